Context: an optimization exercise on an open-source flow, tuned for small area. The choices shown serve that exercise and are no tape-out recipe.
At most, simulation tests tie the RTL to the original design; equivalence was not proved.
Runs are listed by start time; runs that overlapped did not see each other's results, and the first one shown may already differ from the original design.
Not every run is shown, and edits may drop behaviour that the tests do not exercise.
No functional check of the RTL was part of run 6.
The clock port is modelled as an ideal driver; clocking choices that lean on that would not hold on a real chip.
Power figures rest on the tool's default switching activity, not on a simulated workload.

==> constraint.sdc <==
create_clock -name core_clock -period 10.0 [get_ports {clk}]
set_input_delay 2.0000 -clock core_clock [delete_from_list [all_inputs] [get_ports {clk}]]
set_output_delay 2.0000 -clock core_clock [all_outputs]
set_load 0.01 [all_outputs]
==> design.v <==
module pong(clk, row, column, left, right, pause, reset, barra, bola);
	input clk;
	input [9:0] row, column;
	input right, left, pause, reset;
	output reg barra;
	output reg bola;
	reg innerClk;
	reg [19:0] innerCounter;
	reg [9:0] x;
	reg [9:0] y;
	reg [9:0] x1;
	reg [9:0] y1;
	reg [9:0] cont_aux;
	reg [9:0] cont_aux2;
	reg [9:0] colisao;
	reg [9:0] cont;
	always@(posedge clk)
		begin
			barra <= (row < x + 10  && row > x && column < y + 70 && column > y)? 1 : 0;
			bola <= (row < x1 + 12 && row > x1 && column < y1 + 12 && column > y1)? 1 : 0;		
		end
	always@(posedge clk)
	begin
		if(!reset)
		begin
			innerCounter <= 0;
			innerClk <= 0;
		end
		else
		begin
			innerCounter <= (innerCounter >= 255)? 0 : innerCounter + 1;
			innerClk <= (innerCounter == 254)? 1 : 0;
		end
	end
	always@(posedge clk)
	if(!reset || innerClk)
	begin
		if(reset)
		begin
			if(right == 0)
				y <= (y >= 565)? 565 : y + 1;
			if (left == 0)
				y <= (y <= 0)? 0 : y - 1;	
		end
		if(!reset)
		begin
			x <= 439;
			y <= 320;
		end
	end
		always@(posedge clk)
		if(!reset || innerClk)
		begin
			if(!reset)
			begin
				cont = 0;
				x1 <= 20;
				y1 <= 320;
				cont_aux = 0;
				colisao = 0;
			end
			if(reset)
			begin
				if(cont == 0)
				begin
					x1 <= x1 + 1;
				end
				if(x == x1 + 12 && y < y1 + 12 && y + 30 > y1)
				begin
					colisao = 1;
					cont_aux = 0;
					cont_aux2 = 0;
					cont = 1;
				end
				if(x == x1 + 12 && y + 35 > y1 && y1 + 12 > y + 30)
				begin
					colisao = 2;
					cont_aux = 0;
					cont_aux2 = 0;
					cont = 1;
				end
				if(x == x1 + 12 && y + 70 > y1 && y1 + 12 > y + 40)
				begin
					colisao = 3;
					cont_aux2 = 0;
					cont_aux = 0;
					cont = 1;
				end
				if(x == x1 + 12 && y + 40 > y1 && y1 + 12 > y + 35)
				begin
					colisao = 4;
					cont_aux = 0;
					cont_aux2 = 0;
					cont = 1;
				end
				if(colisao == 1)
				begin
					x1 <= x1 - 1;
					y1 <= y1 - 1;
					cont_aux = 0;
				end
				if(colisao == 2)
				begin				
					x1 <= x1 - 1;
					y1 <= y1 - 1;
					y1 <= y1 - 1;
					cont_aux = 0;
				end
				if(colisao == 3)
				begin	
					x1 <= x1 - 1;
					y1 <= y1 + 1;
					cont_aux = 0;
				end
				if(colisao == 4)
				begin
					x1 <= x1 - 1;
					y1 <= y1 + 1;
					y1 <= y1 + 1;		
					cont_aux = 0;
				end
				if(y1 == 630 && cont_aux == 0)
				begin
					cont_aux = 1;
					colisao = 0;
				end
				if(cont_aux == 1)
				begin
					x1 <= x1 - 1;
					y1 <= y1 - 1;
				end
				if(x1 == 0 && cont_aux == 1)
				begin
					cont_aux = 2;
				end
				if(cont_aux == 2)
				begin
					x1 <= x1 + 1;
					y1 <= y1 - 1;
					colisao = 0;
				end
				if(y1 == 0 && cont_aux == 2)
				begin
					cont_aux = 3;
				end
				if(cont_aux == 3)
				begin
					x1 <= x1 + 1;
					y1 <= y1 + 1;
				end
				if(y1 == 0 && cont_aux == 0 && colisao != 2)
				begin
					colisao = 0;
					cont_aux = 4;
				end 
				if(cont_aux == 4)
				begin
					x1 <= x1 - 1;
					y1 <= y1 + 1;
				end
				if(x1 == 0 && cont_aux == 4)
				begin
					cont_aux = 5;
				end
				if(cont_aux == 5)
				begin
					x1 <= x1 + 1;
					y1 <= y1 + 1;
				end 
				if(y1 == 630 && cont_aux == 5)
				begin
					cont_aux = 6;
				end
				if(cont_aux == 6)
				begin
					x1 <= x1 + 1;
					y1 <= y1 - 1;
				end
				if(cont_aux == 0 && x1 == 0 && colisao == 3)
				begin
					colisao = 0;
					cont_aux = 8;
				end
				if(cont_aux == 8)
				begin
					x1 <= x1 + 1;
					y1 <= y1 + 1;
				end
				if(cont_aux == 8 && y1 == 630)
				begin
					cont_aux = 9;
				end
				if(cont_aux == 9)
				begin
					x1 <= x1 + 1;
					y1 <= y1 - 1;
				end
				if(cont_aux == 0 && x1 == 0 && colisao == 1)
				begin
					colisao = 0;
					cont_aux = 10;
				end
				if(cont_aux == 10)
				begin
					x1 <= x1 + 1;
					y1 <= y1 - 1;
				end
				if(y1 == 0 && cont_aux == 10)
				begin
					cont_aux = 11;
				end	
				if(cont_aux == 11)
				begin
					x1 <= x1 + 1;
					y1 <= y1 + 1;
				end
				if(colisao == 4 && x1 <= 0 && cont_aux == 0)
				begin
					colisao = 0;
					cont_aux = 16;
				end
				if(cont_aux == 16)
				begin
					x1 <= x1 + 1;
					y1 <= y1 + 1;
				end
				if(cont_aux == 16 && y1 == 630)
				begin
					cont_aux = 17;
				end
				if(cont_aux == 17)
				begin
					x1 <= x1 + 1;
					y1 <= y1 - 1;
				end
				if(colisao == 4 && y1 >= 630 && cont_aux == 0)
				begin
					colisao = 0;
					cont_aux = 18;
				end
				if(cont_aux == 18)
				begin
					x1 <= x1 - 1;
					y1 <= y1 - 1;
				end
				if(cont_aux == 18 && x1 == 0)
				begin
					cont_aux = 19;
				end
				if(cont_aux == 19)
				begin
					x1 <= x1 + 1;
					y1 <= y1 - 1;
				end
				if(cont_aux == 19 && y1 <= 0)
				begin
					cont_aux = 25;
				end
				if(cont_aux == 25)
				begin
					x1 <= x1 + 1;
					y1 <= y1 + 1;
				end
				if(colisao == 2 && x1 <= 0 && cont_aux == 0)
				begin
					colisao = 0;
					cont_aux = 20;
				end
				if(cont_aux == 20)
				begin
					x1 <= x1 + 1;
					y1 <= y1 - 1;
				end
				if(cont_aux == 20 && y1 <= 0)
				begin
					cont_aux = 21;
				end
				if(cont_aux == 21)
				begin
					x1 <= x1 + 1;
					y1 <= y1 + 1;
				end
				if(colisao == 2 && y1 <= 0 && cont_aux == 0)
				begin
					colisao = 0;
					cont_aux = 22;
				end
				if(cont_aux == 22)
				begin
					x1 <=  x1 - 1;
					y1 <=  y1 + 1;
				end
				if(cont_aux == 22 && x1 <= 0)
				begin
					cont_aux = 23;
				end
				if(cont_aux == 23)
				begin
					x1 <= x1 + 1;
					y1 <= y1 + 1;
				end
				if(cont_aux == 23 && y1 >= 630)
				begin
					cont_aux = 24;
				end
				if(cont_aux == 24)
				begin
					x1 <= x1 + 1;
					y1 <= y1 - 1;
				end
				if(x1 >= 460 || x1 < 0)
				begin
					cont = 0;
					y1 <= 320;
					x1 <= 20;
					cont_aux = 0;
					colisao = 0;
				end
			end	
		end
endmodule 
==> config.mk <==
export PLATFORM = sky130hd
export DESIGN_NAME = pong
export DESIGN_NICKNAME = pong
export VERILOG_FILES = /design/flow/design.v
export SDC_FILE = /design/flow/constraint.sdc
export NUM_CORES = 4
export LEC_CHECK = 0
export CAP_MARGIN = 20
export CORE_MARGIN = 2
export CORE_UTILIZATION = 40
export PLACE_DENSITY = 0.6
export SLEW_MARGIN = 20
==> run.sh <==
#!/bin/bash
# synth_recipe.tcl (not shown) runs the flow's synth.tcl, then flattens the netlist and writes it again
# the make line also repeats each setting of config.mk as NAME=value (left out here)
make -C /OpenROAD-flow-scripts/flow DESIGN_CONFIG=/design/flow/config.mk WORK_HOME=/design/flow/orfs CLKGATE_MAP_FILE= SYNTH_SCRIPT=/design/flow/synth_recipe.tcl finish
==> results_dict.tcl, run 1 <==
set metrics [dict create \
    status "finished clean" \
    drc_errors 0 \
    nNetsFinal 1714 \
    via_per_inst 6.34 \
    synth_area_um2 12100 \
    period_share_pct 91.4 \
    fin_hold_ws_ns 0.504 \
    drive_gt1_share_pct 6.18 \
    routed-via-count 12200 \
    power.leakage_nw 5.18 \
    initial_core_util_pct 40.7 \
    avgSynthCellArea_um2 7.87 \
    min_period_ns 9.14 \
    cts_tree "done" \
    netlist_top_cells_count "ha_1 (157), nor2_1 (123), a21oi_1 (117), nand2_1 (117), inv_1 (84)" \
    cts_htree_levels 3 \
    clk-insertion-delay-late_ns 0.39 \
    hold_class "register to register" \
    end_kind "register" \
    cts-buffers-inserted 9 \
    grt_max_degree 51 \
    synth_top_area_share_pct 16.3 \
    powerDensity_nw_per_um2 112 \
    area_growth_pct 7.27 \
    cts_sinks 83 \
    layout.cells.non_filler 1927 \
    crit_chain "inv_1 > ha_1 > or3_1 > xnor2_1 > inv_1 > ha_1 > a21o_1 > nand2_1 > and4_1 > o22ai_1 > o22ai_1 > o21ai_1 > nand2b_1 > o211ai_2 > o21ai_0 > or3b_1 > o21a_1 > mux2i_1 > o21ai_0 > and4_1 > a32o_1 > a32oi_2 > o211a_1 > o21ai_0" \
    synth_flop_cell "edfxtp_1" \
    yosysMostFrequentCell "ha_1" \
    path_clk_slew_ns 0.08 \
    grt-ovfl-total 0 \
    antenna_cells 0 \
    chipHeight_um 178 \
    first_iter_violations 1336 \
    rsz0062_at_grt "false" \
    critPathKind "register to register" \
    crit_family "compound AO/OA/AOI/OAI gates" \
    crit_path_max_incr_delay_ns 0.82 \
    drt_first_pass_iters 6 \
    place_hpwl_um 31700 \
    grt_pass1_vias 11400 \
    ys_seq_area_share_pct 18.7 \
    ys_ff_latch 83 \
    synthCells 1535 \
    clk_path_buf_depth 2 \
    tns_ns 0 \
    io_pins 27 \
    synth_top_area_cell "ha_1" \
    path_buf_inv 2 \
    tightest_slew_ns 1.04 \
    worst_slew_margin_rel_pct 30.9 \
    antenna_found_initial 1 \
    crit_path_start_kind "register" \
    synth_warnings 1 \
    port_buffers 25 \
    antenna_left 0 \
    skew_ns 0.0276 \
    peakVddDrop_mv 0.105 \
    setup_viol 0 \
    place_inst 1911 \
    drv_slew 0 \
    cp.arrival_ns 9.21 \
    fmax_mhz 109 \
    ys_async_sr_fraction_pct 0 \
    die_area_um2 31600 \
    worstPathMaxFanout 18 \
    wl_per_cell_um 21.5 \
    finalHoldViolCount 0 \
    cp.required_ns 10.08 \
    nFillCells 2991 \
    clock-root-buffer "clkbuf_16" \
    cap_viol_max_count 0 \
    yosysUniqueCellTypes 116 \
    drt-total-wl_um 41400 \
    synth_edf_count 60 \
    synth.area.top_cells "ha_1 (16%), edfxtp_1 (15%), xnor2_1 (5.0%)" \
    place.gp.congestion 0.985 \
    crit_top_cell "o21ai_0" \
    cp_slowest_cell "a32oi_2" \
    rows 63 \
    cts_hold_buf 0 \
    cts_resized 0 \
    post_cts_buffers 0 \
    die_x_um 178 \
    track_usage_pct 26.4 \
    core_um2 29700 \
    grt_pass1_wl_um 65000 \
]
==> cell families (layout without fill, tap and decap cells) <==
family / Yosys count / after routing / synth area share (%)
AND/OR/NAND/NOR: 590 / 590 / 25.9
AO/OA/AOI/OAI: 460 / 460 / 26.9
adder cells (fa/ha/maj): 157 / 157 / 16.3
buffers and inverters: 155 / 146 / 5.49
flip-flops: 83 / 83 / 18.7
XOR/XNOR: 80 / 80 / 5.92
multiplexers: 9 / 9 / 0.797
other: 1 / 12 / 0.0310
==> layout by cell type, fill, tap and decap left out, drive strengths merged, types with 17 or more instances in the layout <==
| cell | netlist | layout |
|---|---|---|
| ha | 157 | 157 |
| nor2 | 125 | 125 |
| a21oi | 120 | 120 |
| nand2 | 117 | 117 |
| inv | 86 | 92 |
| o21ai | 85 | 85 |
| xnor2 | 70 | 70 |
| nand3 | 62 | 62 |
| edfxtp | 60 | 60 |
| nor3 | 47 | 47 |
| and3 | 38 | 38 |
| nand4 | 34 | 34 |
| nor4 | 29 | 29 |
| clkdlybuf4s50 | 0 | 25 |
| a211oi | 25 | 25 |
| or3 | 24 | 24 |
| nor2b | 24 | 24 |
| o211ai | 24 | 24 |
| dfxtp | 23 | 23 |
| a31oi | 21 | 21 |
| nand2b | 21 | 21 |
| a21o | 20 | 20 |
| and2 | 17 | 17 |
| o22ai | 17 | 17 |
==> where the power goes <==
| group | switching, W | leakage, nW | internal (W) | total [W] |
|---|---|---|---|---|
| combinational | 0.000387 | 4.23 | 0.000245 | 0.000632 |
| clock | 0.000184 | 0.155 | 0.000202 | 0.000386 |
| sequential | 0.0000375 | 0.793 | 0.000392 | 0.000429 |
| total | 0.000608 | 5.18 | 0.000838 | 0.00145 |
==> state kept, by name (all words and copies together) (netlist names) <==
signal        cells
barra             1
y                10
x1               10
colisao          10
innerCounter     20
cont_aux         10
y1               10
cont             10
bola              1
innerClk          1
==> layout make-up <==
class	instances	area, um^2	area share (%)
Clock buffer	9	225	1.74
Sequential cell	83	2260	17.5
Multi-Input combinational cell	1308	9200	71.0
Inverter	92	345	2.66
Tap cell	390	488	3.77
Timing Repair Buffer	38	348	2.68
Clock inverter	7	87.6	0.676
==> final timing paths <==
check | slack, ns | cells after the start | endpoint | from
worst min-delay path | 0.50 | 1 | innerCounter[0] | innerCounter[0]
worst max register to register | 0.86 | 24 | y1[8] | y1[3]
worst min register to register | 0.50 | 1 | innerCounter[0] | innerCounter[0]
worst max-delay path | 0.86 | 24 | y1[8] | y1[3]
==> metrics by stage <==
step                total power, W  cell area [um^2]  util [%]  worst slack, ns
floorplan                 0.000882             12100         -             2.81
detailed placement         0.00105             12600      42.6             1.24
finish                     0.00145             13000      43.6            0.863
global placement           0.00104             12600      42.6             1.26
CTS                        0.00144             13000      43.6             1.22
global route               0.00153             13000      43.6            0.457
==> per-layer routing <==
metal / vias up / GRT usage [%] / part of all wire, %
li1: 5784 / - / -
met1: 5798 / 38.6 / 46
met2: 553 / 39.4 / 42
met3: 72 / 4.63 / 8.9
met4: 2 / 7.55 / 2.1
met5: - / 0 / 0.031
==> inputs of run 2 (changes only) <==
==> design.v (replaced) <==
module pong(clk, row, column, left, right, pause, reset, barra, bola);
	input clk;
	input [9:0] row, column;
	input right, left, pause, reset;
	output reg barra;
	output reg bola;
	reg [7:0] lf;
	wire lz = ~|lf[6:0];
	wire tick = lz & ~lf[7];
	wire fb = lf[7] ^ lf[5] ^ lf[4] ^ lf[3] ^ lz;
	reg [9:0] y;
	reg [8:0] x1;
	reg [9:0] y1;
	reg srv, dxn, dyn;
	function [10:0] sub10(input [9:0] a, input [9:0] b);
		integer i;
		reg c;
		begin
			c = 1'b1;
			for (i = 0; i < 10; i = i + 1) begin
				sub10[i] = a[i] ^ ~b[i] ^ c;
				c = (a[i] & ~b[i]) | (a[i] & c) | (~b[i] & c);
			end
			sub10[10] = ~c;
		end
	endfunction
	function [9:0] step10(input [9:0] v, input d);
		integer i;
		reg c;
		begin
			c = 1'b1;
			for (i = 0; i < 10; i = i + 1) begin
				step10[i] = v[i] ^ c;
				c = c & (v[i] ^ d);
			end
		end
	endfunction
	wire [10:0] dpc = sub10(column, y);
	wire [10:0] dbr = sub10(row, {1'b0, x1});
	wire [10:0] dbc = sub10(column, y1);
	wire prow = (row[9:3] == 7'd55) | (row == 10'd448);
	wire pcol = (dpc[10:7] == 4'd0) & (dpc[6:0] != 7'd0) &
		(~dpc[6] | (dpc[5:3] == 3'd0 & ~(dpc[2] & dpc[1])));
	wire brow = (dbr[10:4] == 7'd0) & (dbr[3:0] != 4'd0) & ~(dbr[3] & dbr[2]);
	wire bcol = (dbc[10:4] == 7'd0) & (dbc[3:0] != 4'd0) & ~(dbc[3] & dbc[2]);
	always @(posedge clk) begin
		barra <= prow & pcol;
		bola <= brow & bcol;
	end
	wire [10:0] f = sub10(y1, y);
	wire fneg = (f[10:4] == 7'h7f) & (f[3:0] >= 4'd5);
	wire fpos = (f[10:7] == 4'd0) & (~f[6] | (f[5:3] == 3'd0 & ~(f[2] & f[1])));
	wire hit = (x1 == 9'd427) & (fneg | fpos);
	wire hup = fpos & (f[6] | f[5] | (f[4] & f[3]));
	wire x0 = (x1 == 9'd0);
	wire y0 = (y1 == 10'd0);
	wire y630 = (y1 == 10'd630);
	wire out = (x1 == 9'd460);
	reg ndx, ndy;
	always @(*) begin
		ndx = dxn;
		ndy = dyn;
		if (dxn && x0) ndx = 1'b0;
		if (dyn && y0) ndy = 1'b0;
		if (!dyn && y630) ndy = 1'b1;
		if (hit) begin
			ndx = 1'b1;
			ndy = !hup;
		end
	end
	wire ydn = !left;
	wire ymove = ydn ? (y != 10'd0) : (!right && y != 10'd565);
	wire [9:0] yn = step10(y, ydn);
	wire xd = (srv && !hit) ? 1'b0 : ndx;
	wire [9:0] x1n = step10({1'b0, x1}, xd);
	wire [9:0] y1n = step10(y1, ndy);
	always @(posedge clk) begin
		if (!reset) begin
			lf <= 8'd1;
			y <= 10'd320;
			x1 <= 9'd20;
			y1 <= 10'd320;
			srv <= 1'b1;
			dxn <= 1'b0;
			dyn <= 1'b0;
		end else begin
			lf <= {lf[6:0], fb};
			if (tick) begin
				if (ymove)
					y <= yn;
				if (out) begin
					x1 <= 9'd20;
					y1 <= 10'd320;
					srv <= 1'b1;
				end else begin
					x1 <= x1n[8:0];
					if (!srv || hit) begin
						srv <= 1'b0;
						dxn <= ndx;
						dyn <= ndy;
						y1 <= y1n;
					end
				end
			end
		end
	end
endmodule
==> run 2 against run 1 <==
Still clean on timing, DRC and antenna. Sequential cell count is 41 lower. Via count shrank 76%. Critical path depth down 5. Synthesized cell count shrank 74%. Count of clock-buffer cells in the layout decreased by 4. Non-clock buffer count fell by 10. Largest power group is now sequential cells.
==> results_dict.tcl, run 2 <==
set metrics [dict create \
    status "finished clean" \
    top_regs "y1: 10 flops, y: 10 flops, x1: 9 flops" \
    yosysUniqueCellTypes 63 \
    reg2reg_slack_ns 3.08 \
    tightest_slew_ns 0.981 \
    final_common_cell "inv_1" \
    synth_edf_count 0 \
    crit_path_max_incr_delay_ns 0.85 \
    clock-root-buffer "clkbuf_8" \
    initial_core_util_pct 41.7 \
    grt-ovfl-total 0 \
    place_ws_ns 3.15 \
    synth.area.top_cells "dfxtp_1 (24%), fa_1 (20%), inv_1 (5.2%)" \
    drv_slew 0 \
    path_buf_inv 3 \
    antenna_found_initial 0 \
    antenna_cells 0 \
    powerDensity_nw_per_um2 103 \
    drt_first_pass_iters 4 \
    grt_pass1_wl_um 13900 \
    setup_viol 0 \
    hold_class "register to register" \
    post_cts_buffers 0 \
    finalHoldViolCount 0 \
    synth_top_area_cell "dfxtp_1" \
    p_total_w 0.000399 \
    worst_slew_margin_rel_pct 34.1 \
    clockPowerShare_pct 29.8 \
    cts_resized 0 \
    final_cell_mix "inv_1 (48), dfxtp_1 (42), fa_1 (35)" \
    cp.arrival_ns 7.15 \
    chipHeight_um 97.0 \
    crit_chain "inv_1 > ha_1 > inv_1 > fa_1 > fa_1 > fa_1 > fa_1 > fa_1 > fa_1 > fa_1 > fa_1 > inv_1 > fa_1 > nand4b_1 > o31ai_1 > a21oi_4 > or4_1 > a211o_1 > o22ai_1" \
    min_period_ns 6.92 \
    wl_per_cell_um 15.6 \
    place_hpwl_um 6320 \
    tns_ns 0 \
    p_sw_share_pct 32.7 \
    end_kind "register" \
    fmax_mhz 145 \
    pwr-share-seq_pct 44.7 \
    synth_top_area_share_pct 24.3 \
    worstPathMaxFanout 16 \
    synth_flop_cell "dfxtp_1" \
    synth_area_um2 3460 \
    r2r-end "y1[4]" \
    timing.rr.start "y1[0]" \
    antenna_left 0 \
    clk-insertion-delay-late_ns 0.31 \
    via_per_inst 5.55 \
    cap_viol_max_count 0 \
    drt-total-wl_um 8160 \
    netlist_top_cells_count "inv_1 (48), dfxtp_1 (42), fa_1 (35), nand2_1 (29), nor2_1 (28)" \
    core_um2 8300 \
    track_usage_pct 18.0 \
    path_clk_slew_ns 0.09 \
    grt_pass1_vias 2926 \
    p_sw_w 0.000131 \
    cp.required_ns 10.24 \
    cts_hold_buf 0 \
    area_growth_pct 12.3 \
    fin_util_pct 46.8 \
    whs_endpoint "lf[7]" \
    nNetsFinal 482 \
    cts_tree "done" \
    grt_max_degree 19 \
    dpl_cell_area_um2 3780 \
    cp_slowest_cell "o31ai_1" \
    period_share_pct 69.2 \
    io_pins 27 \
    crit_top_cell "fa_1" \
    synth_warnings 1 \
    rsz0062_at_grt "false" \
    skew_ns 0.0119 \
    routed-via-count 2903 \
    avgSynthCellArea_um2 8.69 \
    rows 33 \
    p_comb_share_pct 25.5 \
    ys_ff_latch 42 \
    ys_seq_area_share_pct 24.3 \
    drive_gt1_share_pct 5.02 \
    critPathKind "register to register" \
    clk_path_buf_depth 2 \
    power.leakage_nw 1.56 \
    p_int_w 0.000268 \
    ys_async_sr_fraction_pct 0 \
    yosysMostFrequentCell "inv_1" \
    port_buffers 25 \
    die_area_um2 9410 \
    drc_errors 0 \
    cts_sinks 42 \
    place.gp.congestion 0.845 \
    fin_ws_ns 3.08 \
    first_iter_violations 216 \
    hold_depth 1 \
    hp-start "lf[6]" \
    synthCells 398 \
    cts-buffers-inserted 5 \
    die_x_um 97.0 \
    cts_htree_levels 2 \
    crit_path_start_kind "register" \
    worstRegToRegCells 19 \
    final_area_um2 3880 \
    crit_family "adder cells" \
    peakVddDrop_mv 0.0463 \
]
run 2: cell count changes in the layout (fill, tap and decap cells not counted), sizes merged, moves of 32 or more:
cell,before,now
o21ai,85,13
edfxtp,60,0
ha,157,5
nand2,117,29
a21oi,120,17
inv,92,49
fa,0,35
nor3,47,15
nor2,125,28
nand3,62,15
xnor2,70,14
run 2: kinds of logic after synthesis:
logic type,Yosys count,share of synthesized area [%]
AO/OA/AOI/OAI,70,14.5
adder cells (fa/ha/maj),40,22.1
XOR/XNOR,19,4.81
flip-flops,42,24.3
AND/OR/NAND/NOR,153,23.9
buffers and inverters,64,7.49
multiplexers,10,2.93
run 2: stage by stage:
stage,hold slack [ns],std cells
finish,0.467,523
CTS,0.474,523
detailed placement,0.446,515
global placement,0.442,515
floorplan,0.430,398
global route,0.485,523
run 2: power by group through the flow:
stage,clock network [W],logic [W],registers [W]
after floorplan,0,0.0000732,0.000179
after global placement,0,0.0000972,0.000182
after detailed placement,0,0.000100,0.000182
after CTS,0.000122,0.000101,0.000179
after global routing,0.000129,0.000116,0.000180
final,0.000119,0.000102,0.000178
run 2: area by class of cell:
cell class | count | area, um^2
timing repair buffer | 28 | 273
multi-input combinational | 292 | 2360
fill | 807 | 4420
clock inverter | 3 | 25.0
inverter | 48 | 180
clock buffer | 5 | 68.8
sequential | 42 | 841
tap | 105 | 131
run 2: how the worst max path moves through the flow:
stage              start    end  cells past startpoint  slack, ns
2_1_floorplan      y1[0]  y1[4]                     20       3.88
3_3_place_gp   column[0]   bola                     17       3.24
3_5_place_dp   column[0]   bola                     17       3.15
4_1_cts            y1[0]  y1[4]                     19       3.13
5_1_grt            y1[0]  y1[4]                     19       2.77
6_report           y1[0]  y1[4]                     19       3.08
run 2: per-layer routing:
layer / GRT usage [%] / part of all wire (%) / wire length [um]
met1: 24.6 / 48 / 3960
met4: 5.85 / 1.9 / 154
met5: 0 / 0 / 0
met2: 28.5 / 45 / 3650
met3: 3.61 / 4.8 / 393
==> inputs of run 3 (changes only) <==
==> design.v (replaced) <==
module pong(clk, row, column, left, right, pause, reset, barra, bola);
	input clk;
	input [9:0] row, column;
	input right, left, pause, reset;
	output reg barra;
	output reg bola;
	reg [7:0] lf;
	wire lz = ~|lf[6:0];
	wire tick = lz & ~lf[7];
	wire fb = lf[7] ^ lf[5] ^ lf[4] ^ lf[3] ^ lz;
	reg [9:0] yc;
	reg [8:0] x1c;
	reg [9:0] y1c;
	reg srv, dxn, dyn;
	function [10:0] add10(input [9:0] a, input [9:0] b);
		integer i;
		reg c;
		begin
			c = 1'b0;
			for (i = 0; i < 10; i = i + 1) begin
				add10[i] = a[i] ^ b[i] ^ c;
				c = (a[i] & b[i]) | (a[i] & c) | (b[i] & c);
			end
			add10[10] = c;
		end
	endfunction
	function [9:0] step10(input [9:0] v, input d, input e);
		integer i;
		reg c;
		begin
			c = e;
			for (i = 0; i < 10; i = i + 1) begin
				step10[i] = v[i] ^ c;
				c = c & (v[i] ^ d);
			end
		end
	endfunction
	wire [10:0] spc = add10(column, yc);
	wire [10:0] sbr = add10(row, {1'b1, x1c});
	wire [10:0] sbc = add10(column, y1c);
	wire prow = (row[9:3] == 7'd55) | (row == 10'd448);
	wire pcol = spc[10] & (spc[9:7] == 3'd0) &
		(~spc[6] | (spc[5:3] == 3'd0 & ~(spc[2] & (spc[1] | spc[0]))));
	wire brow = sbr[10] & (sbr[9:4] == 6'd0) & ~(sbr[3] & (sbr[2] | (sbr[1] & sbr[0])));
	wire bcol = sbc[10] & (sbc[9:4] == 6'd0) & ~(sbc[3] & (sbc[2] | (sbc[1] & sbc[0])));
	always @(posedge clk) begin
		barra <= prow & pcol;
		bola <= brow & bcol;
	end
	wire [10:0] h = add10(~y1c, yc);
	wire fneg = ~h[10] & (h[9:4] == 6'h3f) & (h[3] | h[2]);
	wire fpos = h[10] & (h[9:7] == 3'd0) & (~h[6] | (h[5:3] == 3'd0 & ~(h[2] & (h[1] | h[0]))));
	wire hit = (x1c == ~9'd427) & (fneg | fpos);
	wire hup = fpos & (h[6] | h[5] | (h[4] & (h[3] | (h[2] & h[1] & h[0]))));
	wire x0 = (x1c == 9'h1ff);
	wire y0 = (y1c == 10'h3ff);
	wire y630 = (y1c == ~10'd630);
	wire out = (x1c == ~9'd460);
	reg ndx, ndy;
	always @(*) begin
		ndx = dxn;
		ndy = dyn;
		if (dxn && x0) ndx = 1'b0;
		if (dyn && y0) ndy = 1'b0;
		if (!dyn && y630) ndy = 1'b1;
		if (hit) begin
			ndx = 1'b1;
			ndy = !hup;
		end
	end
	wire ydn = !left;
	wire ymove = tick & (ydn ? (yc != 10'h3ff) : (!right && yc != ~10'd565));
	wire [9:0] ycn = step10(yc, !ydn, ymove);
	wire diag = !srv || hit;
	wire [9:0] x1cn = step10({1'b1, x1c}, !(diag ? ndx : 1'b0), tick);
	wire [9:0] y1cn = step10(y1c, !ndy, tick & diag);
	wire ld = !reset | (tick & out);
	always @(posedge clk) begin
		lf <= reset ? {lf[6:0], fb} : 8'd1;
		yc <= reset ? ycn : ~10'd320;
		x1c <= ld ? ~9'd20 : x1cn[8:0];
		y1c <= ld ? ~10'd320 : y1cn;
		if (ld) begin
			srv <= 1'b1;
		end else if (tick && diag) begin
			srv <= 1'b0;
			dxn <= ndx;
			dyn <= ndy;
		end
	end
endmodule
==> run 3 against run 2 <==
Still clean. Global-route usage grew 0.21 points. First-iteration DRC count shrank 44%. Critical path depth grew 1. Hold slack is essentially flat. Via count shrank 11%. Critical path type unchanged. Critical endpoint is now y1c[5].
==> results_dict.tcl, run 3 <==
set metrics [dict create \
    path_clk_slew_ns 0.08 \
    crit_path_start_kind "register" \
    rows 32 \
    layout.cells.non_filler 478 \
    cts_resized 0 \
    use_met1_pct 24.0 \
    antenna_found_initial 0 \
    synth_xor_xnor_area_share_pct 5.89 \
    drv_slew 0 \
    hold_class "register to register" \
    via_per_inst 5.41 \
    ys_ff_latch 42 \
    netlist_top_cells_count "dfxtp_1 (40), nand2_1 (36), fa_1 (35), inv_1 (26), nor2_1 (19)" \
    use_met2_pct 32.0 \
    crit_chain "inv_1 > ha_1 > fa_1 > fa_1 > fa_1 > fa_1 > fa_1 > fa_1 > fa_1 > inv_1 > fa_1 > inv_1 > fa_1 > nor4bb_1 > nand4_1 > o22a_1 > a211o_1 > o2bb2ai_1 > and3_1 > o21ai_1" \
    place_hpwl_um 5780 \
    synthAdderAreaFrac_pct 23.3 \
    drt_first_pass_iters 4 \
    port_buffers 25 \
    end_kind "register" \
    synth_area_um2 3270 \
    peakVddDrop_mv 0.0796 \
    final_common_cell "dfxtp_1" \
    nNetsFinal 440 \
    status "finished clean" \
    wl_per_cell_um 15.6 \
    powerDensity_nw_per_um2 96.8 \
    first_iter_violations 120 \
    tightest_slew_ns 0.837 \
    post_cts_buffers 0 \
    grt_pass1_wl_um 12600 \
    clk_path_buf_depth 2 \
    period_share_pct 68.2 \
    routed-via-count 2584 \
    ys_seq_area_share_pct 26.3 \
    synth_warnings 1 \
    crit_family "adder cells" \
    grt_max_degree 22 \
    yosysMostFrequentCell "dfxtp_1" \
    grt-ovfl-total 0 \
    worstPathMaxFanout 11 \
    min_period_ns 6.82 \
    cts-buffers-inserted 5 \
    avgSynthCellArea_um2 9.21 \
    place_ws_ns 3.01 \
    power.leakage_nw 1.39 \
    finalHoldViolCount 0 \
    fmax_mhz 147 \
    place.gp.congestion 0.818 \
    place_inst 470 \
    antenna_left 0 \
    synthCells 355 \
    clock-root-buffer "clkbuf_8" \
    core_um2 7810 \
    die_x_um 94.4 \
    setup_viol 0 \
    initial_core_util_pct 41.9 \
    cp_slowest_cell "o2bb2ai_1" \
    crit_top_cell "fa_1" \
    skew_ns 0.00907 \
    met3_usage_pct 2.71 \
    path_buf_inv 3 \
    cts_tree "done" \
    cts_sinks 42 \
    grt_pass1_vias 2601 \
    grt_busiest_layer "met2" \
    cts_hold_buf 0 \
    yosysUniqueCellTypes 62 \
    synth.area.top_cells "dfxtp_1 (24%), fa_1 (21%), xnor2_1 (4.8%)" \
    cp.required_ns 10.15 \
    area_growth_pct 12.9 \
    muxShareOfSynthArea_pct 1.87 \
    ys_async_sr_fraction_pct 0 \
    worst_slew_margin_rel_pct 44.2 \
    rsz0062_at_grt "false" \
    critPathKind "register to register" \
    top_regs "y1c: 10 flops, yc: 10 flops, x1c: 9 flops" \
    final_cell_mix "dfxtp_1 (40), nand2_1 (36), fa_1 (35)" \
    cp.arrival_ns 6.97 \
    die_area_um2 8920 \
    drt-total-wl_um 7460 \
    track_usage_pct 18.2 \
    synth_compound_area_share_pct 15.1 \
    crit_path_max_incr_delay_ns 0.65 \
    tns_ns 0 \
    io_pins 27 \
    clk-insertion-delay-late_ns 0.29 \
    fin_hold_ws_ns 0.467 \
    drc_errors 0 \
    drive_gt1_share_pct 5.85 \
    synth_edf_count 2 \
    antenna_cells 0 \
    synth_flop_cell "dfxtp_1" \
    yosys.area_share.simple_pct 22.6 \
    cts_htree_levels 2 \
    chipHeight_um 94.4 \
    cap_viol_max_count 0 \
    synth_top_family_by_area "adder cells" \
    synth_top_area_share_pct 24.5 \
    fin_ws_ns 3.18 \
    synth_top_area_cell "dfxtp_1" \
]
## run 3: cell types whose count changed after synthesis, sizes merged, moves of 7 or more
cell / previous run / this run
nor2: 28 / 19
or3: 14 / 7
nand2: 29 / 36
inv: 48 / 27
## run 3: report_power, final
part	total [W]	internal, W	switching [W]
Clock	0.000117	0.0000556	0.0000617
Sequential	0.000179	0.000172	0.00000714
Combinational	0.0000608	0.0000303	0.0000305
## run 3: logic make-up after synthesis
group | count (synthesis)
and+or+nand+nor | 137
AOI/OAI and AO/OA | 68
DFF | 42
buffers and inverters | 40
adders and majority gates | 40
xor gates and xnor gates | 22
muxes | 6
## run 3: final cells by class
class | count | area, um^2
clock buffers | 6 | 82.6
clock inverters | 2 | 12.5
fillers | 769 | 4120
inverters | 27 | 101
multi-input cells | 273 | 2250
flip-flops and latches | 42 | 861
well taps | 102 | 128
repair buffers | 26 | 258
## run 3: worst paths after layout
check	startpoint	to	slack, ns	cells after the start
setup / recovery	y1c[0]	y1c[5]	3.18	20
hold reg to reg	lf[2]	lf[3]	0.47	1
setup reg to reg	y1c[0]	y1c[5]	3.18	20
hold / removal	lf[2]	lf[3]	0.47	1
## run 3: per-stage QoR
stage | area (um^2) | util [%] | total power (W)
finish | 3690 | 47.3 | 0.000357
global route | 3690 | 47.3 | 0.000380
CTS | 3690 | 47.3 | 0.000363
detailed placement | 3600 | 46.1 | 0.000245
global placement | 3600 | 46.1 | 0.000243
floorplan | 3270 | - | 0.000220
## run 3: per-layer routing
metal	wire, um	share of wire [%]
met1	3580	48
met2	3650	49
met3	188	2.5
met4	39	0.52
met5	0	0
==> inputs of run 4 (changes only) <==
==> flow/run.sh (new file) <==
#!/bin/bash
# Layout flow: the standard flow (standard.sh) with three changes:
#  - synthesis maps the logic with ABC for area (dch + amap) instead of
#    ORFS's delay script; everything else in synthesis is unchanged, so the
#    registers are those of the standard synthesis;
#  - the port buffers are the smallest buffer, buf_1;
#  - clock tree synthesis settings from flow/cts_args.
# The make output goes to flow.log here; ORFS's own logs are under orfs/logs.
set -euo pipefail
W=$(pwd)
F=$W/flow
sed 's|  log_cmd abc {\*}\$abc_args|  log_cmd abc -script '"$F"'/area.abc {*}[lrange $abc_args 2 end]|' \
	"$FLOW_HOME/scripts/synth.tcl" > "$W/synth_area.tcl"
grep -q 'area.abc' "$W/synth_area.tcl"
sed "s|source \$::env(SCRIPTS_DIR)/synth.tcl|source $W/synth_area.tcl|" \
	"$W/synth_recipe.tcl" > "$W/synth_recipe_area.tcl"
grep -q 'synth_area.tcl' "$W/synth_recipe_area.tcl"
CTS="$(cat "$F/cts_args")"
bash "$W/standard.sh" "SYNTH_SCRIPT=$W/synth_recipe_area.tcl" \
	"BUFFER_PORTS_ARGS=-buffer_cell sky130_fd_sc_hd__buf_1" \
	"CTS_ARGS=$CTS" finish > "$W/flow.log" 2>&1
==> flow/area.abc (new file) <==
strash
dch -f
amap
topo
==> flow/cts_args (new file) <==
-sink_clustering_enable -repair_clock_nets -dont_use_dummy_load -buf_list sky130_fd_sc_hd__clkbuf_4 -root_buf sky130_fd_sc_hd__clkbuf_4 -sink_clustering_size 8
==> standard.sh (new file) <==
#!/bin/bash
# synth_recipe.tcl (not shown) runs the flow's synth.tcl, then flattens the netlist and writes it again
# the make line also repeats each setting of config.mk as NAME=value (left out here)
make -C /OpenROAD-flow-scripts/flow DESIGN_CONFIG=/design/flow/config.mk WORK_HOME=/design/flow/orfs CLKGATE_MAP_FILE= SYNTH_SCRIPT=/design/flow/synth_recipe.tcl "${@:-finish}"
--- a/config.mk
+++ b/config.mk
@@ -8,5 +8,5 @@
 export CAP_MARGIN = 20
 export CORE_MARGIN = 2
-export CORE_UTILIZATION = 40
-export PLACE_DENSITY = 0.6
+export CORE_UTILIZATION = 65
+export PLACE_DENSITY = 0.75
 export SLEW_MARGIN = 20
removed: run.sh
==> run 4 against run 3 <==
Register-to-register slack worse by 2.0 ns. Still clean on timing, DRC and antenna. Global-route usage increased by 9.9 points. Sequential cell count did not move. Power is 17% lower. Largest power group unchanged. Critical path type unchanged. Synthesized area is 12% lower.
==> results_dict.tcl, run 4 <==
set metrics [dict create \
    status "finished clean" \
    io_pins 27 \
    p_sw_w 0.0000818 \
    antenna_cells 0 \
    cp.required_ns 10.28 \
    chipHeight_um 70.6 \
    avgSynthCellArea_um2 9.33 \
    top_regs "y1c: 10 flops, yc: 10 flops, x1c: 9 flops" \
    synth_top_area_share_pct 27.8 \
    drive_gt1_share_pct 2.63 \
    clk_path_buf_depth 2 \
    drv_slew 0 \
    synth.area.top_cells "dfxtp_1 (28%), fa_1 (24%), o221ai_1 (11%)" \
    min_period_ns 8.83 \
    setup_viol 0 \
    clockPowerShare_pct 25.0 \
    die_x_um 70.6 \
    antenna_left 0 \
    cts-buffers-inserted 5 \
    cts_hold_buf 0 \
    final_cell_mix "clkinv_1 (76), dfxtp_1 (40), o221ai_1 (37)" \
    grt_pass1_wl_um 11000 \
    initial_core_util_pct 66.7 \
    peakVddDrop_mv 0.0845 \
    drc_errors 0 \
    fmax_mhz 113 \
    clk-insertion-delay-late_ns 0.34 \
    rows 24 \
    cts_htree_levels 2 \
    synth_top_area_cell "dfxtp_1" \
    crit_top_cell "clkinv_1" \
    area_growth_pct 7.90 \
    fin_hold_ws_ns 0.452 \
    ys_async_sr_fraction_pct 0 \
    grt_max_degree 15 \
    hold_depth 2 \
    routed-via-count 2445 \
    hold_class "register to register" \
    dpl_cell_area_um2 3070 \
    rsz0062_at_grt "false" \
    synthCells 309 \
    final_common_cell "clkinv_1" \
    cp.arrival_ns 9.11 \
    crit_path_start_kind "register" \
    drt-total-wl_um 6310 \
    grt_pass1_vias 2344 \
    p_comb_share_pct 15.4 \
    synth_area_um2 2880 \
    first_iter_violations 195 \
    critPathKind "register to register" \
    place_ws_ns 1.10 \
    drt_first_pass_iters 4 \
    multi_input_area_um2 1750 \
    whs_endpoint "lf[4]" \
    cap_viol_max_count 0 \
    timing.rr.start "y1c[0]" \
    finalHoldViolCount 0 \
    tightest_slew_ns 0.778 \
    cts_resized 0 \
    netlist_top_cells_count "clkinv_1 (76), dfxtp_1 (40), o221ai_1 (37), fa_1 (35), nor2_1 (24)" \
    core_um2 4320 \
    worstPathMaxFanout 9 \
    place_hpwl_um 5200 \
    clock-root-buffer "clkbuf_4" \
    end_kind "register" \
    crit_path_max_incr_delay_ns 0.78 \
    pwr-share-seq_pct 59.6 \
    synth_edf_count 2 \
    regArea_um2 861 \
    path_clk_slew_ns 0.12 \
    hp-start "lf[3]" \
    tns_ns 0 \
    wl_per_cell_um 16.0 \
    yosysUniqueCellTypes 33 \
    startpoint "y1c[0]" \
    power.leakage_nw 1.01 \
    antenna_found_initial 0 \
    reg2reg_slack_ns 1.17 \
    track_usage_pct 28.1 \
    ys_ff_latch 42 \
    skew_ns 0.0193 \
    final_area_um2 3110 \
    cts_sinks 42 \
    fin_util_pct 72.0 \
    powerDensity_nw_per_um2 95.2 \
    r2r-end "x1c[8]" \
    port_buffers 25 \
    cts_tree "done" \
    period_share_pct 88.3 \
    synth_warnings 1 \
    yosysMostFrequentCell "clkinv_1" \
    grt-ovfl-total 0 \
    nNetsFinal 409 \
    p_int_w 0.000214 \
    via_per_inst 6.21 \
    place.gp.congestion 0.905 \
    synth_flop_cell "dfxtp_1" \
    post_cts_buffers 0 \
    die_area_um2 4990 \
    cp_slowest_cell "a2111oi_1" \
    worst_slew_margin_rel_pct 48.0 \
    nFillCells 349 \
    fin_ws_ns 1.17 \
    ys_seq_area_share_pct 29.8 \
    worstRegToRegCells 36 \
    p_sw_share_pct 27.6 \
]
-- run 4: cells by family after synthesis --
group,share of synthesized area (%)
compound gates,22.9
buf+inv,9.89
fa+ha+maj,26.5
flops,29.8
simple gates,10.9
-- run 4: metal layers --
metal  share of wire, %  vias up  GRT usage, %
met3                 10        6          5.56
li1                   -     1197             -
met2                 46       99          43.5
met5                  0        -             0
met4               0.87        0          6.71
met1                 44     1143          41.6
-- run 4: power by group through the flow --
| stage | Combinational [W] | Clock (W) | Sequential (W) |
|---|---|---|---|
| global route | 0.0000538 | 0.0000812 | 0.000177 |
| detailed placement | 0.0000462 | 0 | 0.000180 |
| global placement | 0.0000445 | 0 | 0.000180 |
| floorplan | 0.0000295 | 0 | 0.000179 |
| CTS | 0.0000466 | 0.0000771 | 0.000176 |
| finish | 0.0000457 | 0.0000740 | 0.000176 |
-- run 4: critical path, delay by kind of cell (launching register included) --
family	cells	cell delay [ns]
AOI/OAI and AO/OA	12	2.19
and+or+nand+nor	3	0.94
adders and majority gates	10	3.57
buffers and inverters	11	1.60
DFF	1	0.46
-- run 4: worst max path at each step --
stage	endpoint	slack, ns
after floorplan	y1c[9]	1.83
after global placement	x1c[8]	1.24
after detailed placement	x1c[8]	1.10
after CTS	x1c[8]	1.04
after global routing	x1c[8]	0.40
final	x1c[8]	1.17
-- run 4: area by class of cell --
type	count	area share (%)
multi-input cells	191	56.1
flip-flops and latches	42	27.7
inverters	76	9.17
repair buffers	28	3.74
well taps	52	2.09
clock buffers	5	1.21
-- run 4: metrics by stage --
stage	power, W	std cells
floorplan	0.000208	309
global placement	0.000225	389
detailed placement	0.000226	389
CTS	0.000300	394
global route	0.000312	394
finish	0.000296	394
==> inputs of run 5 (changes only) <==
==> flow/cts_args (replaced) <==
-sink_clustering_enable -repair_clock_nets -dont_use_dummy_load -buf_list sky130_fd_sc_hd__clkbuf_8 -root_buf sky130_fd_sc_hd__clkbuf_8
--- a/config.mk
+++ b/config.mk
@@ -8,5 +8,5 @@
 export CAP_MARGIN = 20
 export CORE_MARGIN = 2
-export CORE_UTILIZATION = 65
-export PLACE_DENSITY = 0.75
+export CORE_UTILIZATION = 40
+export PLACE_DENSITY = 0.6
 export SLEW_MARGIN = 20
==> run 5 against run 4 <==
Global-route usage shrank 9.6 points. Wire length is 5.2% higher. Sequential power about the same. Sequential share of layout area shrank 0.62 points. Synthesized cell count unchanged. Die area grew 59%. Synthesized area is the same. Final cell count increased by 11%.
==> results_dict.tcl, run 5 <==
set metrics [dict create \
    via_per_inst 5.48 \
    rows 30 \
    yosysUniqueCellTypes 33 \
    setup_viol 0 \
    cts_htree_levels 2 \
    antenna_left 0 \
    place_hpwl_um 5380 \
    reg2reg_slack_ns 1.04 \
    dpl_cell_area_um2 3110 \
    first_iter_violations 163 \
    yosysMostFrequentCell "clkinv_1" \
    crit_top_cell "clkinv_1" \
    io_pins 27 \
    whs_endpoint "lf[4]" \
    cts_hold_buf 0 \
    cp_slowest_cell "a2111oi_1" \
    cap_viol_max_count 0 \
    ys_ff_latch 42 \
    clk_path_buf_depth 2 \
    clock-root-buffer "clkbuf_8" \
    drt_first_pass_iters 4 \
    peakVddDrop_mv 0.0649 \
    hp-start "lf[3]" \
    worst_slew_margin_rel_pct 37.6 \
    antenna_found_initial 0 \
    period_share_pct 89.6 \
    die_area_um2 7900 \
    fmax_mhz 112 \
    muxShareOfSynthArea_pct 0 \
    initial_core_util_pct 42.0 \
    crit_path_start_kind "register" \
    final_cell_mix "clkinv_1 (76), dfxtp_1 (40), o221ai_1 (37)" \
    wl_per_cell_um 15.2 \
    routed-via-count 2388 \
    synth_top_area_cell "dfxtp_1" \
    tns_ns 0 \
    drv_slew 0 \
    fin_util_pct 46.3 \
    area_growth_pct 10.4 \
    synth_warnings 1 \
    netlist_top_cells_count "clkinv_1 (76), dfxtp_1 (40), o221ai_1 (37), fa_1 (35), nor2_1 (24)" \
    port_buffers 25 \
    hold_depth 2 \
    nNetsFinal 407 \
    end_kind "register" \
    regArea_um2 861 \
    rsz0062_at_grt "false" \
    synth_xor_xnor_area_share_pct 0 \
    worstPathMaxFanout 9 \
    synthAdderAreaFrac_pct 26.5 \
    power.leakage_nw 1.02 \
    ys_seq_area_share_pct 29.8 \
    place.gp.congestion 0.880 \
    ys_async_sr_fraction_pct 0 \
    core_um2 6870 \
    synth_top_family_by_area "adder cells" \
    drt-total-wl_um 6640 \
    antenna_cells 0 \
    grt_max_degree 15 \
    clk-insertion-delay-late_ns 0.30 \
    top_regs "y1c: 10 flops, yc: 10 flops, x1c: 9 flops" \
    track_usage_pct 18.6 \
    critPathKind "register to register" \
    synth_area_um2 2880 \
    cts_tree "done" \
    path_buf_inv 11 \
    synth.area.top_cells "dfxtp_1 (28%), fa_1 (24%), o221ai_1 (11%)" \
    final_area_um2 3180 \
    cts_resized 0 \
    tightest_slew_ns 0.926 \
    chipHeight_um 88.9 \
    r2r-end "x1c[8]" \
    multi_input_area_um2 1750 \
    worstRegToRegCells 36 \
    status "finished clean" \
    grt_pass1_vias 2270 \
    avgSynthCellArea_um2 9.33 \
    grt_pass1_wl_um 11100 \
    yosys.area_share.simple_pct 10.9 \
    nFillCells 674 \
    synth_top_area_share_pct 27.8 \
    powerDensity_nw_per_um2 101 \
    crit_family "adder cells" \
    skew_ns 0.0350 \
    crit_path_max_incr_delay_ns 0.77 \
    die_x_um 88.9 \
    hold_class "register to register" \
    synth_edf_count 2 \
    cp.arrival_ns 9.20 \
    cp.required_ns 10.24 \
    final_common_cell "clkinv_1" \
    min_period_ns 8.96 \
    synthCells 309 \
    path_clk_slew_ns 0.10 \
    finalHoldViolCount 0 \
    synth_compound_area_share_pct 22.9 \
    cts_sinks 42 \
    post_cts_buffers 0 \
    cts-buffers-inserted 5 \
    drive_gt1_share_pct 2.06 \
    synth_flop_cell "dfxtp_1" \
    grt-ovfl-total 0 \
    drc_errors 0 \
    timing.rr.start "y1c[0]" \
]
==> run 5: cell counts after synthesis <==
No cell type changed its count.
==> run 5: kinds of logic after synthesis <==
group,Yosys count
DFF,42
AOI/OAI and AO/OA,87
and+or+nand+nor,64
buffers and inverters,76
adders and majority gates,40
==> run 5: per-stage QoR <==
| step | setup slack [ns] | instances | total power, W | hold slack (ns) |
|---|---|---|---|---|
| final | 1.04 | 436 | 0.000322 | 0.452 |
| after global routing | 0.271 | 436 | 0.000341 | 0.466 |
| after CTS | 0.879 | 436 | 0.000327 | 0.452 |
| after detailed placement | 0.933 | 431 | 0.000227 | 0.441 |
| after global placement | 1.25 | 431 | 0.000226 | 0.438 |
| after floorplan | 1.83 | 309 | 0.000208 | 0.412 |
==> run 5: where the power goes <==
part,total [W],internal [W],switching (W)
Sequential,0.000177,0.000172,0.00000476
Combinational,0.0000462,0.0000187,0.0000275
Clock,0.0000994,0.0000451,0.0000543
==> run 5: final cells by class <==
cell class	instances	area share [%]
multi-input cells	191	54.9
inverters	76	8.96
flip-flops and latches	42	27.0
well taps	96	3.77
clock buffers	5	2.16
repair buffers	26	3.18
==> run 5: how the worst max path moves through the flow <==
stage	from	cells after the start	slack, ns	endpoint
global placement	y1c[0]	36	1.25	x1c[8]
floorplan	y1c[0]	38	1.83	y1c[9]
finish	y1c[0]	36	1.04	x1c[8]
detailed placement	y1c[0]	36	0.93	x1c[8]
global route	y1c[0]	36	0.27	x1c[8]
CTS	y1c[0]	36	0.88	x1c[8]
==> run 5: tightest hold or removal path, stage by stage, from the launching register on <==
cell	delay, ns
dfxtp_1	0.30
clkinv_1	0.07
nor2_1	0.04
==> run 5: layer usage <==
layer	part of all wire (%)	vias up	global-route usage [%]
met1	49	1119	26.9
met3	4.9	8	3.32
li1	-	1186	-
met4	1.1	0	3.99
met2	45	75	29.2
met5	0	-	0
==> inputs of run 6 (changes only) <==
--- a/design.v
+++ b/design.v
@@ -51,10 +51,10 @@
 	wire fneg = ~h[10] & (h[9:4] == 6'h3f) & (h[3] | h[2]);
 	wire fpos = h[10] & (h[9:7] == 3'd0) & (~h[6] | (h[5:3] == 3'd0 & ~(h[2] & (h[1] | h[0]))));
-	wire hit = (x1c == ~9'd427) & (fneg | fpos);
+	wire hit = ~x1c[8] & ~x1c[7] & ~x1c[5] & x1c[4] & ~x1c[3] & x1c[2] & ~x1c[1] & ~x1c[0] & (fneg | fpos);
 	wire hup = fpos & (h[6] | h[5] | (h[4] & (h[3] | (h[2] & h[1] & h[0]))));
 	wire x0 = (x1c == 9'h1ff);
 	wire y0 = (y1c == 10'h3ff);
 	wire y630 = (y1c == ~10'd630);
-	wire out = (x1c == ~9'd460);
+	wire out = ~x1c[8] & ~x1c[7] & ~x1c[6] & ~x1c[3] & ~x1c[2];
 	reg ndx, ndy;
 	always @(*) begin
@@ -70,5 +70,6 @@
 	end
 	wire ydn = !left;
-	wire ymove = tick & (ydn ? (yc != 10'h3ff) : (!right && yc != ~10'd565));
+	wire ymax = ~yc[9] & ~yc[5] & ~yc[4] & ~yc[2] & ~yc[0];
+	wire ymove = tick & (ydn ? (yc != 10'h3ff) : (!right && !ymax));
 	wire [9:0] ycn = step10(yc, !ydn, ymove);
 	wire diag = !srv || hit;
--- a/flow/run.sh
+++ b/flow/run.sh
@@ -1,9 +1,10 @@
 #!/bin/bash
-# Layout flow: the standard flow (standard.sh) with three changes:
+# Layout flow: the standard flow (standard.sh) with these changes:
 #  - synthesis maps the logic with ABC for area (dch + amap) instead of
 #    ORFS's delay script; everything else in synthesis is unchanged, so the
 #    registers are those of the standard synthesis;
 #  - the port buffers are the smallest buffer, buf_1;
-#  - clock tree synthesis settings from flow/cts_args.
+#  - the clock tree is built of clkbuf_4, and flow/post_cts.tcl upsizes
+#    to clkbuf_8 the buffers whose clock pins would see too high a slew.
 # The make output goes to flow.log here; ORFS's own logs are under orfs/logs.
 set -euo pipefail
@@ -16,6 +17,6 @@
 	"$W/synth_recipe.tcl" > "$W/synth_recipe_area.tcl"
 grep -q 'synth_area.tcl' "$W/synth_recipe_area.tcl"
-CTS="$(cat "$F/cts_args")"
 bash "$W/standard.sh" "SYNTH_SCRIPT=$W/synth_recipe_area.tcl" \
 	"BUFFER_PORTS_ARGS=-buffer_cell sky130_fd_sc_hd__buf_1" \
-	"CTS_ARGS=$CTS" finish > "$W/flow.log" 2>&1
+	"CTS_ARGS=-sink_clustering_enable -repair_clock_nets -dont_use_dummy_load -buf_list sky130_fd_sc_hd__clkbuf_4 -root_buf sky130_fd_sc_hd__clkbuf_4" \
+	"POST_CTS_TCL=$F/post_cts.tcl" finish > "$W/flow.log" 2>&1
==> flow/post_cts.tcl (new file) <==
estimate_parasitics -placement
set resized 0
foreach inst [get_cells *] {
  if { ![string match "*clkbuf_4" [get_property $inst ref_name]] } { continue }
  set out [get_pins -of_objects $inst -filter "direction==output"]
  set worst 0.0
  foreach p [get_pins -of_objects [get_nets -of_objects $out] -filter "direction==input"] {
    set s [get_property $p slew_max]
    if { $s > $worst } { set worst $s }
  }
  if { $worst > 0.100 } {
    replace_cell $inst sky130_fd_sc_hd__clkbuf_8
    incr resized
    puts "post_cts: [get_full_name $inst] worst sink slew $worst ns, now clkbuf_8"
  }
}
puts "post_cts: resized $resized clock buffers"
if { $resized > 0 } {
  detailed_placement
  check_placement -verbose
  estimate_parasitics -placement
}
removed: flow/cts_args
==> run 6 against run 5 <==
Still clean on timing, DRC and antenna. Synthesized cell count down 0.65%. Hold slack got worse by 0.0024 ns. Non-clock buffer count grew 3. Synthesized area fell by 0.48%. Critical endpoint unchanged. Highest routed layer unchanged.
==> results_dict.tcl, run 6 <==
set metrics [dict create \
    synth.area.top_cells "dfxtp_1 (28%), fa_1 (24%), o221ai_1 (11%)" \
    cts_sinks 42 \
    yosysUniqueCellTypes 31 \
    end_kind "register" \
    cp_slowest_cell "nor2_1" \
    path_clk_slew_ns 0.08 \
    first_iter_violations 185 \
    crit_path_start_kind "register" \
    cap_viol_max_count 0 \
    place_hpwl_um 5210 \
    synth_top_area_cell "dfxtp_1" \
    regArea_um2 861 \
    via_per_inst 5.49 \
    dpl_cell_area_um2 3110 \
    antenna_cells 0 \
    fin_util_pct 46.2 \
    tightest_slew_ns 0.796 \
    fmax_mhz 118 \
    synth_area_um2 2870 \
    final_area_um2 3180 \
    peakVddDrop_mv 0.0436 \
    yosysMostFrequentCell "clkinv_1" \
    period_share_pct 84.8 \
    p_int_w 0.000232 \
    synth_flop_cell "dfxtp_1" \
    avgSynthCellArea_um2 9.35 \
    fin_ws_ns 1.52 \
    drc_errors 0 \
    clk-insertion-delay-late_ns 0.34 \
    crit_top_cell "clkinv_1" \
    routed-via-count 2398 \
    place.gp.congestion 0.880 \
    clockPowerShare_pct 30.0 \
    drive_gt1_share_pct 2.64 \
    track_usage_pct 18.0 \
    pwr-share-seq_pct 55.3 \
    place_ws_ns 1.59 \
    worst_slew_margin_rel_pct 46.3 \
    synthCells 307 \
    initial_core_util_pct 41.8 \
    p_sw_w 0.0000885 \
    cp.arrival_ns 8.75 \
    nNetsFinal 408 \
    netlist_top_cells_count "clkinv_1 (77), dfxtp_1 (40), o221ai_1 (36), fa_1 (35), nor2_1 (19)" \
    ys_async_sr_fraction_pct 0 \
    grt_pass1_wl_um 10800 \
    synth_top_area_share_pct 27.9 \
    wl_per_cell_um 14.8 \
    setup_viol 0 \
    cts_tree "done" \
    chipHeight_um 88.7 \
    antenna_left 0 \
    antenna_found_initial 0 \
    area_growth_pct 10.7 \
    power.leakage_nw 1.02 \
    cp.required_ns 10.27 \
    rows 30 \
    finalHoldViolCount 0 \
    status "finished clean" \
    rsz0062_at_grt "false" \
    synth_warnings 1 \
    ys_ff_latch 42 \
    die_x_um 88.7 \
    drt_first_pass_iters 4 \
    final_cell_mix "clkinv_1 (77), dfxtp_1 (40), o221ai_1 (36)" \
    drt-total-wl_um 6460 \
    worstPathMaxFanout 9 \
    p_sw_share_pct 27.6 \
    hold_class "register to register" \
    min_period_ns 8.48 \
    skew_ns 0.0120 \
    powerDensity_nw_per_um2 101 \
    grt-ovfl-total 0 \
    core_um2 6870 \
    p_comb_share_pct 14.7 \
    multi_input_area_um2 1720 \
    grt_pass1_vias 2255 \
    io_pins 27 \
    p_total_w 0.000320 \
    die_area_um2 7870 \
    grt_max_degree 16 \
    ys_seq_area_share_pct 30.0 \
    port_buffers 25 \
    top_regs "y1c: 10 flops, yc: 10 flops, x1c: 9 flops" \
    synth_edf_count 2 \
    final_common_cell "clkinv_1" \
    drv_slew 0 \
    critPathKind "register to register" \
    tns_ns 0 \
    nFillCells 693 \
    crit_path_max_incr_delay_ns 0.49 \
]
## run 6: cell types whose count changed in the layout (fill, tap and decap cells not counted), sizes merged, moves of 3 or more
cell	change
nor2	-5
buf	+3
nor3	+5
nand2	-4
a31oi	+4
## run 6: layer usage
metal | up-vias | share of wire [%] | GRT usage [%]
met5 | - | 0 | 0
met2 | 57 | 46 | 29.0
li1 | 1180 | - | -
met1 | 1156 | 48 | 25.4
met3 | 5 | 5.1 | 3.45
met4 | 0 | 0.96 | 3.99
## run 6: stage by stage
step,hold WS (ns),instances
final,0.450,437
after global routing,0.478,437
after detailed placement,0.451,432
after global placement,0.443,432
after floorplan,0.412,307
## run 6: kinds of logic (layout without fill, tap and decap cells)
kind of cell	count (synthesis)	in the layout	synth area share, %
flip-flops	42	42	30.0
AO/OA/AOI/OAI	86	86	22.2
buffers and inverters	77	111	10.1
AND/OR/NAND/NOR	62	62	11.1
adder cells (fa/ha/maj)	40	40	26.6
## run 6: final timing paths
kind / startpoint / end / slack [ns] / depth (start not counted)
hold / removal: lf[3] / lf[4] / 0.45 / 2
setup / recovery: y1c[0] / x1c[8] / 1.52 / 39
hold reg to reg: lf[3] / lf[4] / 0.45 / 2
setup reg to reg: y1c[0] / x1c[8] / 1.52 / 39
## run 6: area by class of cell
class                      instances  area share (%)
clock buffer                       5            1.97
inverter                          77            9.10
multi-input combinational        188            54.2
sequential                        42            27.1
tap                               96            3.78
timing repair buffer              29            3.90
## run 6: power by group through the flow
stage | clock (W) | sequential [W] | combinational (W)
2_1_floorplan | 0 | 0.000179 | 0.0000306
3_3_place_gp | 0 | 0.000181 | 0.0000470
3_5_place_dp | 0 | 0.000181 | 0.0000479
5_1_grt | 0.000106 | 0.000178 | 0.0000561
6_report | 0.0000960 | 0.000177 | 0.0000472
## run 6: critical path: cells and delay by family (launching register included)
kind            cells  cell delay, ns
compound gates     13            1.58
flops               1            0.46
fa+ha+maj          10            3.47
buf+inv            12            1.82
simple gates        4            1.10
==> inputs of run 7 (changes only) <==
--- a/design.v
+++ b/design.v
@@ -25,4 +25,16 @@
 		end
 	endfunction
+	function [9:0] add9(input [8:0] a, input [8:0] b);
+		integer i;
+		reg c;
+		begin
+			c = 1'b0;
+			for (i = 0; i < 9; i = i + 1) begin
+				add9[i] = a[i] ^ b[i] ^ c;
+				c = (a[i] & b[i]) | (a[i] & c) | (b[i] & c);
+			end
+			add9[9] = c;
+		end
+	endfunction
 	function [9:0] step10(input [9:0] v, input d, input e);
 		integer i;
@@ -37,10 +49,10 @@
 	endfunction
 	wire [10:0] spc = add10(column, yc);
-	wire [10:0] sbr = add10(row, {1'b1, x1c});
+	wire [9:0] sbr = add9(row[8:0], x1c);
 	wire [10:0] sbc = add10(column, y1c);
 	wire prow = (row[9:3] == 7'd55) | (row == 10'd448);
 	wire pcol = spc[10] & (spc[9:7] == 3'd0) &
 		(~spc[6] | (spc[5:3] == 3'd0 & ~(spc[2] & (spc[1] | spc[0]))));
-	wire brow = sbr[10] & (sbr[9:4] == 6'd0) & ~(sbr[3] & (sbr[2] | (sbr[1] & sbr[0])));
+	wire brow = ~row[9] & sbr[9] & (sbr[8:4] == 5'd0) & ~(sbr[3] & (sbr[2] | (sbr[1] & sbr[0])));
 	wire bcol = sbc[10] & (sbc[9:4] == 6'd0) & ~(sbc[3] & (sbc[2] | (sbc[1] & sbc[0])));
 	always @(posedge clk) begin
--- a/config.mk
+++ b/config.mk
@@ -9,4 +9,5 @@
 export CORE_MARGIN = 2
 export CORE_UTILIZATION = 40
+export GPL_TIMING_DRIVEN = 0
 export PLACE_DENSITY = 0.6
 export SLEW_MARGIN = 20
==> run 7 against run 6 <==
Highest routed layer unchanged. Combinational power rose by 6.6%. Largest cell class unchanged. Still clean. Clock power fell by 5.6%. Die area fell by 0.29%. Wire length rose by 0.87%.
==> results_dict.tcl, run 7 <==
set metrics [dict create \
    use_met2_pct 29.5 \
    core_um2 6870 \
    cap_viol_max_count 0 \
    hold_class "register to register" \
    synth.area.top_cells "dfxtp_1 (28%), fa_1 (24%), clkinv_1 (10%)" \
    peakVddDrop_mv 0.0480 \
    synth_top_area_share_pct 28.0 \
    crit_path_start_kind "register" \
    avgSynthCellArea_um2 9.23 \
    rows 30 \
    power.leakage_nw 1.00 \
    drive_gt1_share_pct 2.06 \
    worstRegToRegCells 38 \
    min_period_ns 8.93 \
    cp.arrival_ns 9.16 \
    layout.cells.non_filler 436 \
    rsz0062_at_grt "false" \
    synthCells 310 \
    initial_core_util_pct 41.7 \
    end_kind "register" \
    final_cell_mix "clkinv_1 (77), dfxtp_1 (40), fa_1 (35)" \
    final_area_um2 3140 \
    synth_edf_count 2 \
    ys_async_sr_fraction_pct 0 \
    cp_slowest_cell "clkinv_1" \
    place.gp.congestion 0.915 \
    netlist_top_cells_count "clkinv_1 (77), dfxtp_1 (40), fa_1 (35), o221ai_1 (33), nor2_1 (21)" \
    ys_ff_latch 42 \
    met3_usage_pct 3.17 \
    drc_errors 0 \
    worstPathMaxFanout 10 \
    final_common_cell "clkinv_1" \
    cp-endpoint "y1c[8]" \
    synth_warnings 1 \
    routed-via-count 2381 \
    regArea_um2 861 \
    top_regs "y1c: 10 flops, yc: 10 flops, x1c: 9 flops" \
    drv_slew 0 \
    use_met1_pct 25.7 \
    grt_busiest_layer "met2" \
    powerDensity_nw_per_um2 101 \
    crit_top_cell "clkinv_1" \
    clk-insertion-delay-late_ns 0.33 \
    die_x_um 88.6 \
    port_buffers 25 \
    nFillCells 673 \
    path_clk_slew_ns 0.08 \
    period_share_pct 89.3 \
    antenna_cells 0 \
    nNetsFinal 406 \
    crit_path_max_incr_delay_ns 0.46 \
    startpoint "y1c[0]" \
    chipHeight_um 88.6 \
    place_inst 431 \
    status "finished clean" \
    drt_first_pass_iters 4 \
    grt_max_degree 17 \
    synth_area_um2 2860 \
    synth_flop_cell "dfxtp_1" \
    fmax_mhz 112 \
    cts_tree "done" \
    area_growth_pct 9.79 \
    tns_ns 0 \
    synth_top_area_cell "dfxtp_1" \
    setup_viol 0 \
    tightest_slew_ns 0.747 \
    grt_pass1_vias 2282 \
    grt_pass1_wl_um 11000 \
    grt-ovfl-total 0 \
    wl_per_cell_um 14.9 \
    multi_input_area_um2 1720 \
    antenna_left 0 \
    yosysMostFrequentCell "clkinv_1" \
    place_hpwl_um 5290 \
    worst_slew_margin_rel_pct 50.2 \
    yosysUniqueCellTypes 30 \
    dpl_cell_area_um2 3080 \
    die_area_um2 7850 \
    critPathKind "register to register" \
    first_iter_violations 140 \
    r2r-end "y1c[8]" \
    cts_sinks 42 \
    drt-total-wl_um 6510 \
    track_usage_pct 18.6 \
    reg2reg_slack_ns 1.07 \
    cp.required_ns 10.23 \
    finalHoldViolCount 0 \
    io_pins 27 \
    ys_seq_area_share_pct 30.1 \
    via_per_inst 5.46 \
    skew_ns 0.00976 \
    antenna_found_initial 0 \
    timing.rr.start "y1c[0]" \
]
run 7: changes by cell type in the layout (fill, tap and decap cells not counted), moves of 2 or more:
cell,delta
nand3_1,+5
buf_4,-4
nand4_1,-4
a21oi_1,+3
o21ai_0,+3
o221ai_1,-3
a31oi_1,-2
nand2_1,-2
nor2_1,+2
nor4_1,+2
run 7: worst min path at each step:
stage / from / end / slack [ns] / depth (start not counted)
after floorplan: lf[3] / lf[4] / 0.41 / 2
after global placement: lf[3] / lf[4] / 0.43 / 2
after detailed placement: lf[3] / lf[4] / 0.43 / 2
after global routing: lf[3] / lf[4] / 0.46 / 2
final: lf[3] / lf[4] / 0.44 / 2
run 7: logic make-up after synthesis:
kind of cell	count (synthesis)	share of synthesized area, %
AOI/OAI and AO/OA	89	22.3
adders and majority gates	39	26.2
buffers and inverters	77	10.1
DFF	42	30.1
and+or+nand+nor	63	11.2
run 7: per-layer routing:
metal	vias to the layer above	wire [um]
met5	-	0
li1	1191	-
met4	0	96
met2	46	3030
met3	6	224
met1	1138	3160
run 7: through the flow:
step                utilization, %  hold slack [ns]  total power [W]  setup WS [ns]
finish                        45.7            0.440         0.000317           1.07
global route                  45.7            0.463         0.000338         0.0819
global placement              44.8            0.431         0.000229          0.799
detailed placement            44.8            0.431         0.000231          0.715
floorplan                        -            0.412         0.000211           2.04
run 7: critical path, delay by kind of cell (launching register included):
family | cells | cell delay (ns)
AOI/OAI and AO/OA | 13 | 2.34
adders and majority gates | 10 | 3.48
buffers and inverters | 12 | 1.81
DFF | 1 | 0.41
and+or+nand+nor | 3 | 0.78
run 7: final cells by class:
| cell class | instances | area share, % |
|---|---|---|
| Sequential cell | 42 | 27.4 |
| Multi-Input combinational cell | 191 | 54.8 |
| Clock buffer | 5 | 1.79 |
| Tap cell | 96 | 3.82 |
| Inverter | 77 | 9.20 |
| Timing Repair Buffer | 25 | 2.99 |
run 7: report_power, final:
group          switching [W]  internal [W]  leakage, nW
Sequential        0.00000457      0.000172        0.343
Clock              0.0000542     0.0000364       0.0308
Combinational      0.0000298     0.0000205        0.626
Total              0.0000886      0.000229         1.00
==> inputs of run 8 (changes only) <==
--- a/flow/post_cts.tcl
+++ b/flow/post_cts.tcl
@@ -9,5 +9,5 @@
     if { $s > $worst } { set worst $s }
   }
-  if { $worst > 0.100 } {
+  if { $worst > 0.110 } {
     replace_cell $inst sky130_fd_sc_hd__clkbuf_8
     incr resized
==> run 8 against run 7 <==
Count of clock-buffer cells in the layout stayed put. Core utilization unchanged. Still clean on timing, DRC and antenna. Critical endpoint unchanged. Largest cell class unchanged. Maximum frequency unchanged. Largest power group unchanged. Critical path type unchanged. Combinational power hardly changed. Synthesized area is the same. Clock skew stayed put.
==> results_dict.tcl, run 8 <==
set metrics [dict create \
    grt_pass1_vias 2282 \
    clk-insertion-delay-late_ns 0.33 \
    hold_class "register to register" \
    wl_per_cell_um 14.9 \
    cts_sinks 42 \
    chipHeight_um 88.6 \
    yosysUniqueCellTypes 30 \
    die_x_um 88.6 \
    via_per_inst 5.46 \
    powerDensity_nw_per_um2 101 \
    dpl_cell_area_um2 3080 \
    routed-via-count 2381 \
    cp_slowest_cell "clkinv_1" \
    antenna_found_initial 0 \
    synthCells 310 \
    min_period_ns 8.93 \
    pwr-share-seq_pct 55.6 \
    status "finished clean" \
    end_kind "register" \
    top_regs "y1c: 10 flops, yc: 10 flops, x1c: 9 flops" \
    worstPathMaxFanout 10 \
    timing.rr.start "y1c[0]" \
    r2r-end "y1c[8]" \
    synth_top_area_cell "dfxtp_1" \
    rows 30 \
    peakVddDrop_mv 0.0480 \
    cp.arrival_ns 9.16 \
    cts_tree "done" \
    port_buffers 25 \
    core_um2 6870 \
    grt_pass1_wl_um 11000 \
    synth_warnings 1 \
    finalHoldViolCount 0 \
    final_area_um2 3140 \
    tightest_slew_ns 0.747 \
    ys_ff_latch 42 \
    setup_viol 0 \
    antenna_left 0 \
    place.gp.congestion 0.915 \
    skew_ns 0.00976 \
    ys_async_sr_fraction_pct 0 \
    grt_max_degree 17 \
    crit_path_start_kind "register" \
    initial_core_util_pct 41.7 \
    synth_edf_count 2 \
    synth_top_area_share_pct 28.0 \
    synth.area.top_cells "dfxtp_1 (28%), fa_1 (24%), clkinv_1 (10%)" \
    grt-ovfl-total 0 \
    netlist_top_cells_count "clkinv_1 (77), dfxtp_1 (40), fa_1 (35), o221ai_1 (33), nor2_1 (21)" \
    fin_ws_ns 1.07 \
    area_growth_pct 9.79 \
    synth_flop_cell "dfxtp_1" \
    cap_viol_max_count 0 \
    place_ws_ns 0.715 \
    drc_errors 0 \
    drt-total-wl_um 6510 \
    final_cell_mix "clkinv_1 (77), dfxtp_1 (40), fa_1 (35)" \
    io_pins 27 \
    rsz0062_at_grt "false" \
    track_usage_pct 18.6 \
    reg2reg_slack_ns 1.07 \
    crit_top_cell "clkinv_1" \
    worst_slew_margin_rel_pct 50.2 \
    period_share_pct 89.3 \
    clockPowerShare_pct 28.6 \
    ys_seq_area_share_pct 30.1 \
    place_hpwl_um 5290 \
    first_iter_violations 140 \
    p_comb_share_pct 15.9 \
    yosysMostFrequentCell "clkinv_1" \
    nNetsFinal 406 \
    worstRegToRegCells 38 \
    tns_ns 0 \
    p_sw_share_pct 27.9 \
    antenna_cells 0 \
    hp-start "lf[3]" \
    whs_endpoint "lf[4]" \
    cp.required_ns 10.23 \
    critPathKind "register to register" \
    avgSynthCellArea_um2 9.23 \
    hold_depth 2 \
    drive_gt1_share_pct 2.06 \
    die_area_um2 7850 \
    p_int_w 0.000229 \
    drt_first_pass_iters 4 \
    final_common_cell "clkinv_1" \
    path_clk_slew_ns 0.08 \
    fmax_mhz 112 \
    synth_area_um2 2860 \
    drv_slew 0 \
    crit_path_max_incr_delay_ns 0.46 \
    p_sw_w 0.0000886 \
    power.leakage_nw 1.00 \
]
## run 8: cell counts in the layout (fill, tap and decap cells not counted)
No cell type changed its count.
## run 8: power by group through the flow
stage          sequential [W]  clock (W)  combinational, W
3_5_place_dp         0.000180          0         0.0000505
6_report             0.000176  0.0000906         0.0000503
2_1_floorplan        0.000179          0         0.0000316
3_3_place_gp         0.000180          0         0.0000486
5_1_grt              0.000177   0.000101         0.0000593
## run 8: worst max-delay path, delay by kind of cell (launching register included)
family                   cells  cell delay, ns
AO/OA/AOI/OAI               13            2.34
AND/OR/NAND/NOR              3            0.78
buffers and inverters       12            1.81
flip-flops                   1            0.41
adder cells (fa/ha/maj)     10            3.48
## run 8: worst max-delay path by stage
| stage | from | endpoint | slack (ns) | depth (start not counted) |
|---|---|---|---|---|
| after floorplan | y1c[0] | y1c[8] | 2.04 | 38 |
| after global placement | y1c[0] | y1c[8] | 0.80 | 38 |
| after detailed placement | y1c[0] | y1c[9] | 0.71 | 40 |
| after global routing | y1c[0] | y1c[9] | 0.08 | 40 |
| final | y1c[0] | y1c[8] | 1.07 | 38 |
## run 8: logic make-up after synthesis
logic type | after synthesis | synth area share (%)
buffers and inverters | 77 | 10.1
AO/OA/AOI/OAI | 89 | 22.3
AND/OR/NAND/NOR | 63 | 11.2
flip-flops | 42 | 30.1
adder cells (fa/ha/maj) | 39 | 26.2
## run 8: area by class of cell
cell class | count | area [um^2]
flip-flops and latches | 42 | 861
repair buffers | 25 | 93.8
fillers | 673 | 3730
multi-input cells | 191 | 1720
inverters | 77 | 289
well taps | 96 | 120
clock buffers | 5 | 56.3
## run 8: layer usage
| metal | share of wire, % | global-route usage (%) | up-vias |
|---|---|---|---|
| met5 | 0 | 0 | - |
| met4 | 1.5 | 6.47 | 0 |
| met3 | 3.4 | 3.17 | 6 |
| met2 | 47 | 29.5 | 46 |
| met1 | 49 | 25.7 | 1138 |
| li1 | - | - | 1191 |
## run 8: per-stage QoR
stage	cells	total power, W	hold slack, ns	util, %
3_5_place_dp	431	0.000231	0.431	44.8
2_1_floorplan	310	0.000211	0.412	-
6_report	436	0.000317	0.440	45.7
3_3_place_gp	431	0.000229	0.431	44.8
5_1_grt	436	0.000338	0.463	45.7
==> inputs of run 9 (changes only) <==
--- a/config.mk
+++ b/config.mk
@@ -8,6 +8,6 @@
 export CAP_MARGIN = 20
 export CORE_MARGIN = 2
-export CORE_UTILIZATION = 40
+export CORE_UTILIZATION = 55
 export GPL_TIMING_DRIVEN = 0
-export PLACE_DENSITY = 0.6
+export PLACE_DENSITY = 0.7
 export SLEW_MARGIN = 20
==> run 9 against run 8 <==
Die area fell by 26%. Non-clock buffer count did not move. First-iteration DRC count fell by 0.71%. Core utilization rose by 15 points. Clock power fell by 2%. Combinational power fell by 3%. Highest routed layer unchanged.
==> results_dict.tcl, run 9 <==
set metrics [dict create \
    drv_slew 0 \
    area_growth_pct 8.44 \
    antenna_cells 0 \
    chipHeight_um 76.1 \
    place.gp.congestion 0.880 \
    end_kind "register" \
    synth_top_area_cell "dfxtp_1" \
    fmax_mhz 114 \
    critPathKind "register to register" \
    multi_input_area_um2 1720 \
    grt_pass1_vias 2277 \
    top_regs "y1c: 10 flops, yc: 10 flops, x1c: 9 flops" \
    drc_errors 0 \
    antenna_left 0 \
    synth_flop_cell "dfxtp_1" \
    hold_class "register to register" \
    period_share_pct 88.1 \
    routed-via-count 2376 \
    drt-total-wl_um 6230 \
    power.leakage_nw 1.00 \
    synth_warnings 1 \
    avgSynthCellArea_um2 9.23 \
    cp.arrival_ns 9.05 \
    via_per_inst 5.80 \
    place_hpwl_um 5090 \
    synthCells 310 \
    cts_tree "done" \
    ys_async_sr_fraction_pct 0 \
    worstPathMaxFanout 10 \
    crit_top_cell "clkinv_1" \
    io_pins 27 \
    synth_top_area_share_pct 28.0 \
    first_iter_violations 139 \
    die_area_um2 5800 \
    powerDensity_nw_per_um2 101 \
    crit_path_max_incr_delay_ns 0.48 \
    cap_viol_max_count 0 \
    port_buffers 25 \
    final_common_cell "clkinv_1" \
    fin_hold_ws_ns 0.444 \
    whs_endpoint "lf[4]" \
    wl_per_cell_um 15.2 \
    synth.area.top_cells "dfxtp_1 (28%), fa_1 (24%), clkinv_1 (10%)" \
    path_clk_slew_ns 0.11 \
    final_cell_mix "clkinv_1 (76), dfxtp_1 (40), fa_1 (35)" \
    ys_ff_latch 42 \
    setup_viol 0 \
    nNetsFinal 406 \
    cp.required_ns 10.24 \
    drive_gt1_share_pct 2.06 \
    worst_slew_margin_rel_pct 49.2 \
    antenna_found_initial 0 \
    rows 26 \
    cts_sinks 42 \
    yosysUniqueCellTypes 30 \
    hold_depth 2 \
    initial_core_util_pct 56.4 \
    clk-insertion-delay-late_ns 0.36 \
    grt_pass1_wl_um 10600 \
    cp_slowest_cell "nor4_1" \
    r2r-end "y1c[8]" \
    skew_ns 0.0372 \
    grt_max_degree 17 \
    ys_seq_area_share_pct 30.1 \
    crit_path_start_kind "register" \
    reg2reg_slack_ns 1.19 \
    regArea_um2 861 \
    tightest_slew_ns 0.757 \
    finalHoldViolCount 0 \
    netlist_top_cells_count "clkinv_1 (77), dfxtp_1 (40), fa_1 (35), o221ai_1 (33), nor2_1 (21)" \
    timing.rr.start "y1c[0]" \
    status "finished clean" \
    rsz0062_at_grt "false" \
    drt_first_pass_iters 4 \
    nFillCells 473 \
    synth_edf_count 2 \
    die_x_um 76.1 \
    yosysMostFrequentCell "clkinv_1" \
    core_um2 5070 \
    peakVddDrop_mv 0.0908 \
    min_period_ns 8.81 \
    grt-ovfl-total 0 \
    synth_area_um2 2860 \
    tns_ns 0 \
    track_usage_pct 23.1 \
    fin_util_pct 61.1 \
    worstRegToRegCells 38 \
    hp-start "lf[3]" \
]
==> run 9: cell types whose count changed in the layout (fill, tap and decap cells not counted), sizes merged <==
cell / before / now
inv: 0 / 1
clkinv: 77 / 76
==> run 9: cell type report <==
type | instances | share of cell area (%)
Inverter | 77 | 9.31
Sequential cell | 42 | 27.7
Timing Repair Buffer | 25 | 3.02
Tap cell | 70 | 2.82
Multi-Input combinational cell | 191 | 55.3
Clock buffer | 5 | 1.81
==> run 9: metrics by stage <==
stage               instance area [um^2]  power, W  worst slack, ns  instances
global route                        3100  0.000334            0.270        410
detailed placement                  3050  0.000230            0.827        405
floorplan                           2860  0.000211             2.04        310
finish                              3100  0.000315             1.19        410
global placement                    3040  0.000228            0.881        405
==> run 9: cell families after synthesis <==
| group | after synthesis | share of synthesized area (%) |
|---|---|---|
| buffers and inverters | 77 | 10.1 |
| DFF | 42 | 30.1 |
| and+or+nand+nor | 63 | 11.2 |
| adders and majority gates | 39 | 26.2 |
| AOI/OAI and AO/OA | 89 | 22.3 |
==> run 9: worst max-delay path by stage <==
stage,startpoint,endpoint,slack [ns],cells after the start
2_1_floorplan,y1c[0],y1c[8],2.04,38
3_3_place_gp,y1c[0],y1c[8],0.88,38
3_5_place_dp,y1c[0],y1c[8],0.83,38
5_1_grt,y1c[0],y1c[9],0.27,40
6_report,y1c[0],y1c[8],1.19,38
==> run 9: where the power goes <==
group,switching (W),internal (W)
Sequential,0.00000463,0.000172
Clock,0.0000529,0.0000363
Combinational,0.0000288,0.0000202
Total,0.0000863,0.000228
==> run 9: per-layer routing <==
layer | share of wire [%] | GRT usage (%) | vias to the layer above | routed length [um]
met3 | 4.7 | 4.15 | 4 | 292
met2 | 46 | 36.7 | 63 | 2890
met4 | 0.64 | 7.45 | 0 | 40
met5 | 0 | 0 | - | 0
li1 | - | - | 1182 | -
met1 | 48 | 32.3 | 1127 | 3010
==> run 9: worst max-delay path: cells and delay by family, from the launching register on <==
family,cells,cell delay (ns)
AO/OA/AOI/OAI,13,2.29
adder cells (fa/ha/maj),10,3.53
buffers and inverters,12,1.58
flip-flops,1,0.42
AND/OR/NAND/NOR,3,0.88
==> inputs of run 10 (changes only) <==
--- a/config.mk
+++ b/config.mk
@@ -8,6 +8,6 @@
 export CAP_MARGIN = 20
 export CORE_MARGIN = 2
-export CORE_UTILIZATION = 55
+export CORE_UTILIZATION = 62
 export GPL_TIMING_DRIVEN = 0
-export PLACE_DENSITY = 0.7
+export PLACE_DENSITY = 0.75
 export SLEW_MARGIN = 20
==> run 10 against run 9 <==
Worst setup slack got worse by 0.14 ns. Global-route usage rose by 5.4 points. Synthesized area did not move. Sequential share of layout area rose by 0.090 points. Power rose by 2.5%. Register-to-register slack got worse by 0.14 ns. Sequential cell count did not move. Maximum frequency fell by 1.6%. Sequential power barely moved. Critical path type unchanged. Largest power group unchanged. Highest routed layer unchanged.
==> results_dict.tcl, run 10 <==
set metrics [dict create \
    startpoint "y1c[0]" \
    synth_flop_cell "dfxtp_1" \
    top_regs "y1c: 10 flops, yc: 10 flops, x1c: 9 flops" \
    p_int_w 0.000232 \
    drv_slew 0 \
    cp_slowest_cell "o21ai_1" \
    antenna_left 0 \
    ys_ff_latch 42 \
    wl_per_cell_um 16.2 \
    peakVddDrop_mv 0.116 \
    pwr-share-seq_pct 54.7 \
    synth_top_area_share_pct 28.0 \
    chipHeight_um 71.9 \
    cts_tree "done" \
    p_total_w 0.000323 \
    synthCells 310 \
    tightest_slew_ns 0.821 \
    area_growth_pct 8.09 \
    ys_async_sr_fraction_pct 0 \
    fin_hold_ws_ns 0.448 \
    place.gp.congestion 0.878 \
    status "finished clean" \
    powerDensity_nw_per_um2 104 \
    grt-ovfl-total 0 \
    drive_gt1_share_pct 2.35 \
    avgSynthCellArea_um2 9.23 \
    worst_slew_margin_rel_pct 44.9 \
    worstPathMaxFanout 10 \
    grt_pass1_vias 2462 \
    regArea_um2 861 \
    rows 24 \
    yosysUniqueCellTypes 30 \
    multi_input_area_um2 1720 \
    synth_area_um2 2860 \
    via_per_inst 6.14 \
    cts_sinks 42 \
    critPathKind "register to register" \
    hold_class "register to register" \
    cp.arrival_ns 9.19 \
    cap_viol_max_count 0 \
    initial_core_util_pct 64.8 \
    fmax_mhz 112 \
    rsz0062_at_grt "false" \
    p_sw_share_pct 27.9 \
    crit_path_max_incr_delay_ns 0.52 \
    clk-insertion-delay-late_ns 0.34 \
    grt_pass1_wl_um 11300 \
    place_hpwl_um 5130 \
    track_usage_pct 28.4 \
    grt_max_degree 17 \
    antenna_cells 0 \
    min_period_ns 8.95 \
    core_um2 4410 \
    nNetsFinal 406 \
    yosys.area_share.simple_pct 11.2 \
    die_area_um2 5170 \
    muxShareOfSynthArea_pct 0 \
    crit_path_start_kind "register" \
    drt-total-wl_um 6360 \
    end_kind "register" \
    power.leakage_nw 1.01 \
    yosysMostFrequentCell "clkinv_1" \
    path_clk_slew_ns 0.08 \
    synth_xor_xnor_area_share_pct 0 \
    crit_top_cell "clkinv_1" \
    tns_ns 0 \
    timing.rr.start "y1c[0]" \
    period_share_pct 89.5 \
    cp.required_ns 10.24 \
    antenna_found_initial 0 \
    io_pins 27 \
    routed-via-count 2408 \
    clockPowerShare_pct 30.1 \
    synth_edf_count 2 \
    first_iter_violations 162 \
    drt_first_pass_iters 6 \
    drc_errors 0 \
    p_sw_w 0.0000901 \
    port_buffers 25 \
    synthAdderAreaFrac_pct 26.2 \
    final_cell_mix "clkinv_1 (76), dfxtp_1 (40), fa_1 (35)" \
    synth.area.top_cells "dfxtp_1 (28%), fa_1 (24%), clkinv_1 (10%)" \
    synth_warnings 1 \
    p_comb_share_pct 15.2 \
    final_common_cell "clkinv_1" \
    setup_viol 0 \
    synth_top_area_cell "dfxtp_1" \
    skew_ns 0.00737 \
    die_x_um 71.9 \
    nFillCells 396 \
    synth_compound_area_share_pct 22.3 \
    finalHoldViolCount 0 \
    synth_top_family_by_area "adder cells" \
    netlist_top_cells_count "clkinv_1 (77), dfxtp_1 (40), fa_1 (35), o221ai_1 (33), nor2_1 (21)" \
    hp-start "lf[3]" \
    ys_seq_area_share_pct 30.1 \
]
## run 10: final cells by class
class                      instances  share of cell area [%]
clock buffer                       5                    2.02
tap                               52                    2.10
sequential                        42                    27.8
multi-input combinational        191                    55.7
inverter                          77                    9.34
timing repair buffer              25                    3.03
## run 10: routing by layer
metal  share of wire (%)  vias to the layer above  global-route usage [%]
met5                   0                        -                       0
met4                 1.3                        0                    5.87
met3                 4.0                        7                    5.83
met2                  47                       50                    45.1
met1                  47                     1163                    41.2
li1                    -                     1188                       -
## run 10: worst max-delay path, delay by kind of cell (launching register included)
| family | cells | cell delay [ns] |
|---|---|---|
| AO/OA/AOI/OAI | 13 | 2.49 |
| buffers and inverters | 12 | 1.65 |
| adder cells (fa/ha/maj) | 10 | 3.50 |
| flip-flops | 1 | 0.43 |
| AND/OR/NAND/NOR | 3 | 0.81 |
## run 10: logic make-up after synthesis
kind of cell | count (synthesis)
AO/OA/AOI/OAI | 89
AND/OR/NAND/NOR | 63
flip-flops | 42
buffers and inverters | 77
adder cells (fa/ha/maj) | 39
## run 10: metrics by stage
step / area, um^2 / std cells / worst slack, ns / util [%]
finish: 3090 / 392 / 1.05 / 70.1
global route: 3090 / 392 / 0.283 / 70.1
detailed placement: 3020 / 387 / 0.394 / 68.5
global placement: 3020 / 387 / 0.711 / 68.4
floorplan: 2860 / 310 / 2.04 / -
## run 10: worst paths after layout
kind | cells past startpoint | slack [ns] | to
setup / recovery | 38 | 1.05 | y1c[8]
hold / removal | 2 | 0.45 | lf[4]
setup reg to reg | 38 | 1.05 | y1c[8]
hold reg to reg | 2 | 0.45 | lf[4]
## run 10: power groups by stage
stage | sequential, W | combinational, W | clock, W
after detailed placement | 0.000180 | 0.0000490 | 0
final | 0.000176 | 0.0000491 | 0.0000970
after floorplan | 0.000179 | 0.0000316 | 0
after global routing | 0.000177 | 0.0000575 | 0.000105
after global placement | 0.000180 | 0.0000474 | 0
==> inputs of run 11 (changes only) <==
--- a/config.mk
+++ b/config.mk
@@ -8,6 +8,6 @@
 export CAP_MARGIN = 20
 export CORE_MARGIN = 2
-export CORE_UTILIZATION = 62
+export CORE_UTILIZATION = 70
 export GPL_TIMING_DRIVEN = 0
-export PLACE_DENSITY = 0.75
+export PLACE_DENSITY = 0.8
 export SLEW_MARGIN = 20
==> run 11 against run 10 <==
Still clean. Register-to-register slack lost 0.19 ns. Clock skew grew 0.016 ns. Via count grew 0.33%. Critical endpoint unchanged. Wire length shrank 3.7%.
==> results_dict.tcl, run 11 <==
set metrics [dict create \
    yosysUniqueCellTypes 30 \
    synth_top_area_share_pct 28.0 \
    worstPathMaxFanout 10 \
    finalHoldViolCount 0 \
    timing.rr.start "y1c[0]" \
    power.leakage_nw 0.994 \
    synth_area_um2 2860 \
    cap_viol_max_count 0 \
    multi_input_area_um2 1720 \
    period_share_pct 91.4 \
    drt-total-wl_um 6120 \
    tns_ns 0 \
    worst_slew_margin_rel_pct 51.8 \
    antenna_left 0 \
    rsz0062_at_grt "false" \
    r2r-end "y1c[8]" \
    clk-insertion-delay-late_ns 0.35 \
    avgSynthCellArea_um2 9.23 \
    die_x_um 67.9 \
    critPathKind "register to register" \
    grt_pass1_vias 2143 \
    grt-ovfl-total 0 \
    cp_slowest_cell "nor4_1" \
    setup_viol 0 \
    crit_top_cell "clkinv_1" \
    synth_flop_cell "dfxtp_1" \
    core_um2 3970 \
    initial_core_util_pct 72.1 \
    final_common_cell "clkinv_1" \
    synth_top_area_cell "dfxtp_1" \
    nFillCells 302 \
    synth_edf_count 2 \
    regArea_um2 861 \
    drv_slew 0 \
    nNetsFinal 406 \
    track_usage_pct 29.9 \
    synth_warnings 1 \
    cp.required_ns 10.27 \
    min_period_ns 9.14 \
    routed-via-count 2416 \
    crit_path_start_kind "register" \
    path_clk_slew_ns 0.11 \
    cts_tree "done" \
    peakVddDrop_mv 0.0974 \
    wl_per_cell_um 15.7 \
    synth.area.top_cells "dfxtp_1 (28%), fa_1 (24%), clkinv_1 (10%)" \
    die_area_um2 4620 \
    port_buffers 25 \
    end_kind "register" \
    skew_ns 0.0234 \
    area_growth_pct 7.13 \
    fin_hold_ws_ns 0.446 \
    antenna_found_initial 0 \
    grt_max_degree 17 \
    yosysMostFrequentCell "clkinv_1" \
    place_inst 385 \
    final_cell_mix "clkinv_1 (77), dfxtp_1 (40), fa_1 (35)" \
    via_per_inst 6.19 \
    hold_class "register to register" \
    hold_depth 2 \
    grt_pass1_wl_um 10100 \
    io_pins 27 \
    ys_async_sr_fraction_pct 0 \
    ys_ff_latch 42 \
    drt_first_pass_iters 4 \
    place.gp.congestion 0.945 \
    first_iter_violations 265 \
    crit_path_max_incr_delay_ns 0.49 \
    drc_errors 0 \
    rows 23 \
    reg2reg_slack_ns 0.86 \
    tightest_slew_ns 0.723 \
    status "finished clean" \
    chipHeight_um 67.9 \
    whs_endpoint "lf[4]" \
    cp.arrival_ns 9.40 \
    drive_gt1_share_pct 1.76 \
    antenna_cells 0 \
    cts_sinks 42 \
    place_hpwl_um 5040 \
    layout.cells.non_filler 390 \
    worstRegToRegCells 38 \
    fmax_mhz 109 \
    synthCells 310 \
    hp-start "lf[3]" \
    top_regs "y1c: 10 flops, yc: 10 flops, x1c: 9 flops" \
    netlist_top_cells_count "clkinv_1 (77), dfxtp_1 (40), fa_1 (35), o221ai_1 (33), nor2_1 (21)" \
    ys_seq_area_share_pct 30.1 \
    powerDensity_nw_per_um2 99.3 \
]
## run 11: cell counts after synthesis
Identical to the previous run, type by type.
## run 11: how the worst max path moves through the flow
stage / from / to / slack, ns / cells after the start
after global routing: y1c[0] / y1c[9] / 0.02 / 40
after floorplan: y1c[0] / y1c[8] / 2.04 / 38
final: y1c[0] / y1c[8] / 0.86 / 38
after detailed placement: y1c[0] / y1c[8] / 0.85 / 38
after global placement: y1c[0] / y1c[8] / 0.90 / 38
## run 11: layout make-up
cell class              instances  share of cell area (%)
inverters                      77                    9.43
well taps                      50                    2.04
multi-input cells             191                    56.0
repair buffers                 25                    3.06
flip-flops and latches         42                    28.1
clock buffers                   5                    1.43
## run 11: where the power goes
part           internal [W]  switching [W]  total (W)
Combinational     0.0000203      0.0000293  0.0000496
Sequential         0.000172     0.00000466   0.000176
Clock             0.0000278      0.0000505  0.0000784
## run 11: per-layer routing
metal | track usage [%] | part of all wire (%) | up-vias
met5 | 0 | 0 | -
met4 | 11.0 | 1.9 | 0
met3 | 5.59 | 6.4 | 9
met2 | 44.7 | 46 | 91
met1 | 43.3 | 46 | 1122
li1 | - | - | 1194
## run 11: critical path, delay by kind of cell (launching register included)
family                     cells  cell delay (ns)
DFF                            1             0.43
buffers and inverters         12             1.85
and+or+nand+nor                3             0.90
AOI/OAI and AO/OA             13             2.38
adders and majority gates     10             3.50
## run 11: cell families (layout without fill, tap and decap cells)
group                      after synthesis  after routing  share of synthesized area [%]
adders and majority gates               39             39                           26.2
AOI/OAI and AO/OA                       89             89                           22.3
and+or+nand+nor                         63             63                           11.2
DFF                                     42             42                           30.1
buffers and inverters                   77            107                           10.1
## run 11: per-stage QoR
stage	worst slack, ns	instance area, um^2	total power (W)	util (%)
final	0.861	3070	0.000304	77.2
after global routing	0.0213	3070	0.000321	77.2
after detailed placement	0.852	3020	0.000230	76.0
after global placement	0.901	3020	0.000227	76.0
after floorplan	2.04	2860	0.000211	-
==> inputs of run 12 (changes only) <==
--- a/config.mk
+++ b/config.mk
@@ -8,6 +8,6 @@
 export CAP_MARGIN = 20
 export CORE_MARGIN = 2
-export CORE_UTILIZATION = 70
+export CORE_UTILIZATION = 80
 export GPL_TIMING_DRIVEN = 0
-export PLACE_DENSITY = 0.8
+export PLACE_DENSITY = 0.88
 export SLEW_MARGIN = 20
==> run 12 against run 11 <==
Global-route usage up 12 points. Via count up 14%. Maximum frequency down 2.4%. Final cell count down 1.0%. Core utilization up 14 points. Power up 3.3%. Sequential share of layout area down 0.16 points. Sequential power about the same. Largest cell class unchanged.
==> results_dict.tcl, run 12 <==
set metrics [dict create \
    grt_max_degree 17 \
    synth_compound_area_share_pct 22.3 \
    netlist_top_cells_count "clkinv_1 (77), dfxtp_1 (40), fa_1 (35), o221ai_1 (33), nor2_1 (21)" \
    place_hpwl_um 5960 \
    power.leakage_nw 1.00 \
    antenna_found_initial 0 \
    avgSynthCellArea_um2 9.23 \
    grt_pass1_vias 2694 \
    synth_top_area_cell "dfxtp_1" \
    use_met2_pct 68.9 \
    synth_warnings 1 \
    initial_core_util_pct 84.4 \
    end_kind "register" \
    chipHeight_um 63.8 \
    drt-total-wl_um 7970 \
    io_pins 27 \
    top_regs "y1c: 10 flops, yc: 10 flops, x1c: 9 flops" \
    grt_busiest_layer "met2" \
    synth_area_um2 2860 \
    track_usage_pct 41.8 \
    final_cell_mix "clkinv_1 (76), dfxtp_1 (40), fa_1 (35)" \
    final_common_cell "clkinv_1" \
    place.gp.congestion 0.921 \
    crit_path_start_kind "register" \
    crit_path_max_incr_delay_ns 0.44 \
    port_buffers 25 \
    drv_slew 0 \
    muxShareOfSynthArea_pct 0 \
    via_per_inst 7.14 \
    hold_class "register to register" \
    cap_viol_max_count 0 \
    cp.required_ns 10.29 \
    first_iter_violations 400 \
    setup_viol 0 \
    worst_slew_margin_rel_pct 47.5 \
    grt_pass1_wl_um 12800 \
    rows 21 \
    synth_xor_xnor_area_share_pct 0 \
    skew_ns 0.0335 \
    cp.arrival_ns 9.65 \
    ys_seq_area_share_pct 30.1 \
    antenna_left 0 \
    rsz0062_at_grt "false" \
    drt_first_pass_iters 5 \
    tns_ns 0 \
    die_x_um 63.8 \
    synthCells 310 \
    final_area_um2 3080 \
    die_area_um2 4070 \
    met3_usage_pct 9.86 \
    tightest_slew_ns 0.787 \
    powerDensity_nw_per_um2 102 \
    routed-via-count 2756 \
    area_growth_pct 7.74 \
    synth_edf_count 2 \
    wl_per_cell_um 20.7 \
    synth_top_family_by_area "adder cells" \
    worstPathMaxFanout 10 \
    yosysMostFrequentCell "clkinv_1" \
    timing.rr.start "y1c[0]" \
    ys_ff_latch 42 \
    hp-start "lf[3]" \
    synthAdderAreaFrac_pct 26.2 \
    path_clk_slew_ns 0.12 \
    drive_gt1_share_pct 2.94 \
    worstRegToRegCells 40 \
    nNetsFinal 406 \
    synth_top_area_share_pct 28.0 \
    cts_sinks 42 \
    drc_errors 0 \
    cts_tree "done" \
    grt-ovfl-total 0 \
    yosysUniqueCellTypes 30 \
    core_um2 3390 \
    synth.area.top_cells "dfxtp_1 (28%), fa_1 (24%), clkinv_1 (10%)" \
    hold_depth 2 \
    peakVddDrop_mv 0.0906 \
    synth_flop_cell "dfxtp_1" \
    whs_endpoint "lf[4]" \
    startpoint "y1c[0]" \
    ys_async_sr_fraction_pct 0 \
    critPathKind "register to register" \
    reg2reg_slack_ns 0.63 \
    antenna_cells 0 \
    status "finished clean" \
    fmax_mhz 107 \
    dpl_cell_area_um2 3010 \
    period_share_pct 93.7 \
    crit_top_cell "clkinv_1" \
    clk-insertion-delay-late_ns 0.36 \
    r2r-end "y1c[9]" \
    finalHoldViolCount 0 \
    use_met1_pct 51.2 \
    min_period_ns 9.37 \
    yosys.area_share.simple_pct 11.2 \
    cp_slowest_cell "dfxtp_1" \
    p_total_w 0.000314 \
]
-- run 12: power by group --
group	internal, W	switching (W)	leakage (nW)	total [W]
logic	0.0000212	0.0000332	0.632	0.0000544
registers	0.000172	0.00000532	0.343	0.000177
clock network	0.0000278	0.0000550	0.0256	0.0000828
total	0.000221	0.0000935	1.00	0.000314
-- run 12: logic make-up (layout without fill, tap and decap cells) --
logic type,Yosys count,count (layout)
flops,42,42
buf+inv,77,107
simple gates,63,63
compound gates,89,89
fa+ha+maj,39,39
-- run 12: worst max-delay path by stage --
stage               endpoint  slack (ns)  cells after the start
floorplan             y1c[8]        2.04                     38
global placement      y1c[8]        0.86                     38
finish                y1c[9]        0.63                     40
detailed placement    y1c[8]        0.05                     38
global route          y1c[9]        0.19                     40
-- run 12: layer usage --
layer | share of wire (%) | up-vias
met5 | 0 | -
met4 | 6.0 | 0
met3 | 11 | 65
met2 | 47 | 232
met1 | 36 | 1288
li1 | - | 1171
-- run 12: worst max-delay path: cells and delay by family, from the launching register on --
kind	cells	cell delay, ns
buf+inv	12	1.85
fa+ha+maj	10	3.65
simple gates	3	0.82
flops	1	0.44
compound gates	15	2.51
-- run 12: final cells by class --
cell class              instances  area (um^2)
multi-input cells             191         1740
clock buffers                   5         43.8
well taps                      46         57.6
fillers                       146          307
inverters                      77          290
flip-flops and latches         42          861
repair buffers                 25         93.8
-- run 12: through the flow --
| step | utilization (%) | hold WS (ns) | cells | worst slack, ns |
|---|---|---|---|---|
| floorplan | - | 0.412 | 310 | 2.04 |
| global placement | 88.9 | 0.428 | 381 | 0.864 |
| detailed placement | 88.9 | 0.445 | 381 | 0.0530 |
| global route | 91.0 | 0.482 | 386 | 0.189 |
| finish | 91.0 | 0.460 | 386 | 0.634 |
==> inputs of run 13 (changes only) <==
--- a/design.v
+++ b/design.v
@@ -11,6 +11,7 @@
 	reg [9:0] yc;
 	reg [8:0] x1c;
-	reg [9:0] y1c;
+	reg [9:1] y1h;
 	reg srv, dxn, dyn;
+	wire [9:0] y1c = {y1h, srv | ~x1c[0]};
 	function [10:0] add10(input [9:0] a, input [9:0] b);
 		integer i;
@@ -93,5 +94,5 @@
 		yc <= reset ? ycn : ~10'd320;
 		x1c <= ld ? ~9'd20 : x1cn[8:0];
-		y1c <= ld ? ~10'd320 : y1cn;
+		y1h <= ld ? ~9'd160 : y1cn[9:1];
 		if (ld) begin
 			srv <= 1'b1;
--- a/config.mk
+++ b/config.mk
@@ -8,6 +8,6 @@
 export CAP_MARGIN = 20
 export CORE_MARGIN = 2
-export CORE_UTILIZATION = 80
+export CORE_UTILIZATION = 70
 export GPL_TIMING_DRIVEN = 0
-export PLACE_DENSITY = 0.88
+export PLACE_DENSITY = 0.8
 export SLEW_MARGIN = 20
==> run 13 against run 12 <==
Core utilization shrank 13 points. Global-route usage shrank 11 points. Sequential share of layout area shrank 0.62 points.
==> results_dict.tcl, run 13 <==
set metrics [dict create \
    status "finished clean" \
    multi_input_area_um2 1770 \
    worstRegToRegCells 29 \
    tns_ns 0 \
    cts_tree "done" \
    synth_top_area_share_pct 27.4 \
    ys_async_sr_fraction_pct 0 \
    synth_flop_cell "dfxtp_1" \
    port_buffers 25 \
    avgSynthCellArea_um2 9.00 \
    min_period_ns 9.19 \
    yosysMostFrequentCell "clkinv_1" \
    die_x_um 67.8 \
    antenna_left 0 \
    synth_edf_count 2 \
    drt_first_pass_iters 4 \
    grt-ovfl-total 0 \
    yosys.area_share.simple_pct 13.8 \
    setup_viol 0 \
    grt_pass1_vias 2303 \
    antenna_cells 0 \
    ys_ff_latch 41 \
    die_area_um2 4600 \
    place_inst 393 \
    chipHeight_um 67.8 \
    clk-insertion-delay-late_ns 0.35 \
    antenna_found_initial 0 \
    crit_path_start_kind "register" \
    core_um2 3970 \
    whs_endpoint "lf[4]" \
    hp-start "lf[3]" \
    drv_slew 0 \
    routed-via-count 2388 \
    crit_path_max_incr_delay_ns 0.57 \
    synth_top_area_cell "dfxtp_1" \
    muxShareOfSynthArea_pct 0 \
    synth_warnings 1 \
    powerDensity_nw_per_um2 98.9 \
    first_iter_violations 107 \
    rsz0062_at_grt "false" \
    finalHoldViolCount 0 \
    synth_top_family_by_area "adder cells" \
    via_per_inst 6.00 \
    largest-register "yc" \
    cp_slowest_cell "nor4_1" \
    fmax_mhz 109 \
    final_cell_mix "clkinv_1 (66), dfxtp_1 (39), fa_1 (35)" \
    cp.arrival_ns 9.46 \
    r2r-end "x1c[8]" \
    cap_viol_max_count 0 \
    hold_depth 2 \
    synth_compound_area_share_pct 21.7 \
    worstPathMaxFanout 9 \
    synthCells 317 \
    regArea_um2 841 \
    final_common_cell "clkinv_1" \
    crit_top_cell "fa_1" \
    place.gp.congestion 0.847 \
    io_pins 27 \
    power.leakage_nw 1.01 \
    critPathKind "register to register" \
    synth_area_um2 2850 \
    nNetsFinal 414 \
    synth.area.top_cells "dfxtp_1 (27%), fa_1 (25%), clkinv_1 (8.7%)" \
    timing.rr.start "y1h[1]" \
    worst_slew_margin_rel_pct 49.2 \
    netlist_top_cells_count "clkinv_1 (66), dfxtp_1 (39), fa_1 (35), nor2_1 (34), a21oi_1 (22)" \
    nFillCells 305 \
    tightest_slew_ns 0.757 \
    period_share_pct 91.9 \
    yosysUniqueCellTypes 33 \
    place_hpwl_um 5020 \
    grt_max_degree 14 \
    top_regs "yc: 10 flops, x1c: 9 flops, y1h: 9 flops" \
    track_usage_pct 30.6 \
    synth_xor_xnor_area_share_pct 0 \
    skew_ns 0.00778 \
    end_kind "register" \
    cts_sinks 41 \
    layout.cells.non_filler 398 \
    ys_seq_area_share_pct 29.5 \
    drt-total-wl_um 6160 \
    wl_per_cell_um 15.5 \
    path_clk_slew_ns 0.08 \
    grt_pass1_wl_um 10200 \
    largest_reg_flops 10 \
    reg2reg_slack_ns 0.81 \
    initial_core_util_pct 71.8 \
    cp.required_ns 10.28 \
    synthAdderAreaFrac_pct 26.3 \
    drc_errors 0 \
    hold_class "register to register" \
    area_growth_pct 7.99 \
    drive_gt1_share_pct 2.01 \
    peakVddDrop_mv 0.0811 \
    rows 23 \
]
## run 13: changes by cell type in the layout (fill, tap and decap cells not counted), sizes merged, moves of 3 or more
cell / previous run / this run
o22ai: 2 / 7
clkinv: 77 / 66
o221ai: 33 / 20
nor3: 9 / 6
a21oi: 13 / 22
nor2: 21 / 34
## run 13: worst max-delay path: cells and delay by family, from the launching register on
kind | cells | cell delay [ns]
fa+ha+maj | 9 | 3.37
compound gates | 11 | 2.79
simple gates | 5 | 1.68
buf+inv | 4 | 0.74
flops | 1 | 0.53
## run 13: layout make-up
cell class / count / share of cell area [%]
Tap cell: 50 / 2.03
Clock buffer: 5 / 1.83
Timing Repair Buffer: 26 / 3.41
Multi-Input combinational cell: 210 / 57.4
Inverter: 66 / 8.05
Sequential cell: 41 / 27.3
## run 13: per-layer routing
layer	track usage, %	up-vias	part of all wire [%]
li1	-	1199	-
met1	34.9	1113	40
met2	56.4	64	53
met3	7.24	12	4.9
met4	10.0	0	1.9
met5	0	-	0
## run 13: kinds of logic after synthesis
kind of cell,count (synthesis)
adders and majority gates,39
AOI/OAI and AO/OA,92
and+or+nand+nor,79
buffers and inverters,66
DFF,41
## run 13: how the worst max path moves through the flow
stage,depth (start not counted),from,to
6_report,29,y1h[1],x1c[8]
5_1_grt,29,y1h[1],x1c[8]
3_5_place_dp,29,y1h[1],x1c[8]
3_3_place_gp,29,y1h[1],x1c[8]
2_1_floorplan,31,x1c[0],x1c[8]
## run 13: report_power, final
| part | internal [W] | switching, W | total, W |
|---|---|---|---|
| Clock | 0.0000362 | 0.0000528 | 0.0000891 |
| Combinational | 0.0000184 | 0.0000253 | 0.0000437 |
| Sequential | 0.000167 | 0.00000443 | 0.000172 |
| Total | 0.000222 | 0.0000825 | 0.000305 |
## run 13: through the flow
stage	setup WS, ns	hold slack, ns	total power (W)	area, um^2	util [%]
after detailed placement	1.03	0.438	0.000220	3020	76.1
after global routing	0.113	0.476	0.000320	3080	77.5
final	0.814	0.449	0.000305	3080	77.5
after global placement	1.13	0.427	0.000216	3010	75.7
after floorplan	2.20	0.412	0.000201	2850	-
==> inputs of run 14 (changes only) <==
--- a/flow/run.sh
+++ b/flow/run.sh
@@ -1,7 +1,9 @@
 #!/bin/bash
 # Layout flow: the standard flow (standard.sh) with these changes:
-#  - synthesis maps the logic with ABC for area (dch + amap) instead of
-#    ORFS's delay script; everything else in synthesis is unchanged, so the
-#    registers are those of the standard synthesis;
+#  - synthesis is ORFS's, except that its one abc call is replaced by
+#    flow/abc_portfolio.tcl, which maps the logic for area with each
+#    flow/abc*.abc script (dch + amap and variants) and keeps the smallest
+#    netlist; the registers are mapped before abc and are those of the
+#    standard synthesis;
 #  - the port buffers are the smallest buffer, buf_1;
 #  - the clock tree is built of clkbuf_4, and flow/post_cts.tcl upsizes
@@ -11,7 +13,13 @@
 W=$(pwd)
 F=$W/flow
-sed 's|  log_cmd abc {\*}\$abc_args|  log_cmd abc -script '"$F"'/area.abc {*}[lrange $abc_args 2 end]|' \
-	"$FLOW_HOME/scripts/synth.tcl" > "$W/synth_area.tcl"
-grep -q 'area.abc' "$W/synth_area.tcl"
+export PF_ABC_DIR=$F
+python3 - "$FLOW_HOME/scripts/synth.tcl" "$W/synth_area.tcl" "$F/abc_portfolio.tcl" <<'PY'
+import sys
+src, dst, pf = sys.argv[1:]
+s = open(src).read()
+old = "  log_cmd abc {*}$abc_args\n"
+assert s.count(old) == 1, "abc call not found in synth.tcl"
+open(dst, "w").write(s.replace(old, "  source " + pf + "\n"))
+PY
 sed "s|source \$::env(SCRIPTS_DIR)/synth.tcl|source $W/synth_area.tcl|" \
 	"$W/synth_recipe.tcl" > "$W/synth_recipe_area.tcl"
==> flow/abc1_dch_amap.abc (new file) <==
strash
dch -f
amap
topo
==> flow/abc2_dch_amapm.abc (new file) <==
strash
dch -f
amap -m
topo
==> flow/abc3_compress_amap.abc (new file) <==
strash
balance -l
resub -K 6 -l
rewrite -l
resub -K 6 -N 2 -l
refactor -l
resub -K 8 -l
balance -l
resub -K 8 -N 2 -l
rewrite -l
resub -K 10 -l
rewrite -z -l
resub -K 10 -N 2 -l
balance -l
resub -K 12 -l
refactor -z -l
resub -K 12 -N 2 -l
rewrite -z -l
balance -l
balance -l
resub -K 6 -l
rewrite -l
resub -K 6 -N 2 -l
refactor -l
resub -K 8 -l
balance -l
resub -K 8 -N 2 -l
rewrite -l
resub -K 10 -l
rewrite -z -l
resub -K 10 -N 2 -l
balance -l
resub -K 12 -l
refactor -z -l
resub -K 12 -N 2 -l
rewrite -z -l
balance -l
dch -f
amap
topo
==> flow/abc4_mfs_amap.abc (new file) <==
strash
dch -f
if -K 4 -a
mfs2 -a
strash
dch -f
amap
topo
==> flow/abc_portfolio.tcl (new file) <==
# Replaces ORFS's single abc call in synthesis: maps the logic with each
# flow/abc*.abc script and keeps the netlist with the smallest area. Only
# combinational logic is mapped; the registers are already mapped and are
# not touched.
design -save pf_pre_abc
set pf_best_area -1
foreach pf_script [lsort [glob $::env(PF_ABC_DIR)/abc*.abc]] {
  design -load pf_pre_abc
  log_cmd abc -script $pf_script {*}[lrange $abc_args 2 end]
  set pf_stat [tee -q -s result.string stat {*}$lib_args]
  if { ![regexp {Chip area for module [^:]*: *([0-9.eE+-]+)} $pf_stat -> pf_area] } {
    error "ABC portfolio: no area in stat output"
  }
  puts "ABC portfolio: [file tail $pf_script] area $pf_area"
  if { $pf_best_area < 0 || $pf_area < $pf_best_area } {
    set pf_best_area $pf_area
    set pf_best_script $pf_script
    design -save pf_best
  }
}
design -load pf_best
puts "ABC portfolio: using [file tail $pf_best_script] area $pf_best_area"
removed: flow/area.abc
==> run 14 against run 13 <==
Still clean on timing, DRC and antenna. Global-route usage fell by 0.51 points. Cell area fell by 0.98%. Synthesized cell count rose by 0.63%. Synthesized area fell by 0.35%. Critical path type unchanged. Highest routed layer unchanged.
==> results_dict.tcl, run 14 <==
set metrics [dict create \
    status "finished clean" \
    critPathKind "register to register" \
    yosysUniqueCellTypes 31 \
    cts_tree "done" \
    ys_async_sr_fraction_pct 0 \
    largest-register "yc" \
    cts_sinks 41 \
    reg2reg_slack_ns 2.06 \
    setup_viol 0 \
    chipHeight_um 67.7 \
    ys_ff_latch 41 \
    place_hpwl_um 4930 \
    grt_pass1_wl_um 10100 \
    rows 23 \
    powerDensity_nw_per_um2 99.8 \
    crit_path_start_kind "register" \
    antenna_found_initial 0 \
    startpoint "x1c[0]" \
    grt-ovfl-total 0 \
    fmax_mhz 126 \
    worst_slew_margin_rel_pct 33.9 \
    layout.cells.non_filler 399 \
    skew_ns 0.0281 \
    ys_seq_area_share_pct 29.6 \
    synthCells 319 \
    area_growth_pct 7.31 \
    place_inst 394 \
    synth_warnings 1 \
    whs_endpoint "lf[4]" \
    cp_slowest_cell "fa_1" \
    place.gp.congestion 0.928 \
    finalHoldViolCount 0 \
    crit_top_cell "fa_1" \
    min_period_ns 7.94 \
    worstRegToRegCells 33 \
    wl_per_cell_um 15.4 \
    first_iter_violations 163 \
    tns_ns 0 \
    cp.required_ns 10.29 \
    nFillCells 284 \
    top_regs "yc: 10 flops, x1c: 9 flops, y1h: 9 flops" \
    period_share_pct 79.4 \
    regArea_um2 841 \
    synth_edf_count 2 \
    crit_path_max_incr_delay_ns 0.51 \
    timing.rr.start "x1c[0]" \
    path_clk_slew_ns 0.11 \
    netlist_top_cells_count "clkinv_1 (71), dfxtp_1 (39), nor2_1 (37), fa_1 (35), o221ai_1 (20)" \
    io_pins 27 \
    drv_slew 0 \
    die_x_um 67.7 \
    final_common_cell "clkinv_1" \
    synth.area.top_cells "dfxtp_1 (27%), fa_1 (25%), clkinv_1 (9.4%)" \
    synth_top_area_cell "dfxtp_1" \
    fin_hold_ws_ns 0.423 \
    hp-start "lf[3]" \
    cp.arrival_ns 8.24 \
    drive_gt1_share_pct 1.72 \
    port_buffers 25 \
    nNetsFinal 415 \
    cap_viol_max_count 0 \
    die_area_um2 4580 \
    drt_first_pass_iters 4 \
    grt_pass1_vias 2230 \
    end_kind "register" \
    routed-via-count 2417 \
    final_cell_mix "clkinv_1 (71), dfxtp_1 (39), nor2_1 (37)" \
    drc_errors 0 \
    synth_flop_cell "dfxtp_1" \
    p_total_w 0.000304 \
    drt-total-wl_um 6130 \
    multi_input_area_um2 1740 \
    worstPathMaxFanout 10 \
    antenna_cells 0 \
    power.leakage_nw 1.00 \
    antenna_left 0 \
    avgSynthCellArea_um2 8.91 \
    via_per_inst 6.06 \
    grt_max_degree 15 \
    initial_core_util_pct 72.1 \
    hold_class "register to register" \
    rsz0062_at_grt "false" \
    track_usage_pct 30.1 \
    synth_area_um2 2840 \
    yosysMostFrequentCell "clkinv_1" \
    clk-insertion-delay-late_ns 0.35 \
    largest_reg_flops 10 \
    synth_top_area_share_pct 27.5 \
    peakVddDrop_mv 0.108 \
    r2r-end "y1h[9]" \
    tightest_slew_ns 0.991 \
    core_um2 3940 \
    hold_depth 2 \
]
==> run 14: cell count changes after synthesis, moves of 3 or more <==
cell	before	now
o22ai_1	7	2
o21ai_0	20	16
clkinv_1	66	71
nor2_1	34	37
a22oi_1	2	7
a211oi_1	1	4
nor2b_1	5	0
o211ai_1	0	5
nand2_1	6	14
a21oi_1	22	16
==> run 14: cells by family after synthesis <==
logic type | after synthesis | synth area share [%]
compound gates | 85 | 20.8
simple gates | 83 | 13.8
buf+inv | 71 | 9.38
flops | 41 | 29.6
fa+ha+maj | 39 | 26.4
==> run 14: report_power, final <==
part | total [W] | switching (W) | internal, W | leakage [nW]
sequential | 0.000174 | 0.00000539 | 0.000168 | 0.335
clock | 0.0000808 | 0.0000530 | 0.0000279 | 0.0256
combinational | 0.0000499 | 0.0000292 | 0.0000207 | 0.643
total | 0.000304 | 0.0000876 | 0.000217 | 1.00
==> run 14: how the worst max path moves through the flow <==
stage | endpoint | cells past startpoint
2_1_floorplan | y1h[9] | 32
3_3_place_gp | y1h[9] | 32
3_5_place_dp | y1h[9] | 33
5_1_grt | y1h[9] | 33
6_report | y1h[9] | 33
==> run 14: area by class of cell <==
cell class / instances / area share [%]
Multi-Input combinational cell: 207 / 57.1
Sequential cell: 41 / 27.6
Inverter: 71 / 8.74
Timing Repair Buffer: 25 / 3.08
Tap cell: 50 / 2.05
Clock buffer: 5 / 1.44
==> run 14: worst max-delay path: cells and delay by family (launching register included) <==
| family | cells | cell delay (ns) |
|---|---|---|
| flops | 1 | 0.37 |
| fa+ha+maj | 10 | 3.62 |
| buf+inv | 7 | 0.81 |
| simple gates | 5 | 1.06 |
| compound gates | 11 | 2.00 |
==> run 14: through the flow <==
step / setup WS, ns / util [%] / cell area, um^2
after detailed placement: 2.15 / 76.2 / 3010
final: 2.06 / 77.3 / 3050
after global placement: 1.86 / 76.0 / 3000
after floorplan: 2.85 / - / 2840
after global routing: 1.51 / 77.3 / 3050
==> run 14: layer usage <==
metal,track usage (%),vias up,part of all wire (%)
li1,-,1186,-
met1,40.2,1147,46
met2,50.0,76,48
met3,6.00,8,5.3
met4,8.16,0,0.90
met5,0,-,0
==> inputs of run 15 (changes only) <==
--- a/flow/run.sh
+++ b/flow/run.sh
@@ -1,9 +1,10 @@
 #!/bin/bash
 # Layout flow: the standard flow (standard.sh) with these changes:
-#  - synthesis is ORFS's, except that its one abc call is replaced by
-#    flow/abc_portfolio.tcl, which maps the logic for area with each
-#    flow/abc*.abc script (dch + amap and variants) and keeps the smallest
-#    netlist; the registers are mapped before abc and are those of the
-#    standard synthesis;
+#  - synthesis is ORFS's, except that Yosys's synth runs with -noabc (no
+#    quick generic abc pass before the adder extraction), and ORFS's one
+#    abc call is replaced by flow/abc_portfolio.tcl, which maps the logic
+#    for area with each flow/abc*.abc script (dch + amap and variants) and
+#    keeps the smallest netlist; the registers are mapped before any abc
+#    call and are those of the standard synthesis;
 #  - the port buffers are the smallest buffer, buf_1;
 #  - the clock tree is built of clkbuf_4, and flow/post_cts.tcl upsizes
@@ -25,5 +26,5 @@
 	"$W/synth_recipe.tcl" > "$W/synth_recipe_area.tcl"
 grep -q 'synth_area.tcl' "$W/synth_recipe_area.tcl"
-bash "$W/standard.sh" "SYNTH_SCRIPT=$W/synth_recipe_area.tcl" \
+bash "$W/standard.sh" "SYNTH_SCRIPT=$W/synth_recipe_area.tcl" "SYNTH_ARGS=-noabc" \
 	"BUFFER_PORTS_ARGS=-buffer_cell sky130_fd_sc_hd__buf_1" \
 	"CTS_ARGS=-sink_clustering_enable -repair_clock_nets -dont_use_dummy_load -buf_list sky130_fd_sc_hd__clkbuf_4 -root_buf sky130_fd_sc_hd__clkbuf_4" \
==> flow/abc5_nf.abc (new file) <==
&get -n
&st
&dch -f
&nf -R 1000
&put
topo
==> run 15 against run 14 <==
Still clean on timing, DRC and antenna. Die area shrank 0.69%. Critical path depth stayed put. Combinational power decreased by 4.8%. Via count grew 0.62%. Wire length rose by 0.88%. Global-route usage is 0.19 points higher. Largest power group unchanged.
==> results_dict.tcl, run 15 <==
set metrics [dict create \
    final_common_cell "clkinv_1" \
    hp-start "lf[3]" \
    synth_top_area_share_pct 27.7 \
    via_per_inst 6.19 \
    worstPathMaxFanout 7 \
    place_inst 388 \
    routed-via-count 2432 \
    avgSynthCellArea_um2 9.01 \
    skew_ns 0.0296 \
    ys_ff_latch 41 \
    nNetsFinal 409 \
    first_iter_violations 122 \
    cp.arrival_ns 9.08 \
    port_buffers 25 \
    crit_top_cell "fa_1" \
    timing.rr.start "x1c[0]" \
    initial_core_util_pct 71.5 \
    synth_top_area_cell "dfxtp_1" \
    crit_path_start_kind "register" \
    drt_first_pass_iters 5 \
    period_share_pct 88.4 \
    synth_area_um2 2820 \
    grt_pass1_vias 2308 \
    tns_ns 0 \
    tightest_slew_ns 0.819 \
    cp.required_ns 10.24 \
    grt_max_degree 15 \
    largest_reg_flops 10 \
    place_hpwl_um 5110 \
    cts_tree "done" \
    yosysMostFrequentCell "clkinv_1" \
    finalHoldViolCount 0 \
    netlist_top_cells_count "clkinv_1 (55), nor2_1 (44), dfxtp_1 (39), fa_1 (35), a21oi_1 (18)" \
    drt-total-wl_um 6190 \
    area_growth_pct 7.76 \
    antenna_cells 0 \
    grt-ovfl-total 0 \
    cp_slowest_cell "nor4_1" \
    core_um2 3940 \
    synth.area.top_cells "dfxtp_1 (28%), fa_1 (25%), clkinv_1 (7.3%)" \
    chipHeight_um 67.5 \
    cts_sinks 41 \
    layout.cells.non_filler 393 \
    drv_slew 0 \
    power.leakage_nw 1.01 \
    die_x_um 67.5 \
    wl_per_cell_um 15.7 \
    die_area_um2 4550 \
    antenna_left 0 \
    worst_slew_margin_rel_pct 44.8 \
    final_cell_mix "clkinv_1 (55), nor2_1 (44), dfxtp_1 (39)" \
    top_regs "yc: 10 flops, x1c: 9 flops, y1h: 9 flops" \
    grt_pass1_wl_um 10200 \
    rsz0062_at_grt "false" \
    status "finished clean" \
    crit_path_max_incr_delay_ns 0.54 \
    drc_errors 0 \
    min_period_ns 8.84 \
    ys_async_sr_fraction_pct 0 \
    track_usage_pct 30.3 \
    io_pins 27 \
    end_kind "register" \
    powerDensity_nw_per_um2 101 \
    largest-register "yc" \
    startpoint "x1c[0]" \
    antenna_found_initial 0 \
    synth_edf_count 2 \
    rows 23 \
    cap_viol_max_count 0 \
    synthCells 313 \
    place.gp.congestion 0.853 \
    critPathKind "register to register" \
    fin_util_pct 77.1 \
    ys_seq_area_share_pct 29.8 \
    hold_class "register to register" \
    yosysUniqueCellTypes 33 \
    peakVddDrop_mv 0.133 \
    dpl_cell_area_um2 2980 \
    path_clk_slew_ns 0.10 \
    drive_gt1_share_pct 1.75 \
    fmax_mhz 113 \
    clk-insertion-delay-late_ns 0.35 \
    synth_flop_cell "dfxtp_1" \
    final_area_um2 3040 \
    synth_warnings 1 \
    setup_viol 0 \
]
[run 15: cell count changes in the layout (fill, tap and decap cells not counted), sizes merged, moves of 3 or more]
cell / previous run / this run
o221ai: 20 / 14
nor4: 10 / 6
o211ai: 5 / 8
clkinv: 71 / 55
nor2: 37 / 44
a31oi: 1 / 5
nor2b: 0 / 4
a22oi: 7 / 12
or2: 0 / 4
nand2: 14 / 11
nand3: 4 / 7
[run 15: kinds of logic after synthesis]
family | Yosys count | synth area share, %
fa+ha+maj | 39 | 26.6
xor+xnor | 1 | 0.311
simple gates | 93 | 15.8
compound gates | 84 | 20.1
buf+inv | 55 | 7.32
flops | 41 | 29.8
[run 15: cell type report]
class | instances | area, um^2
clock buffer | 5 | 56.3
tap | 50 | 62.6
timing repair buffer | 25 | 93.8
sequential | 41 | 841
multi-input combinational | 217 | 1780
fill | 292 | 903
inverter | 55 | 206
[run 15: power breakdown]
part | internal [W] | switching (W) | leakage [nW]
logic | 0.0000201 | 0.0000274 | 0.648
clock network | 0.0000363 | 0.0000512 | 0.0308
registers | 0.000168 | 0.00000474 | 0.335
[run 15: final timing paths]
path | end | slack, ns | depth (start not counted)
worst max-delay path | y1h[8] | 1.16 | 33
worst max register to register | y1h[8] | 1.16 | 33
worst min-delay path | lf[4] | 0.46 | 2
worst min register to register | lf[4] | 0.46 | 2
[run 15: through the flow]
step | setup slack [ns] | hold slack [ns] | total power [W]
after global placement | 1.50 | 0.433 | 0.000221
after global routing | 0.486 | 0.475 | 0.000324
final | 1.16 | 0.455 | 0.000308
after detailed placement | 1.42 | 0.444 | 0.000224
after floorplan | 2.55 | 0.420 | 0.000206
[run 15: critical path, delay by kind of cell (launching register included)]
kind / cells / cell delay (ns)
AO/OA/AOI/OAI: 11 / 2.17
buffers and inverters: 6 / 0.83
adder cells (fa/ha/maj): 10 / 3.91
flip-flops: 1 / 0.44
AND/OR/NAND/NOR: 6 / 1.37
[run 15: per-layer routing]
metal / track usage (%) / up-vias / wire length, um
met2: 49.5 / 90 / 2840
met1: 42.2 / 1151 / 2840
li1: - / 1179 / -
met4: 8.16 / 0 / 110
met3: 4.67 / 12 / 393
met5: 0 / - / 0
==> inputs of run 16 (changes only) <==
==> flow/abc10_2xm.abc (new file) <==
strash
dch -f
amap -m
topo
strash
dch -f
amap -m
topo
==> flow/abc11_4x.abc (new file) <==
strash
dch -f
amap
topo
strash
dch -f
amap
topo
strash
dch -f
amap
topo
strash
dch -f
amap
topo
==> flow/abc12_c2x.abc (new file) <==
strash
balance -l
resub -K 6 -l
rewrite -l
resub -K 6 -N 2 -l
refactor -l
resub -K 8 -l
balance -l
resub -K 8 -N 2 -l
rewrite -l
resub -K 10 -l
rewrite -z -l
resub -K 10 -N 2 -l
balance -l
resub -K 12 -l
refactor -z -l
resub -K 12 -N 2 -l
rewrite -z -l
balance -l
dch -f
amap
topo
strash
dch -f
amap
topo
==> flow/abc6_c3.abc (new file) <==
strash
balance -l
resub -K 6 -l
rewrite -l
resub -K 6 -N 2 -l
refactor -l
resub -K 8 -l
balance -l
resub -K 8 -N 2 -l
rewrite -l
resub -K 10 -l
rewrite -z -l
resub -K 10 -N 2 -l
balance -l
resub -K 12 -l
refactor -z -l
resub -K 12 -N 2 -l
rewrite -z -l
balance -l
balance -l
resub -K 6 -l
rewrite -l
resub -K 6 -N 2 -l
refactor -l
resub -K 8 -l
balance -l
resub -K 8 -N 2 -l
rewrite -l
resub -K 10 -l
rewrite -z -l
resub -K 10 -N 2 -l
balance -l
resub -K 12 -l
refactor -z -l
resub -K 12 -N 2 -l
rewrite -z -l
balance -l
balance -l
resub -K 6 -l
rewrite -l
resub -K 6 -N 2 -l
refactor -l
resub -K 8 -l
balance -l
resub -K 8 -N 2 -l
rewrite -l
resub -K 10 -l
rewrite -z -l
resub -K 10 -N 2 -l
balance -l
resub -K 12 -l
refactor -z -l
resub -K 12 -N 2 -l
rewrite -z -l
balance -l
dch -f
amap
topo
==> flow/abc7_cdc.abc (new file) <==
strash
balance -l
resub -K 6 -l
rewrite -l
resub -K 6 -N 2 -l
refactor -l
resub -K 8 -l
balance -l
resub -K 8 -N 2 -l
rewrite -l
resub -K 10 -l
rewrite -z -l
resub -K 10 -N 2 -l
balance -l
resub -K 12 -l
refactor -z -l
resub -K 12 -N 2 -l
rewrite -z -l
balance -l
dc2
balance -l
resub -K 6 -l
rewrite -l
resub -K 6 -N 2 -l
refactor -l
resub -K 8 -l
balance -l
resub -K 8 -N 2 -l
rewrite -l
resub -K 10 -l
rewrite -z -l
resub -K 10 -N 2 -l
balance -l
resub -K 12 -l
refactor -z -l
resub -K 12 -N 2 -l
rewrite -z -l
balance -l
dch -f
amap
topo
==> flow/abc8_2x.abc (new file) <==
strash
dch -f
amap
strash
dch -f
amap
topo
==> flow/abc9_c2m.abc (new file) <==
strash
balance -l
resub -K 6 -l
rewrite -l
resub -K 6 -N 2 -l
refactor -l
resub -K 8 -l
balance -l
resub -K 8 -N 2 -l
rewrite -l
resub -K 10 -l
rewrite -z -l
resub -K 10 -N 2 -l
balance -l
resub -K 12 -l
refactor -z -l
resub -K 12 -N 2 -l
rewrite -z -l
balance -l
balance -l
resub -K 6 -l
rewrite -l
resub -K 6 -N 2 -l
refactor -l
resub -K 8 -l
balance -l
resub -K 8 -N 2 -l
rewrite -l
resub -K 10 -l
rewrite -z -l
resub -K 10 -N 2 -l
balance -l
resub -K 12 -l
refactor -z -l
resub -K 12 -N 2 -l
rewrite -z -l
balance -l
dch -f
amap -m
topo
==> run 16 against run 15 <==
Register-to-register slack lost 0.35 ns. Largest cell class unchanged. Power shrank 1.6%. Synthesized cell count decreased by 1.6%. Still clean on timing, DRC and antenna.
==> results_dict.tcl, run 16 <==
set metrics [dict create \
    fin_util_pct 80.1 \
    core_um2 3740 \
    cp.arrival_ns 9.40 \
    final_common_cell "clkinv_1" \
    yosys.area_share.simple_pct 14.0 \
    synth_compound_area_share_pct 21.1 \
    ys_ff_latch 41 \
    first_iter_violations 206 \
    synth.area.top_cells "dfxtp_1 (28%), fa_1 (25%), clkinv_1 (7.4%)" \
    synthAdderAreaFrac_pct 26.9 \
    synth_flop_cell "dfxtp_1" \
    hold_class "register to register" \
    antenna_found_initial 0 \
    die_area_um2 4500 \
    synth_warnings 1 \
    synth_edf_count 2 \
    finalHoldViolCount 0 \
    area_growth_pct 7.54 \
    place.gp.congestion 0.921 \
    chipHeight_um 67.1 \
    synthCells 308 \
    min_period_ns 9.19 \
    largest_reg_flops 10 \
    worstPathMaxFanout 10 \
    drv_slew 0 \
    synth_top_area_share_pct 28.0 \
    initial_core_util_pct 74.5 \
    ys_seq_area_share_pct 30.2 \
    drt_first_pass_iters 5 \
    critPathKind "register to register" \
    grt-ovfl-total 0 \
    track_usage_pct 31.7 \
    port_buffers 25 \
    drt-total-wl_um 6430 \
    power.leakage_nw 0.978 \
    status "finished clean" \
    grt_max_degree 14 \
    place_hpwl_um 5120 \
    setup_viol 0 \
    antenna_left 0 \
    period_share_pct 91.9 \
    die_x_um 67.1 \
    wl_per_cell_um 16.6 \
    io_pins 27 \
    clk-insertion-delay-late_ns 0.37 \
    ys_async_sr_fraction_pct 0 \
    path_clk_slew_ns 0.08 \
    synth_area_um2 2790 \
    cap_viol_max_count 0 \
    muxShareOfSynthArea_pct 0 \
    top_regs "yc: 10 flops, x1c: 9 flops, y1h: 9 flops" \
    final_cell_mix "clkinv_1 (55), nor2_1 (43), dfxtp_1 (39)" \
    cts_sinks 41 \
    yosysUniqueCellTypes 32 \
    via_per_inst 6.34 \
    cp.required_ns 10.21 \
    avgSynthCellArea_um2 9.05 \
    largest-register "yc" \
    synth_top_family_by_area "adder cells" \
    worst_slew_margin_rel_pct 35.8 \
    cts_tree "done" \
    rsz0062_at_grt "false" \
    fmax_mhz 109 \
    peakVddDrop_mv 0.118 \
    cp_slowest_cell "fa_1" \
    drive_gt1_share_pct 1.78 \
    tightest_slew_ns 0.957 \
    yosysMostFrequentCell "clkinv_1" \
    crit_top_cell "fa_1" \
    routed-via-count 2447 \
    synth_xor_xnor_area_share_pct 0.314 \
    nNetsFinal 404 \
    drc_errors 0 \
    skew_ns 0.0383 \
    netlist_top_cells_count "clkinv_1 (55), nor2_1 (43), dfxtp_1 (39), fa_1 (35), o21ai_0 (19)" \
    grt_pass1_wl_um 10500 \
    powerDensity_nw_per_um2 101 \
    synth_top_area_cell "dfxtp_1" \
    end_kind "register" \
    tns_ns 0 \
    crit_path_start_kind "register" \
    crit_path_max_incr_delay_ns 0.52 \
    grt_pass1_vias 2297 \
    rows 22 \
    antenna_cells 0 \
]
==> run 16: cell types whose count changed in the layout (fill, tap and decap cells not counted), moves of 2 or more <==
cell | previous run | this run
nor3_1 | 6 | 11
a21boi_0 | 0 | 2
o21ai_0 | 14 | 18
a22oi_1 | 12 | 7
o211ai_1 | 8 | 6
nor2b_1 | 4 | 2
a21oi_1 | 18 | 14
a31oi_1 | 4 | 1
or4_1 | 4 | 0
or2_0 | 4 | 0
o221ai_1 | 14 | 18
nand4_1 | 3 | 5
==> run 16: final timing paths <==
kind          start      to  slack, ns  depth (start not counted)
max          x1c[0]  y1h[9]       0.81                         36
min reg2reg   lf[2]   lf[3]       0.43                          2
min           lf[2]   lf[3]       0.43                          2
max reg2reg  x1c[0]  y1h[9]       0.81                         36
==> run 16: final cells by class <==
type | count | area (um^2)
Inverter | 55 | 206
Multi-Input combinational cell | 212 | 1750
Fill cell | 249 | 746
Timing Repair Buffer | 25 | 93.8
Tap cell | 48 | 60.1
Sequential cell | 41 | 841
Clock buffer | 5 | 50.0
==> run 16: cells by family (layout without fill, tap and decap cells) <==
logic type	Yosys count	in the layout
XOR/XNOR	1	1
buffers and inverters	55	85
AND/OR/NAND/NOR	87	87
AO/OA/AOI/OAI	85	85
flip-flops	41	41
adder cells (fa/ha/maj)	39	39
==> run 16: where the power goes <==
part | switching (W) | internal, W | leakage (nW)
clock network | 0.0000534 | 0.0000320 | 0.0282
logic | 0.0000275 | 0.0000181 | 0.622
registers | 0.00000395 | 0.000168 | 0.328
total | 0.0000849 | 0.000218 | 0.978
==> run 16: worst max-delay path, delay by kind of cell (launching register included) <==
kind / cells / cell delay (ns)
compound gates: 11 / 2.05
fa+ha+maj: 10 / 3.89
buf+inv: 7 / 1.02
flops: 1 / 0.43
simple gates: 8 / 1.69
==> run 16: metrics by stage <==
stage / worst slack, ns / power [W] / hold WS, ns / cell area [um^2] / instances
detailed placement: 0.732 / 0.000221 / 0.421 / 2940 / 381
global placement: 1.02 / 0.000218 / 0.413 / 2940 / 381
global route: 0.222 / 0.000317 / 0.471 / 3000 / 386
floorplan: 2.09 / 0.000203 / 0.398 / 2790 / 308
finish: 0.812 / 0.000303 / 0.435 / 3000 / 386
==> run 16: metal layers <==
layer	share of wire, %	GRT usage [%]	vias up
met5	0	0	-
met4	1.9	9.95	0
met3	8.8	5.91	11
met2	47	52.1	111
met1	42	42.7	1157
li1	-	-	1168
==> inputs of run 17 (changes only) <==
--- a/design.v
+++ b/design.v
@@ -40,10 +40,12 @@
 	function [9:0] step10(input [9:0] v, input d, input e);
 		integer i;
-		reg c;
+		reg u, w;
 		begin
-			c = e;
+			u = e & ~d;
+			w = e & d;
 			for (i = 0; i < 10; i = i + 1) begin
-				step10[i] = v[i] ^ c;
-				c = c & (v[i] ^ d);
+				step10[i] = v[i] ^ (u | w);
+				u = u & v[i];
+				w = w & ~v[i];
 			end
 		end
==> run 17 against run 16 <==
Synthesized cell count rose by 2.9%. Wire length fell by 8.8%. Clock skew fell by 0.012 ns. Synthesized area fell by 0.63%. Count of clock-buffer cells in the layout did not move. First-iteration DRC count fell by 9.2%. Non-clock buffer count did not move. Largest power group unchanged.
==> results_dict.tcl, run 17 <==
set metrics [dict create \
    antenna_found_initial 0 \
    synth_area_um2 2770 \
    yosysUniqueCellTypes 34 \
    grt_pass1_vias 2220 \
    netlist_top_cells_count "clkinv_1 (44), dfxtp_1 (39), nor2_1 (39), fa_1 (35), a21oi_1 (27)" \
    crit_path_max_incr_delay_ns 0.51 \
    top_regs "yc: 10 flops, x1c: 9 flops, y1h: 9 flops" \
    cp.arrival_ns 7.61 \
    crit_path_start_kind "register" \
    rsz0062_at_grt "false" \
    ys_seq_area_share_pct 30.4 \
    chipHeight_um 66.9 \
    worstRegToRegCells 28 \
    place_hpwl_um 4840 \
    synth_top_area_cell "dfxtp_1" \
    drc_errors 0 \
    initial_core_util_pct 74.0 \
    power.leakage_nw 0.961 \
    clk-insertion-delay-late_ns 0.35 \
    cp_slowest_cell "fa_1" \
    p_total_w 0.000310 \
    hold_depth 2 \
    grt_max_degree 19 \
    peakVddDrop_mv 0.121 \
    cap_viol_max_count 0 \
    path_clk_slew_ns 0.08 \
    status "finished clean" \
    final_area_um2 2970 \
    powerDensity_nw_per_um2 104 \
    die_area_um2 4480 \
    clockPowerShare_pct 27.4 \
    p_sw_w 0.0000883 \
    final_common_cell "clkinv_1" \
    via_per_inst 6.05 \
    fmax_mhz 135 \
    antenna_cells 0 \
    synthCells 317 \
    synth_warnings 1 \
    first_iter_violations 187 \
    ys_ff_latch 41 \
    track_usage_pct 30.2 \
    period_share_pct 74.0 \
    place_ws_ns 2.59 \
    pwr-share-seq_pct 55.7 \
    die_x_um 66.9 \
    yosysMostFrequentCell "clkinv_1" \
    cts_tree "done" \
    area_growth_pct 7.36 \
    routed-via-count 2391 \
    worstPathMaxFanout 5 \
    end_kind "register" \
    synth.area.top_cells "dfxtp_1 (28%), fa_1 (25%), clkinv_1 (6.0%)" \
    hold_class "register to register" \
    antenna_left 0 \
    port_buffers 25 \
    synth_top_area_share_pct 28.2 \
    drv_slew 0 \
    io_pins 27 \
    grt_pass1_wl_um 9800 \
    place.gp.congestion 0.899 \
    largest_reg_flops 10 \
    p_sw_share_pct 28.5 \
    cp.required_ns 10.21 \
    avgSynthCellArea_um2 8.74 \
    p_comb_share_pct 16.9 \
    fin_util_pct 79.4 \
    grt-ovfl-total 0 \
    skew_ns 0.0264 \
    dpl_cell_area_um2 2920 \
    core_um2 3740 \
    largest-register "yc" \
    worst_slew_margin_rel_pct 64.0 \
    final_cell_mix "clkinv_1 (44), nor2_1 (39), dfxtp_1 (39)" \
    drt_first_pass_iters 5 \
    drt-total-wl_um 5860 \
    tightest_slew_ns 0.536 \
    tns_ns 0 \
    ys_async_sr_fraction_pct 0 \
    drive_gt1_share_pct 1.44 \
    min_period_ns 7.40 \
    p_int_w 0.000222 \
    finalHoldViolCount 0 \
    rows 22 \
    nNetsFinal 413 \
    critPathKind "register to register" \
    cts_sinks 41 \
    crit_top_cell "fa_1" \
    wl_per_cell_um 14.8 \
    synth_edf_count 2 \
    setup_viol 0 \
    fin_ws_ns 2.60 \
    synth_flop_cell "dfxtp_1" \
]
## run 17: cell types whose count changed after synthesis, sizes merged, moves of 4 or more
| cell | before | now |
|---|---|---|
| a21oi | 14 | 27 |
| clkinv | 55 | 44 |
| a22oi | 7 | 2 |
| nor4 | 7 | 11 |
| nor3 | 11 | 15 |
| nand2 | 10 | 20 |
| o22ai | 2 | 6 |
| o21ai | 19 | 26 |
| nor2 | 43 | 39 |
| o221ai | 18 | 0 |
## run 17: logic make-up after synthesis
kind of cell | count (synthesis) | synth area share, %
adders and majority gates | 39 | 27.1
DFF | 41 | 30.4
xor gates and xnor gates | 1 | 0.316
AOI/OAI and AO/OA | 84 | 17.9
and+or+nand+nor | 108 | 18.4
buffers and inverters | 44 | 5.96
## run 17: power by group through the flow
stage / logic (W) / clock network, W / registers (W)
floorplan: 0.0000339 / 0 / 0.000176
global placement: 0.0000487 / 0 / 0.000176
detailed placement: 0.0000518 / 0 / 0.000177
global route: 0.0000600 / 0.0000939 / 0.000174
finish: 0.0000524 / 0.0000851 / 0.000173
## run 17: cell type report
cell class                 count  area, um^2
sequential                    41         841
multi-input combinational    232        1760
inverter                      44         165
tap                           48        60.1
timing repair buffer          25        93.8
clock buffer                   5        50.0
fill                         251         769
## run 17: stage by stage
stage / hold WS, ns / cells
after global routing: 0.434 / 395
after floorplan: 0.397 / 317
after global placement: 0.403 / 390
after detailed placement: 0.409 / 390
final: 0.417 / 395
## run 17: layer usage
metal | global-route usage [%] | wire (um)
met5 | 0 | 0
met4 | 8.67 | 111
met3 | 6.76 | 456
met2 | 47.4 | 2680
met1 | 42.2 | 2620
## run 17: worst max-delay path: cells and delay by family (launching register included)
kind                     cells  cell delay [ns]
buffers and inverters        3             0.36
AO/OA/AOI/OAI                4             0.43
adder cells (fa/ha/maj)     10             3.85
flip-flops                   1             0.37
AND/OR/NAND/NOR             11             2.26
## run 17: path summary, 6_finish.rpt
kind | from | endpoint | slack, ns
worst max-delay path | x1c[0] | y1h[9] | 2.60
worst min-delay path | lf[1] | lf[2] | 0.42
worst max register to register | x1c[0] | y1h[9] | 2.60
worst min register to register | lf[1] | lf[2] | 0.42

==> afterwards: timing with drivers on the ports <==
In the flow no input, the clock included, has a driving cell. The finished layouts below were timed again as built, in two steps.
Step 1 (the two cells are an assumption about what drives the block):
set clk [get_ports {clk}]
set_driving_cell -lib_cell sky130_fd_sc_hd__clkbuf_16 $clk
set_driving_cell -lib_cell sky130_fd_sc_hd__buf_2 [delete_from_list [all_inputs] $clk]
Step 2, shift: input delay + t, output delay - t, t = (earliest + latest rising clock arrival at the registers) / 2. This alone moves slack from input paths to output paths.
Slacks: no drivers / after step 1 / after step 2; pairs: no drivers / after step 1.
| run | t (ns) | setup slack, ns | worst setup path at the end | clock arrival spread, ns | slew at the worst register clock pin (ns) |
|---|---|---|---|---|---|
| run 1 | 0.424 | 0.863 / 0.863 / 0.863 | register to register | 0.028 / 0.028 | 0.10 / 0.10 |
| run 2 | 0.340 | 3.085 / 3.085 / 3.085 | register to register | 0.012 / 0.012 | 0.10 / 0.10 |
| run 3 | 0.322 | 3.182 / 3.182 / 2.975 | input to register | 0.009 / 0.009 | 0.09 / 0.09 |
| run 4 | 0.360 | 1.173 / 1.173 / 1.173 | register to register | 0.020 / 0.020 | 0.12 / 0.12 |
| run 5 | 0.312 | 1.036 / 1.036 / 1.036 | register to register | 0.035 / 0.035 | 0.10 / 0.10 |
| run 6 | 0.356 | 1.519 / 1.519 / 1.519 | register to register | 0.012 / 0.012 | 0.08 / 0.08 |
| run 7 | 0.355 | 1.072 / 1.072 / 1.072 | register to register | 0.010 / 0.010 | 0.08 / 0.08 |
| run 8 | 0.355 | 1.072 / 1.072 / 1.072 | register to register | 0.010 / 0.010 | 0.08 / 0.08 |
| run 9 | 0.366 | 1.193 / 1.193 / 1.193 | register to register | 0.037 / 0.037 | 0.11 / 0.11 |
| run 10 | 0.360 | 1.053 / 1.053 / 1.053 | register to register | 0.008 / 0.007 | 0.08 / 0.08 |
| run 11 | 0.363 | 0.861 / 0.861 / 0.861 | register to register | 0.023 / 0.023 | 0.11 / 0.11 |
| run 12 | 0.373 | 0.634 / 0.634 / 0.634 | register to register | 0.034 / 0.034 | 0.12 / 0.12 |
| run 13 | 0.369 | 0.814 / 0.814 / 0.814 | register to register | 0.008 / 0.008 | 0.08 / 0.08 |
| run 14 | 0.363 | 2.056 / 2.056 / 2.056 | register to register | 0.028 / 0.028 | 0.11 / 0.11 |
| run 15 | 0.356 | 1.157 / 1.157 / 1.157 | register to register | 0.029 / 0.029 | 0.10 / 0.10 |
| run 16 | 0.375 | 0.812 / 0.812 / 0.812 | register to register | 0.038 / 0.038 | 0.11 / 0.11 |
| run 17 | 0.362 | 2.603 / 2.603 / 2.603 | register to register | 0.026 / 0.027 | 0.10 / 0.10 |
After both steps every run listed still meets setup and hold. The setup slack of run 3, which loses most, moves by 0.000 ns with the drivers and by -0.207 ns with both steps.
